Background: an optimization exercise with open tools, aiming at small area. Do not read the settings as production practice.
At most, simulation tests tie the RTL to the original design; equivalence was not proved.
The runs stand in the order in which they began. Some may have run side by side, so a run need not build on the results above it, and the first need not be the original design.
Some runs may be left out. An edit can pass the tests and still lose a function that they never use.
No functional check of the RTL was part of runs 7 and 8.
No activity file was given, so power comes from the tool's default toggle rates.

===== design/flow/config.mk =====
export PLATFORM = sky130hd
export DESIGN_NAME = slave_controller
export DESIGN_NICKNAME = slave_controller
export VERILOG_FILES = /design/flow/design.v
export SDC_FILE = /design/flow/constraint.sdc
export NUM_CORES = 4
export LEC_CHECK = 0
export CAP_MARGIN = 20
export CORE_MARGIN = 2
export CORE_UTILIZATION = 40
export SLEW_MARGIN = 20

===== design/flow/constraint.sdc =====
create_clock -name core_clock -period 4.0 [get_ports {clk}]
set_input_delay 0.8000 -clock core_clock [delete_from_list [all_inputs] [get_ports {clk}]]
set_output_delay 0.8000 -clock core_clock [all_outputs]
set_load 0.01 [all_outputs]

===== design/flow/design.v =====
module motor_controller (input clk, input reset, input dir, input on, input [15:0] period, input [15:0] duty_cycle, output [3:0] out);
  reg [16-1:0] duty_counter;
  reg dir_reg;
  always @(posedge clk)
  begin
    if (reset)
    begin
      duty_counter <= 0;
      dir_reg <= 1'b0;
    end
    else
    begin
      if (duty_counter == period)
        duty_counter <= 0;
      else
        duty_counter <= duty_counter + 1;
      dir_reg <= (on && duty_counter < duty_cycle) ? ~dir : dir;
    end
  end
  motor_internal mi(clk, reset, dir_reg, on, out);
endmodule
module motor_internal (input clk, input reset, input dir, input on, output reg [3:0] out);
  reg [3:0] out_reg;
  reg [9:0] dead_time_counter;
  reg [1:0] prev_in;
  always @(posedge clk)
  begin
    if (reset)
    begin
      dead_time_counter <= 75;
      out_reg <= 4'b0000;
      prev_in <= 2'b00;
      out <= 4'b0000;
    end
    else
    begin
      if ({dir, on} != prev_in)
        dead_time_counter <= 10'd0;
      if (dead_time_counter != 75)
        dead_time_counter <= dead_time_counter + 10'd1;
      casex ({dir, on})
        2'b00: out_reg <= 4'b0000;
        2'b10: out_reg <= 4'b1010;
        2'b11: out_reg <= 4'b1001;
        2'b01: out_reg <= 4'b0110;
      endcase
      prev_in <= {dir, on};
      out <= (dead_time_counter != 75) ? 4'd0 : out_reg;
    end
  end
endmodule
module slave_controller(input clk, input reset, input chipselect, input write, input [3:0]addr, input [31:0] writedata, output [23:0] GPIO_out);
  reg [11:0] in;
  reg [6*16-1:0] duty_cycle;
  reg [15:0] period;
  always @(posedge clk)
    if (reset)
    begin
      in <= 12'd0;
      duty_cycle <= 0;
      period <= 16'd0;
    end
    else if (chipselect & write)
    casex (addr)
      4'b0000:
        in[1:0] <= writedata[1:0];
      4'b0001:
        in[3:2] <= writedata[1:0];
      4'b0010:
        in[5:4] <= writedata[1:0];
      4'b0011:
        in[7:6] <= writedata[1:0];
      4'b0100:
        in[9:8] <= writedata[1:0];
      4'b0101:
        in[11:10] <= writedata[1:0];
      4'b1000:
        duty_cycle[16-1:0] <= writedata[16-1:0];
      4'b1001:
        duty_cycle[2*16-1:16] <= writedata[16-1:0];
      4'b1010:
        duty_cycle[3*16-1:2*16] <= writedata[16-1:0];
      4'b1011:
        duty_cycle[4*16-1:3*16] <= writedata[16-1:0];
      4'b1100:
        duty_cycle[5*16-1:4*16] <= writedata[16-1:0];
      4'b1101:
        duty_cycle[6*16-1:5*16] <= writedata[16-1:0];
      4'b1110:
        period <= writedata[15:0];
      default:
        ;  
    endcase
  generate
  genvar i;
    for (i=0; i<6; i=i+1)
      begin : motor_control_loop
        motor_controller mc(clk, reset, in[i*2 + 1], in[i*2], period, duty_cycle[(i+1)*16-1:i*16], GPIO_out[i*4+3:i*4]);
      end
  endgenerate
endmodule

===== design/flow/run.sh =====
#!/bin/bash
# synth_recipe.tcl (not shown) runs the flow's synth.tcl, then flattens the netlist and writes it again
# the make line also repeats each setting of config.mk as NAME=value (left out here)
make -C /OpenROAD-flow-scripts/flow DESIGN_CONFIG=/design/flow/config.mk WORK_HOME=/design/flow/orfs CLKGATE_MAP_FILE= SYNTH_SCRIPT=/design/flow/synth_recipe.tcl finish

==> summary.txt, run 1 <==
WS Path Type: flop to flop
maximum vdd drop: 334.6 µV
# fillers: 3,997
largest net degree at the start of global routing: 80
Tcrit/Tclk final: 0.6156
DR iter-0 viols: 702
ys flop type: dfxtp_1
sequential area share after synthesis: 0.4160
Critical Path Sink Type: flop
WP data arrival: 2.89 ns
first-pass GRT wire length: 61.90 mm
gr ovfl total: 0
EDFF count, synth: 0
CP startpoint kind: flop
setup_tns: 0 ns
Syn Nets: 2,030
Hold Crit Class: flop to flop
Worst Path Required: 4.43 ns
Area Overhead vs Synth: 13.50%
FP Rows: 74
number of distinct library cells after synthesis: 44
port buffer count: 47
Setup violations, final: 0
hpwl dp: 26.59 mm
all-layer global routing usage: 0.1766
diode count: 0
Max clock buf depth: 3
layout cells sized above 1: 0.04727
via count: 12.47k
area of the core: 0.04092 mm²
routed vias/inst: 5.074
final worst slack: 1.538 ns
Final Max Tran Viols: 0
final routed DRC violation total: 0
Worst Max-Slew Pin Slew: 0.9814 ns
#FFs+latches synth: 346
crit-path max FO: 5
routed wire length per instance: 15.69 µm
Post-DRT Antenna Nets: 0
Syn Inst Count: 1,859
H-tree lvl count: 2
PostCTS Resize Cnt: 0
Clk Latency, worst-skew pair: 0.54 ns
Clk pin slew, worst setup/hold paths: 0.06 ns
largest registers: duty_cycle: 96 flops, motor_control_loop.mc.duty_counter: 96 flops, motor_control_loop.mc.mi.dead_time_counter: 60 flops
Ys Warns: 3
hold_buf cts: 0
CTS root buf: clkbuf_16
asr flop ratio synth: 0
Clock Sinks: 346
initial antenna violation count: 0
DP Worst Slack: 1.212 ns
DRT Wirelength: 38.56 mm
I/O pins: 64
synthesized area per cell: 8.958 µm²
number of global-route vias before repair: 11.96k
Die Y: 208.0 µm
Final GP Congestion: 0.8399
maxcap violations: 0
Max Freq: 406.1 MHz
status: no timing/DRC/antenna violations
DR pass1 iterations: 5
Initial Util: 0.4069
Slew headroom: 0.3421
TritonCTS clock tree: built
pwr dens: 436.9 mW/mm²
Setup Skew: 0.01750 ns
die area: 0.04328 mm²
Cell Area, Synth: 0.01665 mm²
Layout Nets: 2,066
Inserted Clock Buffers: 39
Fin. Hold Viols: 0
minimum clock period: 2.462 ns
number of setup buffers added after CTS: 0
Lkg Pwr: 7.914 nW
width of the chip: 208.0 µm
RSZ-0062 raised after global routing: no
Yosys cell counts, drive strengths merged, types with 28 or more instances:
master    n  area share
nor4     44       0.017
mux2i    90       0.054
nor3     28      0.0087
nand3    77       0.023
nand4    43       0.017
nor2    300       0.069
clkbuf   29      0.0066
xor2    187       0.098
nand2   115       0.026
xnor2    51       0.027
dfxtp   346        0.42
inv     133       0.030
buf      34       0.011
a21oi    61       0.018
ha      131       0.098
worst max-delay path, cell delays in order (launching register included):
cell     delay [ns]
dfxtp_1        0.46
ha_1           0.30
a21oi_1        0.14
o21ai_0        0.08
or3_1          0.32
nor4_1         0.65
mux2_2         0.41
layer usage:
| metal | routed length [µm] | up-vias | global-route usage |
|---|---|---|---|
| met5 | 0 | - | 0 |
| met4 | 953 | 0 | 0.05405 |
| met3 | 1957 | 69 | 0.02642 |
| met2 | 17230 | 264 | 0.2866 |
| met1 | 18420 | 5851 | 0.2420 |
| li1 | - | 6282 | - |
logic make-up (layout without fill, tap and decap cells):
group	count (synthesis)	in the layout	synth area share
buffers and inverters	196	262	0.04749
AO/OA/AOI/OAI	135	135	0.05192
XOR/XNOR	238	238	0.1252
adder cells (fa/ha/maj)	131	131	0.09843
flip-flops	346	346	0.4160
multiplexers	96	96	0.05816
AND/OR/NAND/NOR	717	717	0.2029
layout by cell type (no fill, tap or decap), types with 44 or more instances in the layout:
| cell | n |
|---|---|
| ha_1 | 131 |
| nor4_1 | 44 |
| xnor2_1 | 51 |
| xor2_1 | 187 |
| inv_1 | 133 |
| dfxtp_1 | 346 |
| nand2_1 | 115 |
| clkdlybuf4s50_1 | 46 |
| nand3_1 | 77 |
| mux2i_1 | 90 |
| nor2_1 | 296 |
| a21oi_1 | 61 |
report_power, final:
group / total, mW / switching (mW) / internal (mW) / leakage [nW]
logic: 0.901 / 0.535 / 0.367 / 4.47
clock network: 3.61 / 1.45 / 2.16 / 0.647
registers: 3.75 / 0.158 / 3.59 / 2.79
total: 8.26 / 2.14 / 6.12 / 7.91
area by class of cell:
type / count / area, µm² / share of cell area
flip-flops and latches: 346 / 6927 / 0.3665
repair buffers: 58 / 566.8 / 0.02999
well taps: 532 / 665.6 / 0.03522
multi-input cells: 1317 / 8935 / 0.4727
clock buffers: 51 / 1071 / 0.05667
inverters: 133 / 499.2 / 0.02641
clock inverters: 20 / 236.5 / 0.01251
path summary, 6_finish.rpt:
check                                                             from                                            end  slack [ns]  cells past startpoint
setup reg to reg  motor_control_loop[2].mc.duty_counter[13]$_SDFF_PP0_    motor_control_loop[2].mc.dir_reg$_SDFF_PP0_        1.54                      6
hold reg to reg      motor_control_loop[3].mc.mi.out_reg[0]$_SDFF_PP0_  motor_control_loop[3].mc.mi.out[0]$_SDFF_PP0_        0.42                      1
setup / recovery  motor_control_loop[2].mc.duty_counter[13]$_SDFF_PP0_    motor_control_loop[2].mc.dir_reg$_SDFF_PP0_        1.54                      6
hold / removal       motor_control_loop[3].mc.mi.out_reg[0]$_SDFF_PP0_  motor_control_loop[3].mc.mi.out[0]$_SDFF_PP0_        0.42                      1
per-stage QoR:
step	hold slack (ns)	cell area [µm²]	utilization	instances	total power, mW
finish	0.4223	18900	0.4618	2457	8.258
global route	0.4325	18900	0.4618	2457	8.635
CTS	0.4230	18900	0.4618	2457	8.357
detailed placement	0.4097	17590	0.4299	2386	4.725
global placement	0.4112	17590	0.4299	2386	4.706
floorplan	0.4057	16650	-	1859	4.485
==> inputs of run 2 (changes only) <==
==> design/flow/design.v (replaced) <==
module motor_controller (input clk, input reset, input dir, input on, input [16-1:0] duty_counter, input [15:0] duty_cycle, output [3:0] out);
  reg dir_reg;
  always @(posedge clk)
    if (reset)
      dir_reg <= 1'b0;
    else
      dir_reg <= dir ^ (on && duty_counter < duty_cycle);
  motor_internal mi(clk, reset, dir_reg, on, out);
endmodule
module motor_internal (input clk, input reset, input dir, input on, output [3:0] out);
  localparam [6:0] START = 7'b1110010;
  localparam [6:0] REST  = 7'b1111111;
  reg [6:0] c;
  reg [1:0] prev_in;
  wire at_end = &c[5:0];
  wire change = {dir, on} != prev_in;
  always @(posedge clk)
  begin
    if (reset)
    begin
      c <= REST;
      prev_in <= 2'b00;
    end
    else if (at_end)
    begin
      c <= change ? START : REST;
    end
    else
    begin
      c <= {c[5:0], ~(c[6] ^ c[4])};
      prev_in <= {dir, on};
    end
  end
  wire show = (c == START) | (c == REST);
  wire d = prev_in[1];
  wire o = prev_in[0];
  assign out = show ? {d, ~d & o, d ^ o, d & o} : 4'b0000;
endmodule
module slave_controller(input clk, input reset, input chipselect, input write, input [3:0]addr, input [31:0] writedata, output [23:0] GPIO_out);
  reg [11:0] in;
  reg [6*16-1:0] duty_cycle;
  reg [15:0] period;
  reg [16-1:0] duty_counter;
  wire wen = chipselect & write;
  wire [15:0] wd = writedata[15:0] & {16{~reset}};
  integer k;
  always @(posedge clk)
  begin
    for (k = 0; k < 6; k = k + 1)
    begin
      if (reset | (wen & (addr == k)))
        in[2*k +: 2] <= wd[1:0];
      if (reset | (wen & (addr == k + 8)))
        duty_cycle[16*k +: 16] <= wd;
    end
    if (reset | (wen & (addr == 4'd14)))
      period <= wd;
  end
  always @(posedge clk)
    if (reset || duty_counter == period)
      duty_counter <= 0;
    else
      duty_counter <= duty_counter + 1'b1;
  generate
  genvar i;
    for (i=0; i<6; i=i+1)
      begin : motor_control_loop
        motor_controller mc(clk, reset, in[i*2 + 1], in[i*2], duty_counter, duty_cycle[(i+1)*16-1:i*16], GPIO_out[i*4+3:i*4]);
      end
  endgenerate
endmodule
==> run 2 against run 1 <==
  * Still clean on timing, DRC and antenna
  * Area after synthesis fell by 42%
  * Via count fell by 51%
  * Sequential share of layout area rose by 10 points
  * Design area fell by 41%
  * Setup slack got worse by 0.42 ns
  * Sequential power fell by about 30%
  * Clock power fell by 52%
  * Synthesized cell count fell by 55%
  * Non-clock buffer count fell by 1
  * Wire length fell by 47%
  * Largest power group unchanged
==> summary.txt, run 2 <==
status: no timing/DRC/antenna violations
routed wire length per instance: 16.60 µm
most frequent cells in the layout: 124 x edfxtp_1, 103 x ha_1, 102 x inv_1, 76 x dfxtp_1, 58 x nor2_1
non-filler instance count after layout: 1,229
# placed instances: 1,197
RSZ-0062 raised after global routing: no
Crit path largest cell delay: 0.54 ns
setup_tns: 0 ns
Lkg Pwr: 4.809 nW
sequential area share after synthesis: 0.5436
maximum vdd drop: 228.3 µV
Tcrit/Tclk final: 0.7204
number of global-route vias before repair: 5,739
first-pass GRT wire length: 31.69 mm
largest net degree at the start of global routing: 30
Final Max Tran Viols: 0
number of setup buffers added after CTS: 0
H-tree lvl count: 4
CP startpoint kind: flop
WP data arrival: 2.08 ns
diode count: 0
max reg flops: 96
synth cell count leaders: 124 x edfxtp_1, 103 x ha_1, 102 x inv_1
gr ovfl total: 0
width of the chip: 159.3 µm
worst hold stages: 1
Worst path top cell family by delay: buffers and inverters
Clock Sinks: 200
Fin. Hold Viols: 0
WS Path Type: flop to output pin
Worst Max-Slew Pin Slew: 1.039 ns
Area contributors post-synth: edfxtp_1 39%, dfxtp_1 16%, ha_1 13%
DRT Wirelength: 20.41 mm
minimum clock period: 2.882 ns
via count: 6,115
area leader, netlist: edfxtp_1
Setup violations, final: 0
Clk Latency, worst-skew pair: 0.44 ns
DR pass1 iterations: 5
most numerous cell in the Yosys netlist: edfxtp_1
Cell Area, Synth: 0.009649 mm²
Yosys top cell area share: 0.3859
Max clock buf depth: 2
worst path bufs/invs: 1
R2R depth: 6
I/O pins: 64
PostCTS Resize Cnt: 0
pwr dens: 477.4 mW/mm²
EDFF count, synth: 124
final routed DRC violation total: 0
Max Freq: 347.0 MHz
Worst Path Required: 3.20 ns
routed vias/inst: 4.976
most flop-heavy register: duty_cycle
Inserted Clock Buffers: 17
hpwl dp: 14.56 mm
Initial Util: 0.4099
FP Rows: 56
number of distinct library cells after synthesis: 42
Layout Nets: 1,040
Syn Nets: 981
Design Power: 5.314 mW
maxcap violations: 0
critical path, cell by cell: or3_1 -> a21oi_1 -> nor2b_1 -> clkdlybuf4s50_1
area of the core: 0.02354 mm²
hold_buf cts: 0
TritonCTS clock tree: built
initial antenna violation count: 0
all-layer global routing usage: 0.1652
largest registers: duty_cycle: 96 flops, motor_control_loop.mc.mi.c: 42 flops
asr flop ratio synth: 0
Post-DRT Antenna Nets: 0
Die Y: 159.3 µm
Max stage delay cell, worst path: clkdlybuf4s50_1
port buffer count: 47
#FFs+latches synth: 200
Hold Crit Class: flop to flop
Final GP Congestion: 0.8083
synthesized area per cell: 11.51 µm²
die area: 0.02538 mm²
WP depth: 4
DR iter-0 viols: 375
most common cell after layout, fill and taps aside: edfxtp_1
Critical Path Sink Type: output pin
CTS root buf: clkbuf_16
Clk pin slew, worst setup/hold paths: 0.07 ns
Syn Inst Count: 838
ys flop type: edfxtp_1
layout cells sized above 1: 0.09121
Slew headroom: 0.3048
crit-path max FO: 4
Area Overhead vs Synth: 15.35%
Setup Skew: 0.01169 ns
Ys Warns: 3
[run 2: cell types whose count changed after synthesis, sizes merged, moves of 33 or more]
cell    change
nor2      -242
edfxtp    +124
xor2      -166
nor4       -44
nand3      -53
a21oi      -33
nand2      -90
dfxtp     -270
mux2i      -84
[run 2: final cells by class]
cell class / instances / area (µm²)
timing repair buffer: 57 / 540.5
clock buffer: 18 / 429.2
clock inverter: 14 / 161.4
inverter: 102 / 382.9
multi-input combinational: 519 / 3973
tap: 319 / 399.1
sequential: 200 / 5245
fill: 2188 / 12410
[run 2: cell families after synthesis]
kind of cell    count (synthesis)  share of synthesized area
compound gates                120                    0.08701
simple gates                  236                     0.1312
mux                            12                    0.01323
flops                         200                     0.5436
fa+ha+maj                     103                     0.1336
buf+inv                       119                    0.04785
xor+xnor                       48                    0.04357
[run 2: layer usage]
layer  vias to the layer above  global-route usage  wire length, µm
met5                         -                   0                0
met4                         0             0.06570              417
met3                        27             0.03256              799
met2                       123              0.2628             9405
met1                      2894              0.2225             9783
li1                       3071                   -                -
[run 2: where the power goes]
part / switching [mW] / leakage, nW / internal, mW / total, mW
Combinational: 0.498 / 2.70 / 0.472 / 0.971
Sequential: 0.166 / 1.82 / 2.46 / 2.62
Clock: 0.830 / 0.282 / 0.891 / 1.72
Total: 1.49 / 4.81 / 3.82 / 5.31
[run 2: through the flow]
| step | setup slack (ns) | hold WS [ns] | util | area (µm²) |
|---|---|---|---|---|
| floorplan | 0.8717 | 0.4332 | - | 9649 |
| global placement | 1.236 | 0.4439 | 0.4477 | 10540 |
| detailed placement | 1.226 | 0.4480 | 0.4477 | 10540 |
| CTS | 1.094 | 0.4618 | 0.4728 | 11130 |
| global route | 1.001 | 0.4797 | 0.4728 | 11130 |
| finish | 1.118 | 0.4584 | 0.4728 | 11130 |
[run 2: final timing paths]
path                                                             startpoint                                           to  slack, ns
worst max-delay path            motor_control_loop[5].mc.mi.c[0]$_SDFF_PP1_                                 GPIO_out[21]       1.12
worst max register to register                   duty_counter[2]$_SDFF_PP0_  motor_control_loop[2].mc.dir_reg$_SDFF_PP0_       1.15
worst min register to register  motor_control_loop[0].mc.mi.c[0]$_SDFF_PP1_  motor_control_loop[0].mc.mi.c[1]$_SDFF_PP1_       0.46
worst min-delay path            motor_control_loop[0].mc.mi.c[0]$_SDFF_PP1_  motor_control_loop[0].mc.mi.c[1]$_SDFF_PP1_       0.46
[run 2: worst register-to-register path, stage by stage (launching register included)]
cell and delay, ns:
dfxtp_1 0.69, ha_1 0.36, a211oi_1 0.23, o21ai_0 0.15, a211oi_1 0.64, o41a_1 0.32, mux2_2 0.35
==> inputs of run 3 (changes only) <==
--- a/design/flow/design.v
+++ b/design/flow/design.v
@@ -1,10 +1,19 @@
 module motor_controller (input clk, input reset, input dir, input on, input [16-1:0] duty_counter, input [15:0] duty_cycle, output [3:0] out);
   reg dir_reg;
+  function less;
+    input [15:0] a, b;
+    integer k;
+    begin
+      less = 1'b0;
+      for (k = 0; k < 16; k = k + 1)
+        less = (b[k] & ~a[k]) | ((b[k] | ~a[k]) & less);
+    end
+  endfunction
   always @(posedge clk)
     if (reset)
       dir_reg <= 1'b0;
     else
-      dir_reg <= dir ^ (on && duty_counter < duty_cycle);
+      dir_reg <= dir ^ (on & less(duty_counter, duty_cycle));
   motor_internal mi(clk, reset, dir_reg, on, out);
 endmodule
 module motor_internal (input clk, input reset, input dir, input on, output [3:0] out);
==> run 3 against run 2 <==
  * Final cell count down 9.0%
  * Still clean
  * Sequential share of layout area up 3.6 points
  * Critical endpoint is now motor_control_loop[1].mc.dir_reg$_SDFF_PP0_
  * Fmax down 5.0%
  * Synthesized cell count down 7.3%
  * Highest routed layer unchanged
  * Largest cell class unchanged
  * Clock skew about the same
==> summary.txt, run 3 <==
port buffer count: 47
Clock Sinks: 200
setup_tns: 0 ns
gr ovfl total: 0
Lkg Pwr: 3.727 nW
ys flop type: edfxtp_1
r2r setup slk: 0.97 ns
routed vias/inst: 5.195
Inserted Clock Buffers: 17
Initial Util: 0.4096
minimum clock period: 3.033 ns
TritonCTS clock tree: built
Setup Skew: 0.01189 ns
DRT Wirelength: 19.08 mm
H-tree lvl count: 4
area leader, netlist: edfxtp_1
# fillers: 2,014
layout cells sized above 1: 0.1193
width of the chip: 153.7 µm
hpwl dp: 12.98 mm
diode count: 0
Final Max Tran Viols: 0
all-layer global routing usage: 0.1666
WS Path Type: flop to flop
Worst Path Required: 4.33 ns
number of distinct library cells after synthesis: 66
Hold Crit Class: flop to flop
routed wire length per instance: 17.06 µm
Yosys top cell area share: 0.4153
most common cell after layout, fill and taps aside: edfxtp_1
number of global-route vias before repair: 5,584
most flop-heavy register: duty_cycle
Max Freq: 329.7 MHz
Area contributors post-synth: edfxtp_1 42%, dfxtp_1 17%, nor2b_1 3.3%
Syn Inst Count: 777
Post-DRT Antenna Nets: 0
number of setup buffers added after CTS: 0
synth cell count leaders: 124 x edfxtp_1, 76 x dfxtp_1, 60 x nor2_1
WP data arrival: 3.36 ns
hold_buf cts: 0
die area: 0.02363 mm²
DR pass1 iterations: 5
Ys Warns: 3
maximum vdd drop: 234.5 µV
area of the core: 0.02189 mm²
PostCTS Resize Cnt: 0
initial antenna violation count: 0
reg2reg end: motor_control_loop[1].mc.dir_reg$_SDFF_PP0_
CP startpoint kind: flop
via count: 5,808
crit-path max FO: 11
maxcap violations: 0
RSZ-0062 raised after global routing: no
synthesized area per cell: 11.54 µm²
first-pass GRT wire length: 30.44 mm
Slew headroom: 0.3480
most frequent cells in the layout: 124 x edfxtp_1, 76 x dfxtp_1, 60 x nor2_1, 48 x nor2b_1, 46 x clkdlybuf4s50_1
Clk Latency, worst-skew pair: 0.44 ns
EDFF count, synth: 124
FP Rows: 54
Setup violations, final: 0
Tcrit/Tclk final: 0.7582
Crit Reg-Reg Startpoint: duty_counter[0]$_SDFF_PP0_
I/O pins: 64
most numerous cell in the Yosys netlist: edfxtp_1
Cell Area, Synth: 0.008966 mm²
#FFs+latches synth: 200
CTS root buf: clkbuf_16
Final GP Congestion: 0.7817
status: no timing/DRC/antenna violations
Fin. Hold Viols: 0
Design Power: 5.379 mW
sequential area share after synthesis: 0.5850
max reg flops: 96
R2R depth: 10
crit path capture: motor_control_loop[1].mc.dir_reg$_SDFF_PP0_
DR iter-0 viols: 361
Die Y: 153.7 µm
largest net degree at the start of global routing: 65
Syn Nets: 830
final routed DRC violation total: 0
final worst slack: 0.9673 ns
Area Overhead vs Synth: 15.27%
DP Worst Slack: 1.023 ns
Layout Nets: 878
Worst Max-Slew Pin Slew: 0.9760 ns
pwr dens: 520.5 mW/mm²
Critical Path Sink Type: flop
worst hold start: motor_control_loop[2].mc.mi.c[0]$_SDFF_PP1_
crit path launch: duty_counter[0]$_SDFF_PP0_
largest registers: duty_cycle: 96 flops, motor_control_loop.mc.mi.c: 42 flops
Clk pin slew, worst setup/hold paths: 0.07 ns
Max clock buf depth: 2
asr flop ratio synth: 0
run 3: where the power goes:
part | switching (mW) | leakage, nW | internal (mW)
clock | 0.810 | 0.316 | 0.996
combinational | 0.468 | 1.59 | 0.463
sequential | 0.180 | 1.82 | 2.46
run 3: cell families after synthesis:
logic type      share of synthesized area
compound gates                     0.1035
mux                              0.007954
fa+ha+maj                         0.05261
buf+inv                           0.03935
flops                              0.5850
xor+xnor                          0.04884
simple gates                       0.1627
run 3: critical path: stages, from the launching register on:
cell	delay [ns]
dfxtp_1	0.59
nor2b_1	0.11
maj3_2	0.33
maj3_2	0.31
maj3_1	0.42
a21oi_1	0.24
a221o_1	0.20
a21oi_1	0.14
a2111oi_2	0.29
o311ai_1	0.17
o41ai_1	0.12
run 3: metal layers:
metal  up-vias  share of wire  track usage  wire length [µm]
met1      2782           0.49       0.2362              9375
li1       2888              -            -                 -
met2       121           0.45       0.2538              8568
met3        17          0.045      0.03382               864
met4         0          0.014      0.06029               269
met5         -              0            0                 0
run 3: final cells by class:
cell class	instances	area, µm²	share of cell area
clock buffer	21	525.5	0.05085
tap	280	350.3	0.03390
multi-input combinational	507	3398	0.3288
sequential	200	5245	0.5075
clock inverter	11	110.1	0.01065
timing repair buffer	59	555.5	0.05375
inverter	40	150.1	0.01453
run 3: how the worst min path moves through the flow:
stage                                                  end  depth (start not counted)  slack [ns]
2_1_floorplan  motor_control_loop[0].mc.mi.c[1]$_SDFF_PP1_                          1        0.43
3_3_place_gp   motor_control_loop[0].mc.mi.c[1]$_SDFF_PP1_                          1        0.44
3_5_place_dp   motor_control_loop[0].mc.mi.c[1]$_SDFF_PP1_                          1        0.45
4_1_cts        motor_control_loop[2].mc.mi.c[1]$_SDFF_PP1_                          1        0.47
5_1_grt        motor_control_loop[5].mc.mi.c[1]$_SDFF_PP1_                          1        0.50
6_report       motor_control_loop[2].mc.mi.c[1]$_SDFF_PP1_                          1        0.46
run 3: stage by stage:
step / hold slack (ns) / instance area (µm²) / std cells / util
2_1_floorplan: 0.4332 / 8966 / 777 / -
3_3_place_gp: 0.4429 / 9699 / 1086 / 0.4431
3_5_place_dp: 0.4491 / 9699 / 1086 / 0.4431
4_1_cts: 0.4675 / 10330 / 1118 / 0.4721
5_1_grt: 0.4960 / 10330 / 1118 / 0.4721
6_report: 0.4641 / 10330 / 1118 / 0.4721
==> inputs of run 4 (changes only) <==
--- a/design/flow/config.mk
+++ b/design/flow/config.mk
@@ -8,4 +8,5 @@
 export CAP_MARGIN = 20
 export CORE_MARGIN = 2
 export CORE_UTILIZATION = 40
+export CTS_BUF_LIST = sky130_fd_sc_hd__clkbuf_8
 export SLEW_MARGIN = 20
==> run 4 against run 3 <==
  * Die area unchanged
  * Sequential share of layout area increased by 0.86 points
  * Clock power fell by 18%
  * Via count about the same
  * Non-clock buffer count unchanged
  * Area after synthesis did not move
  * Clock skew rose by 0.0063 ns
  * Register-to-register slack gained 0.04 ns
  * Fmax is 1.3% higher
  * Worst hold slack improved by 0.0031 ns
  * Critical path type unchanged
  * Largest power group unchanged
==> summary.txt, run 4 <==
synth cell count leaders: 124 x edfxtp_1, 76 x dfxtp_1, 60 x nor2_1
die area: 0.02363 mm²
Critical Path Sink Type: flop
Tcrit/Tclk final: 0.7488
gr ovfl total: 0
Crit path largest cell delay: 0.60 ns
maximum vdd drop: 254.3 µV
Initial Util: 0.4096
layout cells sized above 1: 0.1193
Final Max Tran Viols: 0
Layout Nets: 878
Hold Crit Class: flop to flop
DR pass1 iterations: 5
via count: 5,810
CP startpoint kind: flop
r2r setup slk: 1.00 ns
Clock Sinks: 200
FP Rows: 54
asr flop ratio synth: 0
sequential area share after synthesis: 0.5850
ys flop type: edfxtp_1
CTS root buf: clkbuf_8
Inserted Clock Buffers: 17
largest registers: duty_cycle: 96 flops, motor_control_loop.mc.mi.c: 42 flops
Yosys top cell area share: 0.4153
diode count: 0
#FFs+latches synth: 200
Post-DRT Antenna Nets: 0
initial antenna violation count: 0
worst hold stages: 1
DP Worst Slack: 1.023 ns
first-pass GRT wire length: 30.16 mm
final worst slack: 1.005 ns
WP data arrival: 3.37 ns
most frequent cells in the layout: 124 x edfxtp_1, 76 x dfxtp_1, 60 x nor2_1, 48 x nor2b_1, 46 x clkdlybuf4s50_1
most flop-heavy register: duty_cycle
hpwl dp: 12.98 mm
Clk Latency, worst-skew pair: 0.48 ns
worst hold start: motor_control_loop[2].mc.mi.c[0]$_SDFF_PP1_
Slew headroom: 0.3832
I/O pins: 64
Lkg Pwr: 3.647 nW
crit-path max FO: 11
Sw Share: 0.2781
RSZ-0062 raised after global routing: no
port buffer count: 47
reg2reg end: motor_control_loop[1].mc.dir_reg$_SDFF_PP0_
number of distinct library cells after synthesis: 66
PostCTS Resize Cnt: 0
Setup Skew: 0.01816 ns
Final GP Congestion: 0.7817
EDFF count, synth: 124
pwr dens: 497.9 mW/mm²
synthesized area per cell: 11.54 µm²
sequential fraction of design power: 0.522
DR iter-0 viols: 342
Worst Max-Slew Pin Slew: 0.9232 ns
Hold EP: motor_control_loop[2].mc.mi.c[1]$_SDFF_PP1_
largest net degree at the start of global routing: 65
Max clock buf depth: 2
number of global-route vias before repair: 5,506
most numerous cell in the Yosys netlist: edfxtp_1
WS Path Type: flop to flop
TritonCTS clock tree: built
Area Overhead vs Synth: 13.35%
Fin. Hold Viols: 0
Syn Nets: 830
routed wire length per instance: 16.99 µm
Worst Path Required: 4.37 ns
minimum clock period: 2.995 ns
combinational share of power: 0.184
Area contributors post-synth: edfxtp_1 42%, dfxtp_1 17%, nor2b_1 3.3%
Clk pin slew, worst setup/hold paths: 0.10 ns
setup_tns: 0 ns
Syn Inst Count: 777
width of the chip: 153.7 µm
max reg flops: 96
Max Freq: 333.9 MHz
Switching Power: 1.407 mW
final routed DRC violation total: 0
R2R depth: 10
Crit Reg-Reg Startpoint: duty_counter[0]$_SDFF_PP0_
DRT Wirelength: 19.00 mm
hold_buf cts: 0
design area: 0.01016 mm²
H-tree lvl count: 4
most common cell after layout, fill and taps aside: edfxtp_1
routed vias/inst: 5.197
clock share of power: 0.294
Pint: 3.653 mW
placed instance area: 0.009699 mm²
Ys Warns: 3
area of the core: 0.02189 mm²
area leader, netlist: edfxtp_1
Cell Area, Synth: 0.008966 mm²
Die Y: 153.7 µm
status: no timing/DRC/antenna violations
all-layer global routing usage: 0.1644
Max stage delay cell, worst path: dfxtp_1
maxcap violations: 0
Final Util: 0.4643
Setup violations, final: 0
critical path, cell by cell: nor2b_1 -> maj3_2 -> maj3_2 -> maj3_1 -> a21oi_1 -> a221o_1 -> a21oi_1 -> a2111oi_2 -> o311ai_1 -> o41ai_1
number of setup buffers added after CTS: 0
==> run 4: layout make-up <==
cell class | instances | area [µm²]
fill | 2053 | 11730
sequential | 200 | 5245
multi-input combinational | 507 | 3398
timing repair buffer | 59 | 555.5
tap | 280 | 350.3
clock buffer | 17 | 234.0
clock inverter | 15 | 230.2
inverter | 40 | 150.1
==> run 4: critical path, delay by kind of cell (launching register included) <==
kind,cells,cell delay (ns)
AO/OA/AOI/OAI,6,1.14
AND/OR/NAND/NOR,1,0.11
flip-flops,1,0.60
adder cells (fa/ha/maj),3,1.05
==> run 4: how the worst max path moves through the flow <==
stage / start / endpoint / slack, ns / depth (start not counted)
after floorplan: addr[2] / duty_cycle[0]$_DFFE_PP_ / 0.87 / 2
after global placement: duty_counter[0]$_SDFF_PP0_ / motor_control_loop[2].mc.dir_reg$_SDFF_PP0_ / 1.03 / 10
after detailed placement: duty_counter[3]$_SDFF_PP0_ / motor_control_loop[2].mc.dir_reg$_SDFF_PP0_ / 1.02 / 10
after CTS: duty_counter[3]$_SDFF_PP0_ / motor_control_loop[2].mc.dir_reg$_SDFF_PP0_ / 0.99 / 10
after global routing: duty_counter[3]$_SDFF_PP0_ / motor_control_loop[2].mc.dir_reg$_SDFF_PP0_ / 0.76 / 10
final: duty_counter[0]$_SDFF_PP0_ / motor_control_loop[1].mc.dir_reg$_SDFF_PP0_ / 1.00 / 10
==> run 4: cells by family after synthesis <==
logic type / after synthesis / share of synthesized area
adder cells (fa/ha/maj): 43 / 0.05261
multiplexers: 7 / 0.007954
flip-flops: 200 / 0.5850
AO/OA/AOI/OAI: 133 / 0.1035
AND/OR/NAND/NOR: 274 / 0.1627
buffers and inverters: 70 / 0.03935
XOR/XNOR: 50 / 0.04884
==> run 4: metrics by stage <==
stage / cells / hold slack, ns / power (mW)
after floorplan: 777 / 0.4332 / 3.331
after global placement: 1086 / 0.4429 / 3.611
after detailed placement: 1086 / 0.4491 / 3.623
after CTS: 1118 / 0.4715 / 5.100
after global routing: 1118 / 0.5027 / 5.339
final: 1118 / 0.4672 / 5.061
==> run 4: routing by layer <==
| metal | part of all wire | up-vias | track usage |
|---|---|---|---|
| met5 | 0 | - | 0 |
| met4 | 0.015 | 0 | 0.04806 |
| met3 | 0.040 | 19 | 0.03495 |
| met2 | 0.44 | 125 | 0.2499 |
| met1 | 0.50 | 2783 | 0.2374 |
| li1 | - | 2883 | - |
==> run 4: power groups by stage <==
stage | clock network [mW] | registers, mW | logic (mW)
final | 1.49 | 2.64 | 0.930
after global routing | 1.60 | 2.68 | 1.05
after CTS | 1.52 | 2.64 | 0.942
after detailed placement | 0 | 2.69 | 0.933
after global placement | 0 | 2.68 | 0.928
after floorplan | 0 | 2.64 | 0.694
==> inputs of run 5 (changes only) <==
==> design/flow/flow/run.sh (new file) <==
#!/bin/bash
# Layout flow: the standard synthesis, then the combinational logic is
# mapped again for area (flip-flops untouched), then the standard layout steps.
set -euo pipefail
W=$(pwd)
F=$W/flow
R=$W/orfs/results/$FLOW_PLATFORM/slave_controller/base
L=$W/orfs/logs/$FLOW_PLATFORM/slave_controller/base

bash standard.sh synth > $W/synth.log 2>&1

cp $R/1_2_yosys.v $W/std_netlist.v
export REMAP_LIB=$(ls $FLOW_HOME/platforms/$FLOW_PLATFORM/lib/sky130_fd_sc_hd__tt_025C_1v80.lib)
export REMAP_DONTUSE="$(grep -o '\-dont_use [^ ]*' $L/1_2_yosys.log | sort -u | tr '\n' ' ')"
export REMAP_IN=$W/std_netlist.v
export REMAP_OUT=$W/remap_netlist.v
export REMAP_SCRIPT=$F/area.abc
export REMAP_D=3000
yosys -c $F/remap.tcl > $W/remap.log 2>&1
cp $W/remap_netlist.v $R/1_2_yosys.v
rm -f $R/1_synth.odb $R/1_synth.sdc

bash standard.sh finish "BUFFER_PORTS_ARGS=-buffer_cell sky130_fd_sc_hd__buf_1" > $W/layout.log 2>&1
==> design/flow/flow/area.abc (new file) <==
strash; dc2; dch -f; map -a {D}; topo; stime
==> design/flow/flow/remap.tcl (new file) <==
# Re-map the combinational logic of a mapped netlist for area, keeping every
# flip-flop instance (name, cell type, connections) as it is.
# env: REMAP_IN, REMAP_OUT, REMAP_LIB, REMAP_SCRIPT (abc script), REMAP_D (abc -D)
yosys read_liberty -ignore_miss_func $::env(REMAP_LIB)
# keep sequential cells as black boxes
foreach m {dfxtp dfxbp edfxtp edfxbp dfrtp dfrbp dfstp dfbbp dfsbp sdfxtp sdfxbp sedfxtp dlxtp dlxbp dlxtn dlrtp dlclkp sdlclkp dfrtn sdfrtp sdfstp sdfbbp sdfrbp sdfsbp sedfxbp dlrbp dlrbn dlrtn dlxbn} {
  catch { yosys blackbox sky130_fd_sc_hd__${m}_* }
}
yosys read_verilog -overwrite $::env(REMAP_IN)
yosys hierarchy -top slave_controller
yosys flatten
yosys opt -purge
yosys stat
yosys abc -liberty $::env(REMAP_LIB) -script $::env(REMAP_SCRIPT) -D $::env(REMAP_D) {*}$::env(REMAP_DONTUSE)
yosys opt_clean -purge
yosys setundef -zero
yosys hilomap -singleton -hicell sky130_fd_sc_hd__conb_1 HI -locell sky130_fd_sc_hd__conb_1 LO
yosys insbuf -buf sky130_fd_sc_hd__buf_4 A X
yosys splitnets
yosys opt_clean -purge
yosys tee -o $::env(REMAP_OUT).stat stat -liberty $::env(REMAP_LIB)
yosys write_verilog -noattr -nohex -nodec $::env(REMAP_OUT)
==> design/flow/standard.sh (new file) <==
#!/bin/bash
# synth_recipe.tcl (not shown) runs the flow's synth.tcl, then flattens the netlist and writes it again
# the make line also repeats each setting of config.mk as NAME=value (left out here)
make -C /OpenROAD-flow-scripts/flow DESIGN_CONFIG=/design/flow/config.mk WORK_HOME=/design/flow/orfs CLKGATE_MAP_FILE= SYNTH_SCRIPT=/design/flow/synth_recipe.tcl "${@:-finish}"
--- a/design/flow/config.mk
+++ b/design/flow/config.mk
@@ -8,5 +8,4 @@
 export CAP_MARGIN = 20
 export CORE_MARGIN = 2
 export CORE_UTILIZATION = 40
-export CTS_BUF_LIST = sky130_fd_sc_hd__clkbuf_8
 export SLEW_MARGIN = 20
removed: design/flow/run.sh
==> run 5 against run 4 <==
  * Synthesized cell count increased by 1.9%
  * Core utilization increased by 0.24 points
  * Clock skew decreased by 0.0083 ns
  * Critical path depth increased by 8
  * Worst hold slack got worse by 0.027 ns
  * Total power increased by 6.6%
  * First-iteration DRC count increased by 42%
  * Sequential share of layout area increased by 4.1 points
  * Setup slack got worse by 0.18 ns
  * Flip-flop and latch count unchanged
  * Non-clock buffer count unchanged
  * Count of clock-buffer cells in the layout increased by 2
  * Largest cell class unchanged
==> summary.txt, run 5 <==
Initial Util: 0.4074
non-filler instance count after layout: 1,153
width of the chip: 147.3 µm
via count: 5,989
maximum vdd drop: 307.6 µV
Lkg Pwr: 3.239 nW
port buffer count: 47
hold_buf cts: 0
# fillers: 1,922
DR pass1 iterations: 7
Critical Path Sink Type: flop
crit-path max FO: 13
Setup violations, final: 0
Max stage delay cell, worst path: dfxtp_1
Clock Sinks: 200
FP Rows: 52
routed vias/inst: 5.194
crit path launch: duty_counter[1]$_SDFF_PP0_
minimum clock period: 3.173 ns
# placed instances: 1,121
most flop-heavy register: duty_cycle
Die Y: 147.3 µm
WP depth: 18
WP data arrival: 3.54 ns
Crit path largest cell delay: 0.37 ns
Worst Max-Slew Pin Slew: 1.041 ns
routed wire length per instance: 15.59 µm
most frequent cells in the layout: 126 x clkinv_1, 124 x edfxtp_1, 117 x nor2_1, 76 x dfxtp_1, 70 x nand2_1
Ys Warns: 3
Syn Inst Count: 792
Clk pin slew, worst setup/hold paths: 0.07 ns
Storage cell area: 0.005245 mm²
RSZ-0062 raised after global routing: no
worst path bufs/invs: 2
H-tree lvl count: 4
Layout Nets: 910
Syn Nets: 832
area of the core: 0.02017 mm²
maxcap violations: 0
all-layer global routing usage: 0.1754
hpwl dp: 12.88 mm
number of setup buffers added after CTS: 0
Worst Path Required: 4.37 ns
gr ovfl total: 0
Fin. Hold Viols: 0
R2R depth: 18
Setup Skew: 0.009892 ns
Final GP Congestion: 0.8094
final routed DRC violation total: 0
PostCTS Resize Cnt: 0
layout cells sized above 1: 0.06795
I/O pins: 64
pwr dens: 573.4 mW/mm²
Worst path top cell family by delay: simple AND/OR/NAND/NOR gates
Final Max Tran Viols: 0
DRT Wirelength: 17.97 mm
Area Overhead vs Synth: 14.54%
synthesized area per cell: 10.38 µm²
largest net degree at the start of global routing: 21
Max clock buf depth: 2
Slew headroom: 0.3036
CP startpoint kind: flop
Crit Reg-Reg Startpoint: duty_counter[1]$_SDFF_PP0_
critical path, cell by cell: clkinv_1 -> nor2_1 -> nand2_1 -> nor2_1 -> nand2_1 -> nor2_1 -> nand2_1 -> nor2_1 -> nand2_1 -> nor2_1 -> nand2_1 -> nor2_1 -> nand2_1 -> nor2_1 -> nand2_1 -> clkinv_1 -> nor2_1 -> nor3_1
TritonCTS clock tree: built
largest registers: duty_cycle: 96 flops, motor_control_loop.mc.mi.c: 42 flops
max reg flops: 96
Post-DRT Antenna Nets: 0
number of global-route vias before repair: 5,786
first-pass GRT wire length: 29.24 mm
worst hold start: in[3]$_DFFE_PP_
diode count: 0
die area: 0.02171 mm²
multi-input logic area: 0.002509 mm²
Cell Area, Synth: 0.008218 mm²
Clk Latency, worst-skew pair: 0.44 ns
initial antenna violation count: 0
DR iter-0 viols: 487
Hold Crit Class: flop to flop
Worst path most repeated cell: nor2_1
worst hold stages: 1
Tcrit/Tclk final: 0.7932
status: no timing/DRC/antenna violations
most common cell after layout, fill and taps aside: clkinv_1
CTS root buf: clkbuf_16
Max Freq: 315.2 MHz
WS Path Type: flop to flop
Inserted Clock Buffers: 17
setup_tns: 0 ns
[run 5: layout make-up]
type                    instances  area share
clock buffers                  19     0.04825
flip-flops and latches        200      0.5572
inverters                     126     0.05025
clock inverters                13     0.01343
well taps                     270     0.03589
multi-input cells             466      0.2665
repair buffers                 59     0.02845
[run 5: worst register-to-register path: stages (launching register included)]
cell	delay, ns
dfxtp_1	0.37
clkinv_1	0.30
nor2_1	0.31
nand2_1	0.11
nor2_1	0.22
nand2_1	0.12
nor2_1	0.18
nand2_1	0.10
nor2_1	0.21
nand2_1	0.11
nor2_1	0.18
nand2_1	0.10
nor2_1	0.18
nand2_1	0.10
nor2_1	0.18
nand2_1	0.10
clkinv_1	0.07
nor2_1	0.04
nor3_1	0.12
[run 5: per-layer routing]
metal / track usage / wire (µm) / up-vias
li1: - / - / 2993
met1: 0.2337 / 8341 / 2869
met2: 0.2923 / 8704 / 113
met3: 0.03758 / 710 / 14
met4: 0.04663 / 217 / 0
met5: 0 / 0 / -
[run 5: metrics by stage]
step | util | area [µm²] | power, mW | hold WS [ns] | setup slack (ns)
5_1_grt | 0.4667 | 9413 | 5.727 | 0.4500 | 0.2042
4_1_cts | 0.4667 | 9413 | 5.439 | 0.4440 | 0.8154
2_1_floorplan | - | 8218 | 3.470 | 0.4150 | 1.392
3_3_place_gp | 0.4379 | 8832 | 3.746 | 0.4276 | 0.9049
6_report | 0.4667 | 9413 | 5.397 | 0.4403 | 0.8273
3_5_place_dp | 0.4379 | 8832 | 3.769 | 0.4302 | 0.8642
[run 5: report_power, final]
part	switching (mW)	total [mW]	internal [mW]
Combinational	0.659	1.02	0.364
Sequential	0.191	2.70	2.50
Clock	0.814	1.68	0.864
Total	1.66	5.40	3.73
[run 5: worst paths after layout]
kind | slack, ns | to
worst min register to register | 0.44 | motor_control_loop[1].mc.dir_reg$_SDFF_PP0_
worst max register to register | 0.83 | duty_counter[15]$_SDFF_PP0_
worst min-delay path | 0.44 | motor_control_loop[1].mc.dir_reg$_SDFF_PP0_
worst max-delay path | 0.83 | duty_counter[15]$_SDFF_PP0_
==> inputs of run 6 (changes only) <==
--- a/design/flow/flow/run.sh
+++ b/design/flow/flow/run.sh
@@ -20,4 +20,5 @@
 cp $W/remap_netlist.v $R/1_2_yosys.v
 rm -f $R/1_synth.odb $R/1_synth.sdc
 
-bash standard.sh finish "BUFFER_PORTS_ARGS=-buffer_cell sky130_fd_sc_hd__buf_1" > $W/layout.log 2>&1
+bash standard.sh finish "BUFFER_PORTS_ARGS=-buffer_cell sky130_fd_sc_hd__buf_1" \
+  "CTS_ARGS=-sink_clustering_enable -repair_clock_nets -buf_list sky130_fd_sc_hd__clkbuf_8 -dont_use_dummy_load" > $W/layout.log 2>&1
==> run 6 against run 5 <==
  * Still clean
  * Critical path depth stayed put
  * Core utilization is 1.7 points lower
  * First-iteration DRC count is 19% lower
  * Fmax hardly changed
  * Sequential power hardly changed
==> summary.txt, run 6 <==
Worst Path Required: 4.38 ns
pwr dens: 517.6 mW/mm²
Cell Area, Synth: 0.008218 mm²
Fin. Hold Viols: 0
most frequent cells in the layout: 126 x clkinv_1, 124 x edfxtp_1, 117 x nor2_1, 76 x dfxtp_1, 70 x nand2_1
Ys Warns: 3
RSZ-0062 raised after global routing: no
Tcrit/Tclk final: 0.7929
Syn Nets: 832
Final Max Tran Viols: 0
Area Overhead vs Synth: 10.32%
Setup violations, final: 0
Layout Nets: 910
DR iter-0 viols: 396
H-tree lvl count: 4
DRT Wirelength: 17.80 mm
setup_tns: 0 ns
sequential fraction of design power: 0.574
# fillers: 1,976
minimum clock period: 3.172 ns
crit path launch: duty_counter[1]$_SDFF_PP0_
synthesized area per cell: 10.38 µm²
clock share of power: 0.208
most flop-heavy register: duty_cycle
gr ovfl total: 0
Clock Sinks: 200
number of global-route vias before repair: 5,721
Sw Share: 0.3085
Hold Crit Class: flop to flop
CTS root buf: clkbuf_8
Switching Power: 1.448 mW
FP Rows: 52
I/O pins: 64
routed vias/inst: 5.173
Max Freq: 315.3 MHz
Setup Skew: 0.04170 ns
hold_buf cts: 0
Max clock buf depth: 2
critical path, cell by cell: clkinv_1 -> nor2_1 -> nand2_1 -> nor2_1 -> nand2_1 -> nor2_1 -> nand2_1 -> nor2_1 -> nand2_1 -> nor2_1 -> nand2_1 -> nor2_1 -> nand2_1 -> nor2_1 -> nand2_1 -> clkinv_1 -> nor2_1 -> nor3_1
number of setup buffers added after CTS: 0
max reg flops: 96
initial antenna violation count: 0
Pint: 3.245 mW
Worst Max-Slew Pin Slew: 0.9712 ns
status: no timing/DRC/antenna violations
Inserted Clock Buffers: 17
Clk pin slew, worst setup/hold paths: 0.12 ns
most common cell after layout, fill and taps aside: clkinv_1
routed wire length per instance: 15.64 µm
Crit Reg-Reg Startpoint: duty_counter[1]$_SDFF_PP0_
Initial Util: 0.4074
Syn Inst Count: 792
diode count: 0
WS Path Type: flop to flop
Critical Path Sink Type: flop
area of the core: 0.02017 mm²
Clk Latency, worst-skew pair: 0.47 ns
crit-path max FO: 13
maxcap violations: 0
layout cells sized above 1: 0.05300
Lkg Pwr: 3.076 nW
maximum vdd drop: 274.7 µV
via count: 5,887
Crit path largest cell delay: 0.38 ns
Die Y: 147.3 µm
PostCTS Resize Cnt: 0
largest registers: duty_cycle: 96 flops, motor_control_loop.mc.mi.c: 42 flops
first-pass GRT wire length: 28.95 mm
final routed DRC violation total: 0
Slew headroom: 0.3501
Post-DRT Antenna Nets: 0
all-layer global routing usage: 0.1729
DR pass1 iterations: 4
die area: 0.02171 mm²
combinational share of power: 0.218
CP startpoint kind: flop
hpwl dp: 12.88 mm
TritonCTS clock tree: built
width of the chip: 147.3 µm
Worst path most repeated cell: nor2_1
worst hold start: motor_control_loop[4].mc.mi.c[5]$_SDFF_PP1_
hold slack: 0.4220 ns
largest net degree at the start of global routing: 21
Max stage delay cell, worst path: dfxtp_1
Final GP Congestion: 0.8094
WP data arrival: 3.55 ns
port buffer count: 47
run 6: power by group through the flow:
stage	Sequential, mW	Clock, mW	Combinational, mW
floorplan	2.69	0	0.779
global placement	2.73	0	1.01
detailed placement	2.74	0	1.03
CTS	2.69	1.00	1.03
global route	2.73	1.08	1.20
finish	2.69	0.977	1.02
run 6: layer usage:
metal | vias to the layer above | routed length (µm) | GRT usage
met3 | 12 | 553 | 0.03571
met4 | 0 | 160 | 0.03942
met1 | 2824 | 8530 | 0.2336
li1 | 2965 | - | -
met5 | - | 0 | 0
met2 | 86 | 8555 | 0.2888
run 6: final timing paths:
kind / to / slack (ns) / cells after the start
max: duty_counter[15]$_SDFF_PP0_ / 0.83 / 18
min: motor_control_loop[4].mc.mi.c[6]$_SDFF_PP1_ / 0.42 / 1
max reg2reg: duty_counter[15]$_SDFF_PP0_ / 0.83 / 18
min reg2reg: motor_control_loop[4].mc.mi.c[6]$_SDFF_PP1_ / 0.42 / 1
run 6: layout make-up:
type | count | area (µm²) | share of cell area
multi-input cells | 466 | 2509 | 0.2767
repair buffers | 59 | 267.8 | 0.02953
flip-flops and latches | 200 | 5245 | 0.5785
clock buffers | 17 | 234.0 | 0.02581
well taps | 270 | 337.8 | 0.03726
inverters | 126 | 473.0 | 0.05217
run 6: metrics by stage:
stage | setup slack [ns] | std cells | util | cell area [µm²] | power, mW
floorplan | 1.392 | 792 | - | 8218 | 3.470
global placement | 0.9049 | 1121 | 0.4379 | 8832 | 3.746
detailed placement | 0.8642 | 1121 | 0.4379 | 8832 | 3.769
CTS | 0.8366 | 1138 | 0.4495 | 9066 | 4.731
global route | 0.1893 | 1138 | 0.4495 | 9066 | 5.008
finish | 0.8284 | 1138 | 0.4495 | 9066 | 4.693
run 6: critical path, delay by kind of cell, from the launching register on:
kind	cells	cell delay, ns
simple gates	16	2.34
buf+inv	2	0.38
flops	1	0.38
==> inputs of run 7 (changes only) <==
--- a/design/flow/design.v
+++ b/design/flow/design.v
@@ -17,11 +17,11 @@
   motor_internal mi(clk, reset, dir_reg, on, out);
 endmodule
 module motor_internal (input clk, input reset, input dir, input on, output [3:0] out);
-  localparam [6:0] START = 7'b1110010;
-  localparam [6:0] REST  = 7'b1111111;
+  localparam [6:0] START = 7'b0001101;
+  localparam [6:0] REST  = 7'b0000000;
   reg [6:0] c;
   reg [1:0] prev_in;
-  wire at_end = &c[5:0];
+  wire at_end = ~|c[5:0];
   wire change = {dir, on} != prev_in;
   always @(posedge clk)
   begin
@@ -36,7 +36,7 @@
     end
     else
     begin
-      c <= {c[5:0], ~(c[6] ^ c[4])};
+      c <= {c[5:0], c[6] ^ c[4]};
       prev_in <= {dir, on};
     end
   end
--- a/design/flow/config.mk
+++ b/design/flow/config.mk
@@ -5,7 +5,7 @@
 export SDC_FILE = /design/flow/constraint.sdc
 export NUM_CORES = 4
 export LEC_CHECK = 0
-export CAP_MARGIN = 20
+export CAP_MARGIN = 0
 export CORE_MARGIN = 2
 export CORE_UTILIZATION = 40
-export SLEW_MARGIN = 20
+export SLEW_MARGIN = 0
==> run 7 against run 6 <==
  * Still clean on timing, DRC and antenna
  * Worst hold slack worse by 0.026 ns
  * Fmax is essentially flat
  * Non-clock buffer count down 3
  * Final cell count up 0.79%
  * Core utilization fell by 0.16 points
  * Register-to-register slack about the same
  * Critical path depth decreased by 1
  * Via count grew 0.36%
  * Count of clock-buffer cells in the layout unchanged
  * Setup slack got worse by 0.0026 ns
  * Critical endpoint unchanged
  * Largest cell class unchanged
==> summary.txt, run 7 <==
status: no timing/DRC/antenna violations
max reg flops: 96
port buffer count: 47
largest registers: duty_cycle: 96 flops, motor_control_loop.mc.mi.c: 42 flops
worst hold start: motor_control_loop[5].mc.mi.c[5]$_SDFF_PP0_
Final Max Tran Viols: 0
Final GP Congestion: 0.7956
hold_buf cts: 0
Hold Crit Class: flop to flop
pwr dens: 511.1 mW/mm²
# placed instances: 1,130
Area Overhead vs Synth: 10.11%
gr ovfl total: 0
Max Used Layer: met4
synthesized area per cell: 10.20 µm²
RSZ-0062 raised after global routing: no
Worst path most repeated cell: nor2_1
maximum vdd drop: 244.9 µV
Layout Nets: 919
Syn Inst Count: 804
PostCTS Resize Cnt: 0
Max Freq: 315.0 MHz
most flop-heavy register: duty_cycle
Cell Area, Synth: 0.008204 mm²
M1 WL: 9.243 mm
Crit Reg-Reg Startpoint: duty_counter[1]$_SDFF_PP0_
Setup violations, final: 0
Max clock buf depth: 2
Clock Sinks: 200
Lkg Pwr: 3.081 nW
maxcap violations: 0
most common cell after layout, fill and taps aside: clkinv_1
Design Power: 4.617 mW
initial antenna violation count: 0
Post-DRT Antenna Nets: 0
routed vias/inst: 5.151
design area: 0.009034 mm²
placed instance area: 0.008800 mm²
CTS root buf: clkbuf_8
largest net degree at the start of global routing: 36
hpwl dp: 12.70 mm
most frequent cells in the layout: 130 x clkinv_1, 124 x edfxtp_1, 116 x nor2_1, 76 x dfxtp_1, 69 x nand2_1
Setup Skew: 0.02214 ns
diode count: 0
number of global-route vias before repair: 5,443
routed wl met2: 7.947 mm
Die Y: 147.2 µm
crit-path max FO: 13
WS Path Type: flop to flop
Max stage delay cell, worst path: dfxtp_1
via count: 5,908
area of the core: 0.02017 mm²
WL met3: 725 µm
Syn Nets: 844
FP Rows: 52
Clk pin slew, worst setup/hold paths: 0.10 ns
Critical Path Sink Type: flop
all-layer global routing usage: 0.1721
routed wire length per instance: 15.75 µm
Crit path largest cell delay: 0.38 ns
Fin. Hold Viols: 0
first-pass GRT wire length: 28.92 mm
Worst Path Required: 4.29 ns
WP data arrival: 3.47 ns
DRT Wirelength: 18.07 mm
Clk Latency, worst-skew pair: 0.46 ns
final routed DRC violation total: 0
DR iter-0 viols: 490
H-tree lvl count: 4
Ys Warns: 3
minimum clock period: 3.174 ns
non-filler instance count after layout: 1,147
crit path launch: duty_counter[1]$_SDFF_PP0_
width of the chip: 147.2 µm
layout cells sized above 1: 0.03877
DR pass1 iterations: 5
die area: 0.02167 mm²
Slew headroom: 0.1958
critical path, cell by cell: clkinv_1 -> nor2_1 -> nand2_1 -> nor2_1 -> nand2_1 -> nor2_1 -> nand2_1 -> nor2_1 -> nand2_1 -> nor2_1 -> nand2_1 -> nor2_1 -> nand2_1 -> nor2_1 -> nand2_1 -> nor2_1 -> nor3_1
Worst Max-Slew Pin Slew: 1.198 ns
I/O pins: 64
CP startpoint kind: flop
Inserted Clock Buffers: 17
TritonCTS clock tree: built
Tcrit/Tclk final: 0.7936
number of setup buffers added after CTS: 0
setup_tns: 0 ns
Initial Util: 0.4068
## run 7: worst max-delay path, delay by kind of cell (launching register included)
family | cells | cell delay [ns]
buf+inv | 1 | 0.31
flops | 1 | 0.38
simple gates | 16 | 2.33
## run 7: layout make-up
| type | instances | area (µm²) |
|---|---|---|
| Multi-Input combinational cell | 474 | 2484 |
| Sequential cell | 200 | 5245 |
| Fill cell | 1969 | 11140 |
| Timing Repair Buffer | 56 | 245.2 |
| Clock buffer | 17 | 234.0 |
| Inverter | 130 | 488.0 |
| Tap cell | 270 | 337.8 |
## run 7: metal layers
layer,GRT usage,vias to the layer above
met1,0.2541,2778
met5,0,-
met3,0.03696,11
met4,0.03894,0
li1,-,3018
met2,0.2614,101
## run 7: final timing paths
path	endpoint	slack, ns	depth (start not counted)
max	duty_counter[15]$_SDFF_PP0_	0.83	17
min	motor_control_loop[5].mc.mi.c[6]$_SDFF_PP0_	0.40	2
max reg2reg	duty_counter[15]$_SDFF_PP0_	0.83	17
min reg2reg	motor_control_loop[5].mc.mi.c[6]$_SDFF_PP0_	0.40	2
## run 7: power breakdown
part / switching, mW / leakage [nW] / internal, mW
clock network: 0.595 / 0.122 / 0.377
logic: 0.642 / 1.14 / 0.332
registers: 0.181 / 1.82 / 2.49
total: 1.42 / 3.08 / 3.20
## run 7: metrics by stage
| step | hold WS (ns) | utilization | worst slack [ns] |
|---|---|---|---|
| 6_report | 0.3963 | 0.4479 | 0.8258 |
| 5_1_grt | 0.4173 | 0.4479 | 0.3353 |
| 4_1_cts | 0.4073 | 0.4479 | 0.8322 |
| 3_5_place_dp | 0.4091 | 0.4363 | 0.8680 |
| 3_3_place_gp | 0.4051 | 0.4363 | 0.9503 |
| 2_1_floorplan | 0.3970 | - | 1.246 |
==> inputs of run 8 (changes only) <==
--- a/design/flow/design.v
+++ b/design/flow/design.v
@@ -17,30 +17,25 @@
   motor_internal mi(clk, reset, dir_reg, on, out);
 endmodule
 module motor_internal (input clk, input reset, input dir, input on, output [3:0] out);
-  localparam [6:0] START = 7'b0001101;
-  localparam [6:0] REST  = 7'b0000000;
+  localparam [6:0] START  = 7'b0010000;
+  localparam [6:0] BEFORE = 7'b1100000;    
   reg [6:0] c;
   reg [1:0] prev_in;
-  wire at_end = ~|c[5:0];
+  wire low_clear = ~|{c[5], c[3:0]};
+  wire at_end = low_clear & ~c[4];
+  wire show = low_clear & ~c[6];
   wire change = {dir, on} != prev_in;
   always @(posedge clk)
   begin
     if (reset)
-    begin
-      c <= REST;
-      prev_in <= 2'b00;
-    end
+      c <= BEFORE;
     else if (at_end)
-    begin
-      c <= change ? START : REST;
-    end
+      c <= change ? START : 7'b0000000;
     else
-    begin
-      c <= {c[5:0], c[6] ^ c[4]};
+      c <= {c[5:0], c[6] ^ c[5] ^ c[2] ^ c[1]};
+    if (!at_end)
       prev_in <= {dir, on};
-    end
   end
-  wire show = (c == START) | (c == REST);
   wire d = prev_in[1];
   wire o = prev_in[0];
   assign out = show ? {d, ~d & o, d ^ o, d & o} : 4'b0000;
--- a/design/flow/flow/run.sh
+++ b/design/flow/flow/run.sh
@@ -21,4 +21,5 @@
 rm -f $R/1_synth.odb $R/1_synth.sdc
 
 bash standard.sh finish "BUFFER_PORTS_ARGS=-buffer_cell sky130_fd_sc_hd__buf_1" \
-  "CTS_ARGS=-sink_clustering_enable -repair_clock_nets -buf_list sky130_fd_sc_hd__clkbuf_8 -dont_use_dummy_load" > $W/layout.log 2>&1
+  "CTS_ARGS=-sink_clustering_enable -repair_clock_nets -buf_list sky130_fd_sc_hd__clkbuf_8 -dont_use_dummy_load -sink_clustering_size 30 -sink_clustering_max_diameter 150" \
+  > $W/layout.log 2>&1
==> run 8 against run 7 <==
  * Setup slack better by 0.038 ns
  * Synthesized cell count down 3.7%
  * Still clean
  * Non-clock buffer count decreased by 3
==> summary.txt, run 8 <==
most common cell after layout, fill and taps aside: nor2_1
H-tree lvl count: 4
M1 WL: 8.371 mm
Final Max Tran Viols: 0
Syn Nets: 814
Fin. Hold Viols: 0
first-pass GRT wire length: 27.74 mm
Worst Max-Slew Pin Slew: 1.082 ns
layout cells sized above 1: 0.05687
hpwl dp: 12.01 mm
diode count: 0
DR pass1 iterations: 5
Tcrit/Tclk final: 0.7841
routed vias/inst: 5.164
max reg flops: 96
Cell Area, Synth: 0.008184 mm²
Die Y: 147.0 µm
most flop-heavy register: duty_cycle
Clk pin slew, worst setup/hold paths: 0.09 ns
Layout Nets: 886
Max clock buf depth: 2
gr ovfl total: 0
I/O pins: 64
WP data arrival: 3.50 ns
width of the chip: 147.0 µm
status: no timing/DRC/antenna violations
TritonCTS clock tree: built
number of global-route vias before repair: 5,468
crit-path max FO: 15
Post-DRT Antenna Nets: 0
Final GP Congestion: 0.8022
Max Freq: 318.9 MHz
Ys Warns: 3
Setup Skew: 0.02428 ns
Critical Path Sink Type: flop
design area: 0.009007 mm²
largest registers: duty_cycle: 96 flops, motor_control_loop.mc.mi.c: 42 flops
final routed DRC violation total: 0
number of setup buffers added after CTS: 0
area of the core: 0.02017 mm²
# placed instances: 1,097
maxcap violations: 0
largest net degree at the start of global routing: 53
# fillers: 1,957
Setup violations, final: 0
Final Util: 0.4466
RSZ-0062 raised after global routing: no
Slew headroom: 0.2784
Max Used Layer: met4
CTS root buf: clkbuf_8
setup_tns: 0 ns
FP Rows: 52
routed wl met2: 8.006 mm
Worst Path Required: 4.36 ns
Initial Util: 0.4058
DRT Wirelength: 17.38 mm
PostCTS Resize Cnt: 0
maximum vdd drop: 181.9 µV
worst hold stages: 2
CP startpoint kind: flop
minimum clock period: 3.136 ns
via count: 5,753
Inserted Clock Buffers: 17
Clk Latency, worst-skew pair: 0.47 ns
DR iter-0 viols: 400
Hold Crit Class: flop to flop
hold_buf cts: 0
Clock Sinks: 200
pwr dens: 432.1 mW/mm²
Lkg Pwr: 3.055 nW
initial antenna violation count: 0
WL met3: 710 µm
die area: 0.02162 mm²
synthesized area per cell: 10.57 µm²
most frequent cells in the layout: 137 x nor2_1, 136 x edfxtp_1, 118 x clkinv_1, 65 x nand2_1, 64 x dfxtp_1
all-layer global routing usage: 0.1660
routed wire length per instance: 15.60 µm
Syn Inst Count: 774
non-filler instance count after layout: 1,114
WS Path Type: flop to flop
Area Overhead vs Synth: 10.06%
hold slack: 0.4009 ns
placed instance area: 0.008773 mm²
port buffer count: 47
R2R depth: 18
[run 8: worst paths after layout]
path | from | end | slack [ns]
max | duty_counter[1]$_SDFF_PP0_ | duty_counter[15]$_SDFF_PP0_ | 0.86
min reg2reg | motor_control_loop[1].mc.mi.c[0]$_SDFF_PP0_ | motor_control_loop[1].mc.mi.c[1]$_SDFF_PP0_ | 0.40
max reg2reg | duty_counter[1]$_SDFF_PP0_ | duty_counter[15]$_SDFF_PP0_ | 0.86
min | motor_control_loop[1].mc.mi.c[0]$_SDFF_PP0_ | motor_control_loop[1].mc.mi.c[1]$_SDFF_PP0_ | 0.40
[run 8: power by group]
part           switching (mW)  internal [mW]
registers              0.0994           2.41
logic                   0.259          0.138
clock network           0.605          0.377
[run 8: layout make-up]
cell class	instances	area, µm²	share of cell area
clock buffer	17	234.0	0.02598
inverter	118	442.9	0.04917
multi-input combinational	456	2405	0.2670
sequential	200	5365	0.5956
tap	270	337.8	0.03751
timing repair buffer	53	222.7	0.02473
[run 8: per-stage QoR]
step / setup WS, ns / power [mW]
after floorplan: 1.392 / 2.819
after global placement: 0.9529 / 2.950
after detailed placement: 0.9016 / 2.959
after CTS: 0.8571 / 3.918
after global routing: 0.3966 / 4.073
final: 0.8637 / 3.892
[run 8: metal layers]
layer | GRT usage | up-vias
li1 | - | 2868
met1 | 0.2256 | 2743
met2 | 0.2668 | 118
met3 | 0.03602 | 24
met4 | 0.05385 | 0
met5 | 0 | -
[run 8: critical path, stage by stage, from the launching register on]
cell and delay [ns]:
dfxtp_1 0.33, clkinv_1 0.34, nor2_1 0.30, nand2_1 0.11, nor2_1 0.19, nand2_1 0.10
nor2_1 0.18, nand2_1 0.10, nor2_1 0.18, nand2_1 0.10, nor2_1 0.18, nand2_1 0.10
nor2_1 0.18, nand2_1 0.10, nor2_1 0.17, nand2_1 0.10, clkinv_1 0.07, nand2_1 0.04
a21oi_1 0.14
==> inputs of run 9 (changes only) <==
--- a/design/flow/design.v
+++ b/design/flow/design.v
@@ -60,11 +60,14 @@
     if (reset | (wen & (addr == 4'd14)))
       period <= wd;
   end
+  reg [16-1:0] duty_counter_n;
   always @(posedge clk)
     if (reset || duty_counter == period)
-      duty_counter <= 0;
+      duty_counter_n <= {16{1'b1}};
     else
-      duty_counter <= duty_counter + 1'b1;
+      duty_counter_n <= duty_counter_n - 1'b1;
+  always @*
+    duty_counter = ~duty_counter_n;
   generate
   genvar i;
     for (i=0; i<6; i=i+1)
--- a/design/flow/flow/run.sh
+++ b/design/flow/flow/run.sh
@@ -21,5 +21,5 @@
 rm -f $R/1_synth.odb $R/1_synth.sdc
 
 bash standard.sh finish "BUFFER_PORTS_ARGS=-buffer_cell sky130_fd_sc_hd__buf_1" \
-  "CTS_ARGS=-sink_clustering_enable -repair_clock_nets -buf_list sky130_fd_sc_hd__clkbuf_8 -dont_use_dummy_load -sink_clustering_size 30 -sink_clustering_max_diameter 150" \
+  "CTS_ARGS=-sink_clustering_enable -repair_clock_nets -buf_list sky130_fd_sc_hd__clkbuf_8 -dont_use_dummy_load" \
   > $W/layout.log 2>&1
==> design/flow/flow/area.abc (replaced) <==
strash; dc2; dch -f; &get -n; &nf -a -R 1000 {D}; &put; topo; stime
==> run 9 against run 8 <==
  * Still clean
  * Register-to-register slack worse by 0.48 ns
  * Wire length is 3.1% lower
  * Final cell count is 14% lower
  * Count of clock-buffer cells in the layout stayed put
  * Area after synthesis is 3.2% lower
  * Die area is 3.2% lower
  * Non-clock buffer count is 8 higher
  * Design area is 2.5% lower
  * Largest power group unchanged
  * Highest routed layer unchanged
==> summary.txt, run 9 <==
worst hold stages: 1
Clk Latency, worst-skew pair: 0.46 ns
crit-path max FO: 15
Design Power: 3.871 mW
number of setup buffers added after CTS: 0
Crit path largest cell delay: 0.48 ns
reg2reg end: duty_counter_n[15]$_SDFF_PP1_
diode count: 0
first-pass GRT wire length: 26.76 mm
Post-DRT Antenna Nets: 0
WP data arrival: 3.97 ns
status: no timing/DRC/antenna violations
# placed instances: 943
Initial Util: 0.4069
R2R depth: 10
all-layer global routing usage: 0.1686
final routed DRC violation total: 0
Worst Max-Slew Pin Slew: 0.9406 ns
Max clock buf depth: 2
non-filler instance count after layout: 960
area of the core: 0.01946 mm²
DR pass1 iterations: 7
clock share of power: 0.250
pwr dens: 440.8 mW/mm²
WS Path Type: flop to flop
maximum vdd drop: 217.6 µV
hold_buf cts: 0
setup_tns: 0 ns
Clk pin slew, worst setup/hold paths: 0.10 ns
max reg flops: 96
worst hold start: in[7]$_DFFE_PP_
Hold Crit Class: flop to flop
Worst Path Required: 4.36 ns
Max Freq: 276.6 MHz
Setup Skew: 0.02431 ns
layout cells sized above 1: 0.04892
initial antenna violation count: 0
maxcap violations: 0
Final Max Tran Viols: 0
number of global-route vias before repair: 5,255
largest net degree at the start of global routing: 29
final worst slack: 0.3847 ns
routed vias/inst: 5.519
r2r setup slk: 0.38 ns
port buffer count: 47
hpwl dp: 11.38 mm
Critical Path Sink Type: flop
DR iter-0 viols: 384
RSZ-0062 raised after global routing: no
hold slack: 0.4369 ns
Lkg Pwr: 2.930 nW
Sw Share: 0.2394
Crit Reg-Reg Startpoint: duty_counter_n[2]$_SDFF_PP1_
Setup violations, final: 0
Worst path most repeated cell: or3_1
minimum clock period: 3.615 ns
Pint: 2.944 mW
gr ovfl total: 0
# fillers: 1,764
Slew headroom: 0.3716
Cell Area, Synth: 0.007919 mm²
critical path, cell by cell: or3_1 -> or3_1 -> or3_1 -> or3_1 -> or3_1 -> or3_1 -> or2_0 -> nor2_1 -> xnor2_1 -> nand2_1
DP Worst Slack: 0.3921 ns
synthesized area per cell: 12.83 µm²
die area: 0.02094 mm²
H-tree lvl count: 4
Final GP Congestion: 0.8037
CP startpoint kind: flop
sequential fraction of design power: 0.656
DRT Wirelength: 16.84 mm
most common cell after layout, fill and taps aside: edfxtp_1
PostCTS Resize Cnt: 0
routed wire length per instance: 17.54 µm
Switching Power: 0.9268 mW
TritonCTS clock tree: built
width of the chip: 144.7 µm
Max stage delay cell, worst path: or3_1
I/O pins: 64
most flop-heavy register: duty_cycle
Fin. Hold Viols: 0
Hold EP: motor_control_loop[3].mc.dir_reg$_SDFF_PP0_
combinational share of power: 0.094
Worst path top cell family by delay: simple AND/OR/NAND/NOR gates
Die Y: 144.7 µm
Area Overhead vs Synth: 10.90%
Syn Nets: 657
via count: 5,298
worst path bufs/invs: 0
Layout Nets: 737
Clock Sinks: 200
largest registers: duty_cycle: 96 flops, motor_control_loop.mc.mi.c: 42 flops
FP Rows: 51
Tcrit/Tclk final: 0.9038
CTS root buf: clkbuf_8
most frequent cells in the layout: 136 x edfxtp_1, 64 x dfxtp_1, 46 x buf_1, 42 x nand2_1, 37 x nor2b_1
Syn Inst Count: 617
Inserted Clock Buffers: 17
Ys Warns: 3
==> run 9: cell count changes in the layout (fill, tap and decap cells not counted), sizes merged, moves of 10 or more <==
cell and delta:
clkinv -105, nor2 -105, nor2b +37, xnor2 +31, nor3 -25, nand2 -23, a211oi +11, nor4 +10
==> run 9: per-layer routing <==
metal  vias up  GRT usage  share of wire
met1      2633     0.2062           0.45
met2       105     0.3011           0.51
met3        22    0.03685          0.032
met5         -          0              0
met4         0    0.04701          0.013
li1       2538          -              -
==> run 9: power groups by stage <==
| stage | clock network (mW) | registers, mW | logic, mW |
|---|---|---|---|
| floorplan | 0 | 2.55 | 0.253 |
| global placement | 0 | 2.58 | 0.351 |
| detailed placement | 0 | 2.59 | 0.363 |
| CTS | 0.994 | 2.54 | 0.365 |
| global route | 1.07 | 2.56 | 0.410 |
| finish | 0.969 | 2.54 | 0.363 |
==> run 9: worst register-to-register path: stages, from the launching register on <==
cell	delay [ns]
dfxtp_1	0.47
or3_1	0.48
or3_1	0.40
or3_1	0.41
or3_1	0.39
or3_1	0.39
or3_1	0.37
or2_0	0.25
nor2_1	0.16
xnor2_1	0.13
nand2_1	0.06
==> run 9: area by class of cell <==
type | instances | area, µm² | share of cell area
sequential | 200 | 5365 | 0.6109
clock buffer | 17 | 234.0 | 0.02664
tap | 265 | 331.6 | 0.03775
inverter | 13 | 48.80 | 0.005556
timing repair buffer | 61 | 282.8 | 0.03220
multi-input combinational | 404 | 2520 | 0.2869
==> run 9: per-stage QoR <==
step	cell area, µm²	utilization
floorplan	7919	-
global placement	8548	0.4392
detailed placement	8548	0.4392
CTS	8782	0.4512
global route	8782	0.4512
finish	8782	0.4512
==> run 9: worst max path at each step <==
stage / start / endpoint / slack [ns] / cells after the start
global route: duty_counter_n[2]$_SDFF_PP1_ / duty_counter_n[15]$_SDFF_PP1_ / 0.12 / 10
CTS: duty_counter_n[2]$_SDFF_PP1_ / duty_counter_n[15]$_SDFF_PP1_ / 0.39 / 10
floorplan: duty_counter_n[1]$_SDFF_PP1_ / duty_counter_n[15]$_SDFF_PP1_ / 0.62 / 10
detailed placement: duty_counter_n[2]$_SDFF_PP1_ / duty_counter_n[15]$_SDFF_PP1_ / 0.39 / 10
finish: duty_counter_n[2]$_SDFF_PP1_ / duty_counter_n[15]$_SDFF_PP1_ / 0.38 / 10
global placement: duty_counter_n[2]$_SDFF_PP1_ / duty_counter_n[15]$_SDFF_PP1_ / 0.50 / 10
==> inputs of run 10 (changes only) <==
--- a/design/flow/flow/run.sh
+++ b/design/flow/flow/run.sh
@@ -21,5 +21,5 @@
 rm -f $R/1_synth.odb $R/1_synth.sdc
 
 bash standard.sh finish "BUFFER_PORTS_ARGS=-buffer_cell sky130_fd_sc_hd__buf_1" \
-  "CTS_ARGS=-sink_clustering_enable -repair_clock_nets -buf_list sky130_fd_sc_hd__clkbuf_8 -dont_use_dummy_load" \
+  "CTS_ARGS=-sink_clustering_enable -repair_clock_nets -buf_list {sky130_fd_sc_hd__clkbuf_4 sky130_fd_sc_hd__clkbuf_8} -dont_use_dummy_load" \
   > $W/layout.log 2>&1
==> run 10 against run 9 <==
  * Global-route usage is the same
  * Synthesized cell count unchanged
  * First-iteration DRC count is the same
  * Register-to-register slack hardly changed
  * Count of clock-buffer cells in the layout stayed put
  * Total power unchanged
  * Sequential power about the same
  * Combinational power about the same
  * Core utilization unchanged
  * Setup slack did not move
  * Critical path type unchanged
  * Still clean
==> summary.txt, run 10 <==
maximum vdd drop: 217.6 µV
met3 usage: 0.03685
largest registers: duty_cycle: 96 flops, motor_control_loop.mc.mi.c: 42 flops
Worst path most repeated cell: or3_1
Final Util: 0.4512
combinational share of power: 0.094
Layout Nets: 737
# fillers: 1,764
DP Worst Slack: 0.3921 ns
DR pass1 iterations: 7
Syn Nets: 657
layout cells sized above 1: 0.04892
Hold Crit Class: flop to flop
most frequent cells in the layout: 136 x edfxtp_1, 64 x dfxtp_1, 46 x buf_1, 42 x nand2_1, 37 x nor2b_1
reg2reg end: duty_counter_n[15]$_SDFF_PP1_
Inserted Clock Buffers: 17
Worst Path Required: 4.36 ns
via count: 5,298
width of the chip: 144.7 µm
Crit Reg-Reg Startpoint: duty_counter_n[2]$_SDFF_PP1_
WP data arrival: 3.97 ns
Hold EP: motor_control_loop[3].mc.dir_reg$_SDFF_PP0_
pwr dens: 440.8 mW/mm²
gr ovfl total: 0
first-pass GRT wire length: 26.76 mm
Setup Skew: 0.02431 ns
Clock Sinks: 200
Clk pin slew, worst setup/hold paths: 0.10 ns
most flop-heavy register: duty_cycle
GRT Max-Usage Layer: met2
I/O pins: 64
Lkg Pwr: 2.930 nW
most common cell after layout, fill and taps aside: edfxtp_1
Sw Share: 0.2394
Pint: 2.944 mW
routed vias/inst: 5.519
all-layer global routing usage: 0.1686
CTS root buf: clkbuf_8
final worst slack: 0.3847 ns
Ys Warns: 3
worst hold start: in[7]$_DFFE_PP_
Die Y: 144.7 µm
largest net degree at the start of global routing: 29
minimum clock period: 3.615 ns
routed wire length per instance: 17.54 µm
DRT Wirelength: 16.84 mm
Slew headroom: 0.3716
synthesized area per cell: 12.83 µm²
diode count: 0
Max stage delay cell, worst path: or3_1
critical path, cell by cell: or3_1 -> or3_1 -> or3_1 -> or3_1 -> or3_1 -> or3_1 -> or2_0 -> nor2_1 -> xnor2_1 -> nand2_1
max reg flops: 96
met1 usage: 0.2062
PostCTS Resize Cnt: 0
Tcrit/Tclk final: 0.9038
DR iter-0 viols: 384
number of global-route vias before repair: 5,255
port buffer count: 47
area of the core: 0.01946 mm²
Area Overhead vs Synth: 10.90%
maxcap violations: 0
Max clock buf depth: 2
Final Max Tran Viols: 0
Initial Util: 0.4069
die area: 0.02094 mm²
Switching Power: 0.9268 mW
Fin. Hold Viols: 0
Crit path largest cell delay: 0.48 ns
H-tree lvl count: 4
R2R depth: 10
Cell Area, Synth: 0.007919 mm²
initial antenna violation count: 0
RSZ-0062 raised after global routing: no
Worst Max-Slew Pin Slew: 0.9406 ns
met2 usage: 0.3011
FP Rows: 51
r2r setup slk: 0.38 ns
number of setup buffers added after CTS: 0
worst hold stages: 1
Setup violations, final: 0
Max Freq: 276.6 MHz
Final GP Congestion: 0.8037
TritonCTS clock tree: built
Syn Inst Count: 617
clock share of power: 0.250
hold_buf cts: 0
CP startpoint kind: flop
setup_tns: 0 ns
Post-DRT Antenna Nets: 0
Critical Path Sink Type: flop
hpwl dp: 11.38 mm
crit-path max FO: 15
Design Power: 3.871 mW
sequential fraction of design power: 0.656
final routed DRC violation total: 0
status: no timing/DRC/antenna violations
Clk Latency, worst-skew pair: 0.46 ns
WS Path Type: flop to flop
[run 10: layout make-up]
cell class	instances	area (µm²)	share of cell area
timing repair buffer	61	282.8	0.03220
sequential	200	5365	0.6109
clock buffer	17	234.0	0.02664
inverter	13	48.80	0.005556
multi-input combinational	404	2520	0.2869
tap	265	331.6	0.03775
[run 10: routing by layer]
layer,part of all wire,routed length [µm]
met1,0.45,7573
met2,0.51,8509
met3,0.032,532
met4,0.013,224
met5,0,0
[run 10: worst max path at each step]
stage / cells past startpoint / startpoint / endpoint
3_3_place_gp: 10 / duty_counter_n[2]$_SDFF_PP1_ / duty_counter_n[15]$_SDFF_PP1_
6_report: 10 / duty_counter_n[2]$_SDFF_PP1_ / duty_counter_n[15]$_SDFF_PP1_
5_1_grt: 10 / duty_counter_n[2]$_SDFF_PP1_ / duty_counter_n[15]$_SDFF_PP1_
2_1_floorplan: 10 / duty_counter_n[1]$_SDFF_PP1_ / duty_counter_n[15]$_SDFF_PP1_
3_5_place_dp: 10 / duty_counter_n[2]$_SDFF_PP1_ / duty_counter_n[15]$_SDFF_PP1_
4_1_cts: 10 / duty_counter_n[2]$_SDFF_PP1_ / duty_counter_n[15]$_SDFF_PP1_
[run 10: metrics by stage]
stage	cells	instance area (µm²)	hold WS (ns)
3_5_place_dp	943	8548	0.4272
2_1_floorplan	617	7919	0.4161
5_1_grt	960	8782	0.4657
6_report	960	8782	0.4369
3_3_place_gp	943	8548	0.4260
4_1_cts	960	8782	0.4405
[run 10: power by group through the flow]
stage	clock, mW	combinational, mW	sequential [mW]
2_1_floorplan	0	0.253	2.55
3_3_place_gp	0	0.351	2.58
3_5_place_dp	0	0.363	2.59
4_1_cts	0.994	0.365	2.54
5_1_grt	1.07	0.410	2.56
6_report	0.969	0.363	2.54
[run 10: critical path, delay by kind of cell (launching register included)]
kind / cells / cell delay, ns
xor gates and xnor gates: 1 / 0.13
DFF: 1 / 0.47
and+or+nand+nor: 9 / 2.91
==> inputs of run 11 (changes only) <==
--- a/design/flow/design.v
+++ b/design/flow/design.v
@@ -17,25 +17,25 @@
   motor_internal mi(clk, reset, dir_reg, on, out);
 endmodule
 module motor_internal (input clk, input reset, input dir, input on, output [3:0] out);
-  localparam [6:0] START  = 7'b0010000;
-  localparam [6:0] BEFORE = 7'b1100000;    
+  localparam [6:0] FIRST = 7'b1110111;
+  localparam [6:0] LAST  = 7'b1001100;    
   reg [6:0] c;
-  reg [1:0] prev_in;
-  wire low_clear = ~|{c[5], c[3:0]};
-  wire at_end = low_clear & ~c[4];
-  wire show = low_clear & ~c[6];
+  wire show = ~c[6] & ~c[5] & ~c[3] & ~c[2];      
+  wire at_end = ~c[6] & ~c[5] & c[4] & ~c[2];     
+  wire start = show & ~c[4];
+  wire [1:0] prev_in = c[1:0];
   wire change = {dir, on} != prev_in;
   always @(posedge clk)
-  begin
     if (reset)
-      c <= BEFORE;
+      c <= LAST;
     else if (at_end)
-      c <= change ? START : 7'b0000000;
+      c <= {2'b00, ~change, 2'b00, prev_in};      
+    else if (start)
+      c <= FIRST;
+    else if (c == LAST)
+      c <= {5'b00110, dir, on};                    
     else
-      c <= {c[5:0], c[6] ^ c[5] ^ c[2] ^ c[1]};
-    if (!at_end)
-      prev_in <= {dir, on};
-  end
+      c <= {c[5:0], c[6] ^ c[2]};
   wire d = prev_in[1];
   wire o = prev_in[0];
   assign out = show ? {d, ~d & o, d ^ o, d & o} : 4'b0000;
--- a/design/flow/flow/run.sh
+++ b/design/flow/flow/run.sh
@@ -21,5 +21,5 @@
 rm -f $R/1_synth.odb $R/1_synth.sdc
 
 bash standard.sh finish "BUFFER_PORTS_ARGS=-buffer_cell sky130_fd_sc_hd__buf_1" \
-  "CTS_ARGS=-sink_clustering_enable -repair_clock_nets -buf_list {sky130_fd_sc_hd__clkbuf_4 sky130_fd_sc_hd__clkbuf_8} -dont_use_dummy_load" \
+  "CTS_ARGS=-sink_clustering_enable -repair_clock_nets -buf_list sky130_fd_sc_hd__clkbuf_8 -dont_use_dummy_load" \
   > $W/layout.log 2>&1
==> run 11 against run 10 <==
  * Area after synthesis decreased by 1.5%
  * Still clean
  * Clock skew increased by 0.0030 ns
  * Total power decreased by 6.2%
  * Fmax grew 5.0%
  * First-iteration DRC count up 1.8%
  * Worst hold slack gained 0.0084 ns
  * Design area fell by 1.5%
  * Count of clock-buffer cells in the layout unchanged
  * Clock power shrank 2.9%
  * Flip-flop and latch count fell by 12
  * Register-to-register slack improved by 0.17 ns
  * Sequential power down 7%
==> summary.txt, run 11 <==
layout cells sized above 1: 0.04496
via count: 5,736
Ys Warns: 3
Max Freq: 290.4 MHz
# fillers: 1,830
most common cell after layout, fill and taps aside: edfxtp_1
maxcap violations: 0
Slew headroom: 0.3014
non-filler instance count after layout: 999
CP startpoint kind: flop
RSZ-0062 raised after global routing: no
Clk Latency, worst-skew pair: 0.46 ns
Worst Max-Slew Pin Slew: 1.038 ns
die area: 0.02063 mm²
initial antenna violation count: 0
worst hold stages: 1
Critical Path Sink Type: flop
Final GP Congestion: 0.8469
WP data arrival: 3.79 ns
critical path, cell by cell: or3_1 -> or3_1 -> or3_1 -> or3_1 -> or3_1 -> or2_0 -> or3_1 -> nor2_1 -> xnor2_1 -> nand2_1
Syn Inst Count: 657
I/O pins: 64
Fin. Hold Viols: 0
pwr dens: 419.6 mW/mm²
Setup Skew: 0.02727 ns
# placed instances: 982
Storage cell area: 0.005005 mm²
setup_tns: 0 ns
TritonCTS clock tree: built
Inserted Clock Buffers: 17
multi-input logic area: 0.002744 mm²
first-pass GRT wire length: 28.87 mm
Worst Path Required: 4.35 ns
diode count: 0
Pint: 2.751 mW
clock share of power: 0.259
PostCTS Resize Cnt: 0
Crit Reg-Reg Startpoint: duty_counter_n[2]$_SDFF_PP1_
Clk pin slew, worst setup/hold paths: 0.09 ns
maximum vdd drop: 217.5 µV
Die Y: 143.6 µm
DR iter-0 viols: 391
most frequent cells in the layout: 124 x edfxtp_1, 64 x dfxtp_1, 49 x nand2_1, 46 x buf_1, 42 x o21ai_0
Hold EP: motor_control_loop[1].mc.dir_reg$_SDFF_PP0_
Final Max Tran Viols: 0
R2R depth: 10
Post-DRT Antenna Nets: 0
Setup violations, final: 0
status: no timing/DRC/antenna violations
area of the core: 0.01927 mm²
FP Rows: 51
Sw Share: 0.2423
Initial Util: 0.4046
Clock Sinks: 188
crit-path max FO: 5
all-layer global routing usage: 0.1845
Cell Area, Synth: 0.007797 mm²
max reg flops: 96
final routed DRC violation total: 0
Max stage delay cell, worst path: or3_1
H-tree lvl count: 4
Crit path largest cell delay: 0.43 ns
Lkg Pwr: 2.896 nW
routed vias/inst: 5.742
gr ovfl total: 0
WS Path Type: flop to flop
Worst path most repeated cell: or3_1
minimum clock period: 3.443 ns
synthesized area per cell: 11.87 µm²
DR pass1 iterations: 5
port buffer count: 47
Syn Nets: 697
number of setup buffers added after CTS: 0
Max clock buf depth: 2
Switching Power: 0.8798 mW
Hold Crit Class: flop to flop
width of the chip: 143.6 µm
Area Overhead vs Synth: 10.98%
combinational share of power: 0.089
CTS root buf: clkbuf_8
Tcrit/Tclk final: 0.8608
Layout Nets: 776
r2r setup slk: 0.56 ns
largest net degree at the start of global routing: 29
DRT Wirelength: 18.44 mm
hpwl dp: 12.56 mm
largest registers: duty_cycle: 96 flops, motor_control_loop.mc.mi.c: 42 flops
most flop-heavy register: duty_cycle
sequential fraction of design power: 0.652
hold_buf cts: 0
worst hold start: in[3]$_DFFE_PP_
routed wire length per instance: 18.46 µm
Worst path top cell family by delay: simple AND/OR/NAND/NOR gates
reg2reg end: duty_counter_n[15]$_SDFF_PP1_
number of global-route vias before repair: 5,502
worst path bufs/invs: 0
[run 11: cell type report]
class	count	share of cell area
Multi-Input combinational cell	452	0.3171
Inverter	17	0.007374
Timing Repair Buffer	60	0.03181
Sequential cell	188	0.5784
Clock buffer	17	0.02704
Tap cell	265	0.03832
[run 11: power by group through the flow]
stage                     logic (mW)  clock network, mW  registers, mW
after global placement         0.308                  0           2.40
after detailed placement       0.322                  0           2.41
after CTS                      0.323              0.968           2.37
after floorplan                0.215                  0           2.38
final                          0.322              0.941           2.37
after global routing           0.363               1.04           2.39
[run 11: through the flow]
step / utilization / setup WS [ns] / power, mW / cell area (µm²) / hold slack [ns]
after floorplan: - / 0.6381 / 2.593 / 7797 / 0.4206
after global placement: 0.4369 / 0.6450 / 2.710 / 8419 / 0.4283
after global routing: 0.4490 / 0.3417 / 3.796 / 8653 / 0.4680
after CTS: 0.4490 / 0.5587 / 3.657 / 8653 / 0.4482
final: 0.4490 / 0.5569 / 3.631 / 8653 / 0.4453
after detailed placement: 0.4369 / 0.5970 / 2.732 / 8419 / 0.4339
[run 11: worst max path at each step]
| stage | from | cells after the start | to | slack, ns |
|---|---|---|---|---|
| detailed placement | duty_counter_n[2]$_SDFF_PP1_ | 10 | duty_counter_n[15]$_SDFF_PP1_ | 0.60 |
| finish | duty_counter_n[2]$_SDFF_PP1_ | 10 | duty_counter_n[15]$_SDFF_PP1_ | 0.56 |
| floorplan | duty_counter_n[1]$_SDFF_PP1_ | 10 | duty_counter_n[15]$_SDFF_PP1_ | 0.64 |
| CTS | duty_counter_n[2]$_SDFF_PP1_ | 10 | duty_counter_n[15]$_SDFF_PP1_ | 0.56 |
| global route | duty_counter_n[2]$_SDFF_PP1_ | 10 | duty_counter_n[15]$_SDFF_PP1_ | 0.34 |
| global placement | duty_counter_n[2]$_SDFF_PP1_ | 10 | duty_counter_n[15]$_SDFF_PP1_ | 0.64 |
[run 11: metal layers]
layer  vias to the layer above  part of all wire  wire length, µm  global-route usage
li1                       2750                 -                -                   -
met1                      2786              0.45             8244              0.2410
met2                       173              0.48             8839              0.3030
met4                         0             0.022              414             0.07018
met3                        27             0.051              940             0.03865
met5                         -                 0                0                   0
==> inputs of run 12 (changes only) <==
--- a/design/flow/flow/run.sh
+++ b/design/flow/flow/run.sh
@@ -21,5 +21,5 @@
 rm -f $R/1_synth.odb $R/1_synth.sdc
 
 bash standard.sh finish "BUFFER_PORTS_ARGS=-buffer_cell sky130_fd_sc_hd__buf_1" \
-  "CTS_ARGS=-sink_clustering_enable -repair_clock_nets -buf_list sky130_fd_sc_hd__clkbuf_8 -dont_use_dummy_load" \
+  "CTS_ARGS=-sink_clustering_enable -repair_clock_nets -buf_list sky130_fd_sc_hd__clkbuf_8 -dont_use_dummy_load -sink_clustering_size 40 -sink_clustering_max_diameter 300 -sink_clustering_levels 1" \
   > $W/layout.log 2>&1
==> run 12 against run 11 <==
  * Still clean
  * Worst hold slack did not move
  * First-iteration DRC count did not move
  * Core utilization stayed put
  * Area after synthesis stayed put
  * Register-to-register slack about the same
  * Count of clock-buffer cells in the layout is the same
  * Flip-flop and latch count is the same
  * Die area stayed put
  * Setup slack stayed put
  * Clock power is essentially flat
  * Highest routed layer unchanged
==> summary.txt, run 12 <==
all-layer global routing usage: 0.1845
number of setup buffers added after CTS: 0
H-tree lvl count: 4
Area Overhead vs Synth: 10.98%
width of the chip: 143.6 µm
DR pass1 iterations: 5
crit-path max FO: 5
Post-DRT Antenna Nets: 0
die area: 0.02063 mm²
routed vias/inst: 5.742
maxcap violations: 0
max reg flops: 96
FP Rows: 51
Syn Nets: 697
number of global-route vias before repair: 5,502
most common cell after layout, fill and taps aside: edfxtp_1
Max Freq: 290.4 MHz
CP startpoint kind: flop
Clk Latency, worst-skew pair: 0.46 ns
Final Max Tran Viols: 0
Worst path most repeated cell: or3_1
critical path, cell by cell: or3_1 -> or3_1 -> or3_1 -> or3_1 -> or3_1 -> or2_0 -> or3_1 -> nor2_1 -> xnor2_1 -> nand2_1
PostCTS Resize Cnt: 0
Critical Path Sink Type: flop
diode count: 0
hpwl dp: 12.56 mm
port buffer count: 47
DR iter-0 viols: 391
hold slack: 0.4453 ns
status: no timing/DRC/antenna violations
TritonCTS clock tree: built
Setup violations, final: 0
Slew headroom: 0.3014
final routed DRC violation total: 0
synthesized area per cell: 11.87 µm²
Ys Warns: 3
most flop-heavy register: duty_cycle
Hold Crit Class: flop to flop
WP data arrival: 3.79 ns
first-pass GRT wire length: 28.87 mm
I/O pins: 64
worst path bufs/invs: 0
minimum clock period: 3.443 ns
Cell Area, Synth: 0.007797 mm²
# placed instances: 982
CTS root buf: clkbuf_8
maximum vdd drop: 217.5 µV
Layout Nets: 776
Max clock buf depth: 2
non-filler instance count after layout: 999
gr ovfl total: 0
largest registers: duty_cycle: 96 flops, motor_control_loop.mc.mi.c: 42 flops
hold_buf cts: 0
largest net degree at the start of global routing: 29
Fin. Hold Viols: 0
Syn Inst Count: 657
DRT Wirelength: 18.44 mm
WS Path Type: flop to flop
layout cells sized above 1: 0.04496
area of the core: 0.01927 mm²
Clock Sinks: 188
most frequent cells in the layout: 124 x edfxtp_1, 64 x dfxtp_1, 49 x nand2_1, 46 x buf_1, 42 x o21ai_0
Setup Skew: 0.02727 ns
pwr dens: 419.6 mW/mm²
Crit path largest cell delay: 0.43 ns
RSZ-0062 raised after global routing: no
Die Y: 143.6 µm
Worst Path Required: 4.35 ns
placed instance area: 0.008419 mm²
Inserted Clock Buffers: 17
setup_tns: 0 ns
initial antenna violation count: 0
Worst Max-Slew Pin Slew: 1.038 ns
Initial Util: 0.4046
design area: 0.008653 mm²
routed wire length per instance: 18.46 µm
via count: 5,736
Lkg Pwr: 2.896 nW
Worst path top cell family by delay: simple AND/OR/NAND/NOR gates
Final GP Congestion: 0.8469
Max stage delay cell, worst path: or3_1
Clk pin slew, worst setup/hold paths: 0.09 ns
Tcrit/Tclk final: 0.8608
-- run 12: area by class of cell --
cell class	count	area (µm²)
multi-input cells	452	2744
flip-flops and latches	188	5005
well taps	265	331.6
repair buffers	60	275.3
fillers	1830	10620
clock buffers	17	234.0
inverters	17	63.81
-- run 12: path summary, 6_finish.rpt --
path / from / endpoint / slack [ns] / cells after the start
worst max-delay path: duty_counter_n[2]$_SDFF_PP1_ / duty_counter_n[15]$_SDFF_PP1_ / 0.56 / 10
worst min-delay path: in[3]$_DFFE_PP_ / motor_control_loop[1].mc.dir_reg$_SDFF_PP0_ / 0.45 / 1
worst max register to register: duty_counter_n[2]$_SDFF_PP1_ / duty_counter_n[15]$_SDFF_PP1_ / 0.56 / 10
worst min register to register: in[3]$_DFFE_PP_ / motor_control_loop[1].mc.dir_reg$_SDFF_PP0_ / 0.45 / 1
-- run 12: through the flow --
step	total power, mW	worst slack, ns	utilization
after CTS	3.657	0.5587	0.4490
final	3.631	0.5569	0.4490
after detailed placement	2.732	0.5970	0.4369
after global placement	2.710	0.6450	0.4369
after global routing	3.796	0.3417	0.4490
after floorplan	2.593	0.6381	-
-- run 12: where the power goes --
part | switching [mW] | leakage (nW) | internal, mW
combinational | 0.191 | 1.04 | 0.131
sequential | 0.124 | 1.73 | 2.24
clock | 0.565 | 0.122 | 0.376
-- run 12: layer usage --
layer	part of all wire	track usage	wire length (µm)
met2	0.48	0.3030	8839
met1	0.45	0.2410	8244
met4	0.022	0.07018	414
met5	0	0	0
met3	0.051	0.03865	940
==> inputs of run 13 (changes only) <==
--- a/design/flow/flow/run.sh
+++ b/design/flow/flow/run.sh
@@ -21,5 +21,5 @@
 rm -f $R/1_synth.odb $R/1_synth.sdc
 
 bash standard.sh finish "BUFFER_PORTS_ARGS=-buffer_cell sky130_fd_sc_hd__buf_1" \
-  "CTS_ARGS=-sink_clustering_enable -repair_clock_nets -buf_list sky130_fd_sc_hd__clkbuf_8 -dont_use_dummy_load -sink_clustering_size 40 -sink_clustering_max_diameter 300 -sink_clustering_levels 1" \
+  "CTS_ARGS=-repair_clock_nets -buf_list sky130_fd_sc_hd__clkbuf_8 -dont_use_dummy_load" \
   > $W/layout.log 2>&1
==> run 13 against run 12 <==
  * Highest routed layer unchanged
  * Flip-flop and latch count stayed put
  * Largest cell class unchanged
  * Still clean on timing, DRC and antenna
  * Core utilization is the same
  * Sequential power barely moved
  * Clock power is essentially flat
  * Count of clock-buffer cells in the layout stayed put
  * Register-to-register slack about the same
  * Area after synthesis unchanged
==> summary.txt, run 13 <==
I/O pins: 64
initial antenna violation count: 0
Final GP Congestion: 0.8469
status: no timing/DRC/antenna violations
Tcrit/Tclk final: 0.8608
area of the core: 0.01927 mm²
maxcap violations: 0
H-tree lvl count: 4
die area: 0.02063 mm²
routed vias/inst: 5.742
largest net degree at the start of global routing: 29
DP Worst Slack: 0.5970 ns
most common cell after layout, fill and taps aside: edfxtp_1
DR pass1 iterations: 5
final routed DRC violation total: 0
maximum vdd drop: 217.5 µV
minimum clock period: 3.443 ns
hpwl dp: 12.56 mm
Ys Warns: 3
Setup Skew: 0.02727 ns
pwr dens: 419.6 mW/mm²
RSZ-0062 raised after global routing: no
Lkg Pwr: 2.896 nW
non-filler instance count after layout: 999
largest registers: duty_cycle: 96 flops, motor_control_loop.mc.mi.c: 42 flops
Syn Inst Count: 657
max reg flops: 96
port buffer count: 47
Slew headroom: 0.3014
WP data arrival: 3.79 ns
number of global-route vias before repair: 5,502
number of setup buffers added after CTS: 0
Layout Nets: 776
Critical Path Sink Type: flop
hold slack: 0.4453 ns
Final Max Tran Viols: 0
most frequent cells in the layout: 124 x edfxtp_1, 64 x dfxtp_1, 49 x nand2_1, 46 x buf_1, 42 x o21ai_0
Die Y: 143.6 µm
diode count: 0
Initial Util: 0.4046
Design Power: 3.631 mW
gr ovfl total: 0
CP startpoint kind: flop
Setup violations, final: 0
Clk Latency, worst-skew pair: 0.46 ns
routed wire length per instance: 18.46 µm
DR iter-0 viols: 391
Max clock buf depth: 2
final worst slack: 0.5569 ns
CTS root buf: clkbuf_8
synthesized area per cell: 11.87 µm²
Post-DRT Antenna Nets: 0
Syn Nets: 697
Inserted Clock Buffers: 17
Fin. Hold Viols: 0
hold_buf cts: 0
all-layer global routing usage: 0.1845
width of the chip: 143.6 µm
FP Rows: 51
setup_tns: 0 ns
# placed instances: 982
TritonCTS clock tree: built
DRT Wirelength: 18.44 mm
Worst Max-Slew Pin Slew: 1.038 ns
Hold Crit Class: flop to flop
via count: 5,736
crit-path max FO: 5
Area Overhead vs Synth: 10.98%
WS Path Type: flop to flop
Worst Path Required: 4.35 ns
first-pass GRT wire length: 28.87 mm
PostCTS Resize Cnt: 0
most flop-heavy register: duty_cycle
Clk pin slew, worst setup/hold paths: 0.09 ns
Max Freq: 290.4 MHz
Clock Sinks: 188
layout cells sized above 1: 0.04496
Cell Area, Synth: 0.007797 mm²
-- run 13: stage by stage --
| step | utilization | area [µm²] |
|---|---|---|
| after global routing | 0.4490 | 8653 |
| after CTS | 0.4490 | 8653 |
| after floorplan | - | 7797 |
| after detailed placement | 0.4369 | 8419 |
| final | 0.4490 | 8653 |
| after global placement | 0.4369 | 8419 |
-- run 13: critical path, stage by stage, from the launching register on --
cell	delay, ns
dfxtp_1	0.32
or3_1	0.43
or3_1	0.39
or3_1	0.40
or3_1	0.39
or3_1	0.36
or2_0	0.29
or3_1	0.38
nor2_1	0.16
xnor2_1	0.14
nand2_1	0.07
-- run 13: final cells by class --
type / count / area [µm²]
repair buffers: 60 / 275.3
well taps: 265 / 331.6
clock buffers: 17 / 234.0
inverters: 17 / 63.81
fillers: 1830 / 10620
multi-input cells: 452 / 2744
flip-flops and latches: 188 / 5005
-- run 13: final timing paths --
| kind | end | slack (ns) | from | cells after the start |
|---|---|---|---|---|
| setup / recovery | duty_counter_n[15]$_SDFF_PP1_ | 0.56 | duty_counter_n[2]$_SDFF_PP1_ | 10 |
| hold / removal | motor_control_loop[1].mc.dir_reg$_SDFF_PP0_ | 0.45 | in[3]$_DFFE_PP_ | 1 |
| setup reg to reg | duty_counter_n[15]$_SDFF_PP1_ | 0.56 | duty_counter_n[2]$_SDFF_PP1_ | 10 |
| hold reg to reg | motor_control_loop[1].mc.dir_reg$_SDFF_PP0_ | 0.45 | in[3]$_DFFE_PP_ | 1 |
-- run 13: power by group --
part	switching [mW]	internal (mW)	total, mW
clock network	0.565	0.376	0.941
logic	0.191	0.131	0.322
registers	0.124	2.24	2.37
total	0.880	2.75	3.63
-- run 13: layer usage --
metal,global-route usage,vias up,routed length [µm],share of wire
met1,0.2410,2786,8244,0.45
met5,0,-,0,0
met2,0.3030,173,8839,0.48
met4,0.07018,0,414,0.022
met3,0.03865,27,940,0.051
li1,-,2750,-,-
==> inputs of run 14 (changes only) <==
--- a/design/flow/flow/run.sh
+++ b/design/flow/flow/run.sh
@@ -21,5 +21,5 @@
 rm -f $R/1_synth.odb $R/1_synth.sdc
 
 bash standard.sh finish "BUFFER_PORTS_ARGS=-buffer_cell sky130_fd_sc_hd__buf_1" \
-  "CTS_ARGS=-repair_clock_nets -buf_list sky130_fd_sc_hd__clkbuf_8 -dont_use_dummy_load" \
+  "CTS_ARGS=-sink_clustering_enable -repair_clock_nets -buf_list sky130_fd_sc_hd__clkbuf_8 -dont_use_dummy_load" \
   > $W/layout.log 2>&1
--- a/design/flow/config.mk
+++ b/design/flow/config.mk
@@ -7,5 +7,5 @@
 export LEC_CHECK = 0
 export CAP_MARGIN = 0
 export CORE_MARGIN = 2
-export CORE_UTILIZATION = 40
+export CORE_UTILIZATION = 60
 export SLEW_MARGIN = 0
==> run 14 against run 13 <==
  * Via count up 2.1%
  * Register-to-register slack got worse by 0.05 ns
  * Area after synthesis unchanged
  * Setup slack lost 0.048 ns
  * Critical endpoint unchanged
  * Largest power group unchanged
==> summary.txt, run 14 <==
Max Used Layer: met4
sequential fraction of design power: 0.652
M1 WL: 7.669 mm
critical path, cell by cell: or3_1 -> or3_1 -> or3_1 -> or3_1 -> or3_1 -> or2_0 -> or3_1 -> nor2_1 -> xnor2_1 -> nand2_1
number of global-route vias before repair: 5,619
Worst path most repeated cell: or3_1
Hold Crit Class: flop to flop
TritonCTS clock tree: built
Clock Sinks: 188
hold_buf cts: 0
WP data arrival: 3.81 ns
status: no timing/DRC/antenna violations
area of the core: 0.01267 mm²
design area: 0.008552 mm²
Max Freq: 286.5 MHz
via count: 5,857
I/O pins: 64
maximum vdd drop: 295.4 µV
port buffer count: 47
# placed instances: 891
CTS root buf: clkbuf_8
Sw Share: 0.2425
most frequent cells in the layout: 124 x edfxtp_1, 64 x dfxtp_1, 49 x nand2_1, 46 x buf_1, 42 x o21ai_0
final routed DRC violation total: 0
Inserted Clock Buffers: 17
placed instance area: 0.008318 mm²
PostCTS Resize Cnt: 0
Slew headroom: 0.3086
Cell Area, Synth: 0.007797 mm²
Fin. Hold Viols: 0
hpwl dp: 11.85 mm
max reg flops: 96
Final Util: 0.6749
minimum clock period: 3.491 ns
Syn Inst Count: 657
width of the chip: 118 µm
first-pass GRT wire length: 27.94 mm
Post-DRT Antenna Nets: 0
largest net degree at the start of global routing: 29
Final Max Tran Viols: 0
Setup violations, final: 0
most common cell after layout, fill and taps aside: edfxtp_1
crit-path max FO: 5
RSZ-0062 raised after global routing: no
routed wl met2: 8.492 mm
WL met3: 1.067 mm
gr ovfl total: 0
Crit path largest cell delay: 0.44 ns
H-tree lvl count: 4
Ys Warns: 3
FP Rows: 41
pwr dens: 424.7 mW/mm²
Initial Util: 0.6154
Worst Path Required: 4.32 ns
diode count: 0
Area Overhead vs Synth: 9.676%
most flop-heavy register: duty_cycle
number of setup buffers added after CTS: 0
Syn Nets: 697
WS Path Type: flop to flop
# fillers: 981
CP startpoint kind: flop
Design Power: 3.632 mW
combinational share of power: 0.088
Final GP Congestion: 0.8159
non-filler instance count after layout: 908
Clk pin slew, worst setup/hold paths: 0.09 ns
Max stage delay cell, worst path: or3_1
layout cells sized above 1: 0.04755
worst path bufs/invs: 0
Pint: 2.751 mW
clock share of power: 0.260
Clk Latency, worst-skew pair: 0.46 ns
all-layer global routing usage: 0.2579
Tcrit/Tclk final: 0.8727
Worst Max-Slew Pin Slew: 1.028 ns
Setup Skew: 0.02623 ns
maxcap violations: 0
die area: 0.01392 mm²
routed vias/inst: 6.450
setup_tns: 0 ns
synthesized area per cell: 11.87 µm²
Lkg Pwr: 2.905 nW
Layout Nets: 778
DR iter-0 viols: 515
DR pass1 iterations: 5
Max clock buf depth: 2
Critical Path Sink Type: flop
Switching Power: 0.8808 mW
Die Y: 118 µm
largest registers: duty_cycle: 96 flops, motor_control_loop.mc.mi.c: 42 flops
DRT Wirelength: 17.42 mm
initial antenna violation count: 0
routed wire length per instance: 19.18 µm
Worst path top cell family by delay: simple AND/OR/NAND/NOR gates
[run 14: power groups by stage]
| stage | Clock (mW) | Sequential (mW) | Combinational, mW |
|---|---|---|---|
| 2_1_floorplan | 0 | 2.38 | 0.215 |
| 3_3_place_gp | 0 | 2.40 | 0.304 |
| 3_5_place_dp | 0 | 2.41 | 0.319 |
| 4_1_cts | 0.956 | 2.37 | 0.321 |
| 5_1_grt | 1.03 | 2.39 | 0.360 |
| 6_report | 0.943 | 2.37 | 0.321 |
[run 14: metrics by stage]
step	setup slack, ns	hold slack, ns
6_report	0.5091	0.4378
3_5_place_dp	0.5696	0.4368
5_1_grt	0.3242	0.4620
3_3_place_gp	0.6519	0.4309
4_1_cts	0.5377	0.4343
2_1_floorplan	0.6381	0.4206
[run 14: metal layers]
| layer | vias to the layer above | GRT usage |
|---|---|---|
| met4 | 0 | 0.07229 |
| met1 | 2887 | 0.3467 |
| li1 | 2759 | - |
| met3 | 23 | 0.05814 |
| met2 | 188 | 0.4248 |
| met5 | - | 0 |
[run 14: worst paths after layout]
kind         cells after the start                         start                                          end  slack, ns
min                              1               in[3]$_DFFE_PP_  motor_control_loop[1].mc.dir_reg$_SDFF_PP0_       0.44
max reg2reg                     10  duty_counter_n[2]$_SDFF_PP1_                duty_counter_n[15]$_SDFF_PP1_       0.51
min reg2reg                      1               in[3]$_DFFE_PP_  motor_control_loop[1].mc.dir_reg$_SDFF_PP0_       0.44
max                             10  duty_counter_n[2]$_SDFF_PP1_                duty_counter_n[15]$_SDFF_PP1_       0.51
[run 14: area by class of cell]
class | instances | area, µm² | share of cell area
flip-flops and latches | 188 | 5005 | 0.5852
clock buffers | 17 | 234.0 | 0.02736
multi-input cells | 452 | 2744 | 0.3208
inverters | 17 | 63.81 | 0.007462
repair buffers | 62 | 290.3 | 0.03394
well taps | 172 | 215.2 | 0.02516
==> inputs of run 15 (changes only) <==
--- a/design/flow/config.mk
+++ b/design/flow/config.mk
@@ -7,5 +7,6 @@
 export LEC_CHECK = 0
 export CAP_MARGIN = 0
 export CORE_MARGIN = 2
-export CORE_UTILIZATION = 60
+export CORE_UTILIZATION = 70
+export PLACE_DENSITY = 0.85
 export SLEW_MARGIN = 0
==> run 15 against run 14 <==
  * Clock skew fell by 0.0015 ns
  * Fmax fell by 3.4%
  * Flip-flop and latch count did not move
  * Still clean
  * Count of clock-buffer cells in the layout did not move
  * Critical path depth did not move
  * Wire length rose by 3.7%
  * First-iteration DRC count rose by 59%
  * Sequential power barely moved
  * Worst hold slack improved by 0.022 ns
  * Highest routed layer unchanged
  * Sequential share of layout area rose by 0.28 points
  * Largest power group unchanged
  * Synthesized cell count did not move
  * Area after synthesis did not move
==> summary.txt, run 15 <==
Worst path most repeated cell: or3_1
Worst Max-Slew Pin Slew: 0.9965 ns
Layout Nets: 778
Max stage delay cell, worst path: dfxtp_1
combinational share of power: 0.089
diode count: 0
Clk Latency, worst-skew pair: 0.48 ns
die area: 0.01200 mm²
Final Max Tran Viols: 0
WP data arrival: 3.96 ns
area of the core: 0.01084 mm²
DR pass1 iterations: 5
setup_tns: 0 ns
largest registers: duty_cycle: 96 flops, motor_control_loop.mc.mi.c: 42 flops
width of the chip: 109.5 µm
Clk pin slew, worst setup/hold paths: 0.09 ns
r2r setup slk: 0.39 ns
Max Used Layer: met4
RSZ-0062 raised after global routing: no
I/O pins: 64
gr ovfl total: 0
Crit Reg-Reg Startpoint: duty_counter_n[0]$_SDFF_PP1_
hold_buf cts: 0
crit-path max FO: 12
clock share of power: 0.260
worst hold stages: 1
R2R depth: 10
hold slack: 0.4593 ns
Lkg Pwr: 2.905 nW
layout cells sized above 1: 0.04755
Max clock buf depth: 2
all-layer global routing usage: 0.3174
TritonCTS clock tree: built
Die Y: 109.5 µm
Switching Power: 0.8921 mW
largest net degree at the start of global routing: 35
Tcrit/Tclk final: 0.9034
Sw Share: 0.2449
H-tree lvl count: 4
status: no timing/DRC/antenna violations
WS Path Type: flop to flop
pwr dens: 427.9 mW/mm²
Syn Inst Count: 657
M1 WL: 7.240 mm
Worst Path Required: 4.35 ns
final routed DRC violation total: 0
minimum clock period: 3.614 ns
Slew headroom: 0.3295
Syn Nets: 697
Setup violations, final: 0
routed wire length per instance: 20.61 µm
DR iter-0 viols: 820
routed vias/inst: 6.912
# fillers: 653
Design Power: 3.643 mW
routed wl met2: 8.902 mm
Inserted Clock Buffers: 17
CTS root buf: clkbuf_8
via count: 6,055
FP Rows: 38
Crit path largest cell delay: 0.43 ns
DRT Wirelength: 18.05 mm
initial antenna violation count: 0
maxcap violations: 0
Worst path top cell family by delay: simple AND/OR/NAND/NOR gates
Fin. Hold Viols: 0
Post-DRT Antenna Nets: 0
Pint: 2.751 mW
reg2reg end: duty_counter_n[15]$_SDFF_PP1_
sequential fraction of design power: 0.651
critical path, cell by cell: or3_1 -> or3_1 -> or3_1 -> or3_1 -> or3_1 -> or2_0 -> or3_1 -> nor2_1 -> xnor2_1 -> nand2_1
Ys Warns: 3
first-pass GRT wire length: 28.43 mm
Clock Sinks: 188
most common cell after layout, fill and taps aside: edfxtp_1
max reg flops: 96
Cell Area, Synth: 0.007797 mm²
Initial Util: 0.7193
Final GP Congestion: 0.8955
synthesized area per cell: 11.87 µm²
worst hold start: in[7]$_DFFE_PP_
port buffer count: 47
Hold EP: motor_control_loop[3].mc.dir_reg$_SDFF_PP0_
hpwl dp: 12.08 mm
WL met3: 1.509 mm
most flop-heavy register: duty_cycle
multi-input logic area: 0.002744 mm²
number of global-route vias before repair: 5,839
Area Overhead vs Synth: 9.162%
most frequent cells in the layout: 124 x edfxtp_1, 64 x dfxtp_1, 49 x nand2_1, 46 x buf_1, 42 x o21ai_0
Storage cell area: 0.005005 mm²
number of setup buffers added after CTS: 0
maximum vdd drop: 306.2 µV
CP startpoint kind: flop
Max Freq: 276.7 MHz
Setup Skew: 0.02471 ns
worst path bufs/invs: 0
PostCTS Resize Cnt: 0
Hold Crit Class: flop to flop
Critical Path Sink Type: flop
run 15: layout make-up:
type                       instances  share of cell area
timing repair buffer              62             0.03410
inverter                          17            0.007497
multi-input combinational        452              0.3224
clock buffer                      17             0.02749
sequential                       188              0.5880
tap                              140             0.02058
run 15: worst max path at each step:
stage,slack [ns],depth (start not counted),end,start
after floorplan,0.64,10,duty_counter_n[15]$_SDFF_PP1_,duty_counter_n[1]$_SDFF_PP1_
after global placement,0.59,10,duty_counter_n[15]$_SDFF_PP1_,duty_counter_n[0]$_SDFF_PP1_
after global routing,0.21,10,duty_counter_n[15]$_SDFF_PP1_,duty_counter_n[0]$_SDFF_PP1_
final,0.39,10,duty_counter_n[15]$_SDFF_PP1_,duty_counter_n[0]$_SDFF_PP1_
after detailed placement,0.47,10,duty_counter_n[15]$_SDFF_PP1_,duty_counter_n[0]$_SDFF_PP1_
after CTS,0.42,10,duty_counter_n[15]$_SDFF_PP1_,duty_counter_n[0]$_SDFF_PP1_
run 15: stage by stage:
step | utilization | cell area [µm²] | setup WS, ns | instances
global route | 0.7852 | 8512 | 0.2135 | 876
global placement | 0.7636 | 8278 | 0.5877 | 859
floorplan | - | 7797 | 0.6381 | 657
detailed placement | 0.7636 | 8278 | 0.4712 | 859
CTS | 0.7852 | 8512 | 0.4237 | 876
finish | 0.7852 | 8512 | 0.3864 | 876
run 15: layer usage:
metal | vias to the layer above | GRT usage
met1 | 2933 | 0.4140
met5 | - | 0
met4 | 0 | 0.1157
met2 | 323 | 0.5225
met3 | 50 | 0.07587
li1 | 2749 | -
run 15: power groups by stage:
stage	combinational, mW	clock (mW)	sequential (mW)
finish	0.324	0.946	2.37
global route	0.359	1.01	2.39
CTS	0.319	0.936	2.37
detailed placement	0.316	0	2.41
global placement	0.298	0	2.40
floorplan	0.215	0	2.38
==> inputs of run 16 (changes only) <==
--- a/design/flow/flow/run.sh
+++ b/design/flow/flow/run.sh
@@ -21,5 +21,5 @@
 rm -f $R/1_synth.odb $R/1_synth.sdc
 
 bash standard.sh finish "BUFFER_PORTS_ARGS=-buffer_cell sky130_fd_sc_hd__buf_1" \
-  "CTS_ARGS=-sink_clustering_enable -repair_clock_nets -buf_list sky130_fd_sc_hd__clkbuf_8 -dont_use_dummy_load" \
+  "CTS_ARGS=-sink_clustering_enable -buf_list sky130_fd_sc_hd__clkbuf_8 -dont_use_dummy_load" \
   > $W/layout.log 2>&1
--- a/design/flow/config.mk
+++ b/design/flow/config.mk
@@ -7,6 +7,6 @@
 export LEC_CHECK = 0
 export CAP_MARGIN = 0
 export CORE_MARGIN = 2
-export CORE_UTILIZATION = 70
-export PLACE_DENSITY = 0.85
+export CORE_UTILIZATION = 40
+export GPL_TIMING_DRIVEN = 0
 export SLEW_MARGIN = 0
==> run 16 against run 15 <==
  * Flip-flop and latch count did not move
  * Sequential power barely moved
  * Clock skew rose by 0.018 ns
  * Critical endpoint unchanged
  * Wire length rose by 0.93%
  * Largest power group unchanged
  * First-iteration DRC count fell by 40%
  * Fmax fell by 3.1%
  * Clock power barely moved
  * Area after synthesis did not move
  * Total power fell by 0.22%
  * Synthesized cell count did not move
==> summary.txt, run 16 <==
Setup Skew: 0.04240 ns
hold slack: 0.4431 ns
final routed DRC violation total: 0
Syn Inst Count: 657
DR pass1 iterations: 5
number of setup buffers added after CTS: 0
R2R depth: 10
die area: 0.02063 mm²
H-tree lvl count: 4
via count: 5,791
CP startpoint kind: flop
CTS root buf: clkbuf_8
WP data arrival: 4.03 ns
first-pass GRT wire length: 27.91 mm
clock share of power: 0.260
Initial Util: 0.4046
synthesized area per cell: 11.87 µm²
hold_buf cts: 0
Clock Sinks: 188
Final Max Tran Viols: 0
Cell Area, Synth: 0.007797 mm²
sequential fraction of design power: 0.654
width of the chip: 143.6 µm
Hold EP: motor_control_loop[0].mc.dir_reg$_SDFF_PP0_
multi-input logic area: 0.002765 mm²
Layout Nets: 771
Fin. Hold Viols: 0
final worst slack: 0.2726 ns
routed wl met2: 8.536 mm
DR iter-0 viols: 495
gr ovfl total: 0
Ys Warns: 3
r2r setup slk: 0.27 ns
most common cell after layout, fill and taps aside: edfxtp_1
pwr dens: 419.6 mW/mm²
maxcap violations: 0
Design Power: 3.635 mW
combinational share of power: 0.086
max reg flops: 96
WS Path Type: flop to flop
Max clock buf depth: 2
number of global-route vias before repair: 5,394
largest registers: duty_cycle: 96 flops, motor_control_loop.mc.mi.c: 42 flops
routed wire length per instance: 18.33 µm
Slew headroom: 0.2678
Max Freq: 268.3 MHz
hpwl dp: 12.18 mm
Pint: 2.751 mW
Critical Path Sink Type: flop
DP Worst Slack: 0.2396 ns
all-layer global routing usage: 0.1782
M1 WL: 8.407 mm
crit-path max FO: 16
Clk pin slew, worst setup/hold paths: 0.09 ns
area of the core: 0.01927 mm²
diode count: 0
Storage cell area: 0.005007 mm²
Syn Nets: 697
Die Y: 143.6 µm
FP Rows: 51
worst hold start: in[1]$_DFFE_PP_
status: no timing/DRC/antenna violations
most frequent cells in the layout: 124 x edfxtp_1, 62 x dfxtp_1, 49 x nand2_1, 46 x buf_1, 42 x o21ai_0
Hold Crit Class: flop to flop
DRT Wirelength: 18.22 mm
Setup violations, final: 0
I/O pins: 64
initial antenna violation count: 0
most flop-heavy register: duty_cycle
Final Util: 0.4496
Inserted Clock Buffers: 17
Clk Latency, worst-skew pair: 0.48 ns
Max Used Layer: met4
Lkg Pwr: 2.886 nW
Switching Power: 0.8838 mW
layout cells sized above 1: 0.04801
PostCTS Resize Cnt: 0
WL met3: 905 µm
maximum vdd drop: 221.1 µV
Worst Path Required: 4.30 ns
port buffer count: 47
RSZ-0062 raised after global routing: no
largest net degree at the start of global routing: 37
# fillers: 1,794
minimum clock period: 3.727 ns
Area Overhead vs Synth: 11.10%
Final GP Congestion: 0.8424
reg2reg end: duty_counter_n[15]$_SDFF_PP1_
Sw Share: 0.2432
Worst Max-Slew Pin Slew: 1.091 ns
routed vias/inst: 5.826
worst hold stages: 1
Tcrit/Tclk final: 0.9318
Post-DRT Antenna Nets: 0
TritonCTS clock tree: built
Crit Reg-Reg Startpoint: duty_counter_n[2]$_SDFF_PP1_
-- run 16: stage by stage --
stage / TNS (ns) / instances / area [µm²]
after floorplan: 0 / 657 / 7797
after global placement: -256.58 / 969 / 8305
after detailed placement: 0 / 977 / 8427
after CTS: 0 / 994 / 8661
after global routing: 0 / 994 / 8663
final: 0 / 994 / 8663
-- run 16: area by class of cell --
class | instances | area share
multi-input cells | 452 | 0.3192
flip-flops and latches | 188 | 0.5780
repair buffers | 55 | 0.03018
well taps | 265 | 0.03827
inverters | 17 | 0.007366
clock buffers | 17 | 0.02701
-- run 16: worst max path at each step --
stage,end,from,depth (start not counted)
finish,duty_counter_n[15]$_SDFF_PP1_,duty_counter_n[2]$_SDFF_PP1_,10
floorplan,duty_counter_n[15]$_SDFF_PP1_,duty_counter_n[1]$_SDFF_PP1_,10
detailed placement,duty_counter_n[15]$_SDFF_PP1_,duty_counter_n[2]$_SDFF_PP1_,10
CTS,duty_counter_n[15]$_SDFF_PP1_,duty_counter_n[2]$_SDFF_PP1_,10
global route,duty_counter_n[15]$_SDFF_PP1_,duty_counter_n[2]$_SDFF_PP1_,10
global placement,duty_cycle[39]$_DFFE_PP_,reset,3
-- run 16: metal layers --
layer  track usage  vias up
met4       0.06140        0
met2        0.2825      189
met5             0        -
met1        0.2445     2830
li1              -     2742
met3       0.03699       30
-- run 16: critical path, stage by stage, from the launching register on --
cell and delay (ns):
dfxtp_2 0.42, or3_1 0.48, or3_1 0.40, or3_1 0.44, or3_1 0.42, or3_1 0.37
or2_0 0.29, or3_1 0.37, nor2_1 0.17, xnor2_1 0.14, nand2_1 0.07
-- run 16: power groups by stage --
stage | sequential [mW] | combinational, mW | clock, mW
after floorplan | 2.38 | 0.215 | 0
after global placement | 2.41 | 0.287 | 0
after detailed placement | 2.42 | 0.310 | 0
after CTS | 2.37 | 0.311 | 0.969
after global routing | 2.40 | 0.349 | 1.04
final | 2.38 | 0.312 | 0.946
==> inputs of run 17 (changes only) <==
--- a/design/flow/flow/run.sh
+++ b/design/flow/flow/run.sh
@@ -21,5 +21,5 @@
 rm -f $R/1_synth.odb $R/1_synth.sdc
 
 bash standard.sh finish "BUFFER_PORTS_ARGS=-buffer_cell sky130_fd_sc_hd__buf_1" \
-  "CTS_ARGS=-sink_clustering_enable -buf_list sky130_fd_sc_hd__clkbuf_8 -dont_use_dummy_load" \
+  "CTS_ARGS=-sink_clustering_enable -repair_clock_nets -buf_list sky130_fd_sc_hd__clkbuf_8 -dont_use_dummy_load" \
   > $W/layout.log 2>&1
==> design/flow/flow/area.abc (replaced) <==
strash; dc2; &get -n; &deepsyn -T 180; &put; dch -f; &get -n; &nf -R 1000 {D}; &put; topo; stime
--- a/design/flow/config.mk
+++ b/design/flow/config.mk
@@ -8,5 +8,4 @@
 export CAP_MARGIN = 0
 export CORE_MARGIN = 2
 export CORE_UTILIZATION = 40
-export GPL_TIMING_DRIVEN = 0
 export SLEW_MARGIN = 0
==> run 17 against run 16 <==
  * Count of clock-buffer cells in the layout did not move
  * Area after synthesis fell by 1.2%
  * Design area fell by 1.8%
  * Global-route usage fell by 0.40 points
  * Sequential share of layout area rose by 1.1 points
  * Final cell count fell by 2.2%
  * Die area fell by 1.1%
  * Flip-flop and latch count did not move
  * Fmax rose by 10%
  * Largest power group unchanged
==> summary.txt, run 17 <==
RSZ-0062 raised after global routing: no
non-filler instance count after layout: 972
routed vias/inst: 5.680
CTS root buf: clkbuf_8
Syn Inst Count: 640
Max Freq: 295.5 MHz
Clock Sinks: 188
Lkg Pwr: 2.828 nW
largest registers: duty_cycle: 96 flops, motor_control_loop.mc.mi.c: 42 flops
diode count: 0
H-tree lvl count: 4
Slew headroom: 0.3378
hpwl dp: 11.34 mm
hold_buf cts: 0
die area: 0.02039 mm²
number of setup buffers added after CTS: 0
DR iter-0 viols: 452
WP data arrival: 3.73 ns
Fin. Hold Viols: 0
most frequent cells in the layout: 124 x edfxtp_1, 64 x dfxtp_1, 51 x nor2_1, 47 x o21ai_0, 46 x buf_1
all-layer global routing usage: 0.1742
minimum clock period: 3.384 ns
crit-path max FO: 5
Inserted Clock Buffers: 17
port buffer count: 47
most flop-heavy register: duty_cycle
synthesized area per cell: 12.04 µm²
initial antenna violation count: 0
largest net degree at the start of global routing: 56
PostCTS Resize Cnt: 0
Clk Latency, worst-skew pair: 0.47 ns
maxcap violations: 0
Critical Path Sink Type: flop
TritonCTS clock tree: built
first-pass GRT wire length: 27.23 mm
layout cells sized above 1: 0.03652
final routed DRC violation total: 0
setup_tns: 0 ns
Final GP Congestion: 0.8225
Die Y: 142.8 µm
Initial Util: 0.4093
Worst Max-Slew Pin Slew: 0.9913 ns
Tcrit/Tclk final: 0.8459
DR pass1 iterations: 6
maximum vdd drop: 247.5 µV
FP Rows: 50
r2r setup slk: 0.62 ns
width of the chip: 142.8 µm
routed wire length per instance: 17.62 µm
Worst Path Required: 4.34 ns
Cell Area, Synth: 0.007707 mm²
CP startpoint kind: flop
via count: 5,521
gr ovfl total: 0
Syn Nets: 680
DRT Wirelength: 17.12 mm
most common cell after layout, fill and taps aside: edfxtp_1
Max clock buf depth: 2
number of global-route vias before repair: 5,172
Setup violations, final: 0
Area Overhead vs Synth: 10.34%
# placed instances: 955
Final Max Tran Viols: 0
Layout Nets: 754
WS Path Type: flop to flop
max reg flops: 96
Clk pin slew, worst setup/hold paths: 0.08 ns
status: no timing/DRC/antenna violations
Setup Skew: 0.02619 ns
Ys Warns: 3
# fillers: 1,736
area of the core: 0.01883 mm²
pwr dens: 423.6 mW/mm²
placed instance area: 0.008270 mm²
Hold Crit Class: flop to flop
I/O pins: 64
Post-DRT Antenna Nets: 0
design area: 0.008504 mm²
[run 17: area by class of cell]
type | instances | area, µm² | share of cell area
repair buffers | 55 | 237.7 | 0.02795
flip-flops and latches | 188 | 5005 | 0.5885
clock buffers | 17 | 234.0 | 0.02751
inverters | 9 | 33.78 | 0.003972
well taps | 260 | 325.3 | 0.03825
multi-input cells | 443 | 2669 | 0.3138
[run 17: metrics by stage]
| stage | total power [mW] | setup WS (ns) | util | hold WS (ns) |
|---|---|---|---|---|
| 5_1_grt | 3.757 | 0.4324 | 0.4516 | 0.4497 |
| 6_report | 3.603 | 0.6164 | 0.4516 | 0.4327 |
| 4_1_cts | 3.629 | 0.6175 | 0.4516 | 0.4364 |
| 3_5_place_dp | 2.700 | 0.6441 | 0.4392 | 0.4467 |
| 3_3_place_gp | 2.682 | 0.6644 | 0.4392 | 0.4324 |
| 2_1_floorplan | 2.571 | 0.6401 | - | 0.4234 |
[run 17: final timing paths]
kind | start | end | cells after the start
hold reg to reg | in[1]$_DFFE_PP_ | motor_control_loop[0].mc.dir_reg$_SDFF_PP0_ | 1
setup / recovery | duty_counter_n[2]$_SDFF_PP1_ | duty_counter_n[15]$_SDFF_PP1_ | 10
hold / removal | in[1]$_DFFE_PP_ | motor_control_loop[0].mc.dir_reg$_SDFF_PP0_ | 1
setup reg to reg | duty_counter_n[2]$_SDFF_PP1_ | duty_counter_n[15]$_SDFF_PP1_ | 10
[run 17: critical path, stage by stage (launching register included)]
cell and delay [ns]:
dfxtp_1 0.31, or3_1 0.45, or3_1 0.39, or3_1 0.38
or3_1 0.39, or3_1 0.36, or2_0 0.27, or3_1 0.36
nor2_1 0.15, xnor2_1 0.13, nand2_1 0.06
[run 17: report_power, final]
group	internal [mW]	total, mW	leakage [nW]	switching (mW)
Sequential	2.24	2.36	1.73	0.122
Combinational	0.120	0.295	0.975	0.175
Clock	0.376	0.944	0.122	0.568
Total	2.74	3.60	2.83	0.865
[run 17: per-layer routing]
metal	track usage	vias to the layer above	wire, µm
met3	0.03353	16	769
met4	0.05524	0	201
met2	0.2763	142	8200
met1	0.2426	2690	7950
met5	0	-	0
li1	-	2673	-
==> inputs of run 18 (changes only) <==
--- a/design/flow/design.v
+++ b/design/flow/design.v
@@ -47,17 +47,19 @@
   reg [16-1:0] duty_counter;
   wire wen = chipselect & write;
   wire [15:0] wd = writedata[15:0] & {16{~reset}};
+  wire [3:0] hi = {4{reset}} | ({4{wen}} & (4'b0001 << addr[3:2]));
+  wire [3:0] lo = {4{reset}} | (4'b0001 << addr[1:0]);
   integer k;
   always @(posedge clk)
   begin
     for (k = 0; k < 6; k = k + 1)
     begin
-      if (reset | (wen & (addr == k)))
+      if (hi[k / 4] & lo[k % 4])
         in[2*k +: 2] <= wd[1:0];
-      if (reset | (wen & (addr == k + 8)))
+      if (hi[(k + 8) / 4] & lo[(k + 8) % 4])
         duty_cycle[16*k +: 16] <= wd;
     end
-    if (reset | (wen & (addr == 4'd14)))
+    if (hi[3] & lo[2])
       period <= wd;
   end
   reg [16-1:0] duty_counter_n;
==> run 18 against run 17 <==
  * Sequential power up 2%
  * Via count barely moved
  * Synthesized cell count unchanged
  * Still clean
  * Clock power decreased by 1%
  * Highest routed layer unchanged
==> summary.txt, run 18 <==
max reg flops: 96
port buffer count: 47
Initial Util: 0.4102
FP Rows: 50
Clk pin slew, worst setup/hold paths: 0.08 ns
Fin. Hold Viols: 0
final routed DRC violation total: 0
Slew headroom: 0.3426
Max clock buf depth: 2
Critical Path Sink Type: flop
Clk Latency, worst-skew pair: 0.46 ns
I/O pins: 64
Post-DRT Antenna Nets: 0
TritonCTS clock tree: built
maxcap violations: 0
Clock Sinks: 188
routed vias/inst: 5.664
R2R depth: 10
Storage cell area: 0.005005 mm²
routed wire length per instance: 17.53 µm
Die Y: 143.0 µm
Layout Nets: 757
diode count: 0
Inserted Clock Buffers: 17
most frequent cells in the layout: 124 x edfxtp_1, 67 x nor2_1, 64 x dfxtp_1, 46 x buf_1, 43 x a21oi_1
synthesized area per cell: 12.07 µm²
Max stage delay cell, worst path: dfxtp_1
worst hold stages: 1
layout cells sized above 1: 0.04056
number of setup buffers added after CTS: 0
most flop-heavy register: duty_cycle
Final GP Congestion: 0.8306
first-pass GRT wire length: 27.03 mm
Tcrit/Tclk final: 0.8988
die area: 0.02044 mm²
hpwl dp: 11.33 mm
Crit path largest cell delay: 0.47 ns
Ys Warns: 3
hold_buf cts: 0
pwr dens: 426.8 mW/mm²
largest registers: duty_cycle: 96 flops, motor_control_loop.mc.mi.c: 42 flops
Worst Path Required: 4.34 ns
Cell Area, Synth: 0.007725 mm²
CTS root buf: clkbuf_8
status: no timing/DRC/antenna violations
minimum clock period: 3.595 ns
Crit Reg-Reg Startpoint: duty_counter_n[2]$_SDFF_PP1_
Hold EP: motor_control_loop[3].mc.dir_reg$_SDFF_PP0_
area of the core: 0.01883 mm²
Setup violations, final: 0
number of global-route vias before repair: 5,111
most common cell after layout, fill and taps aside: edfxtp_1
Final Max Tran Viols: 0
Area Overhead vs Synth: 10.77%
WS Path Type: flop to flop
Worst Max-Slew Pin Slew: 0.9771 ns
initial antenna violation count: 0
Worst path most repeated cell: or3_1
crit-path max FO: 15
WP data arrival: 3.94 ns
Syn Nets: 680
Lkg Pwr: 2.742 nW
all-layer global routing usage: 0.1722
hold slack: 0.4734 ns
CP startpoint kind: flop
worst path bufs/invs: 0
gr ovfl total: 0
setup_tns: 0 ns
H-tree lvl count: 4
critical path, cell by cell: or3_1 -> or3_1 -> or3_1 -> or3_1 -> or3_1 -> or2_0 -> or3_1 -> nor2_1 -> xnor2_1 -> nand2_1
Worst path top cell family by delay: simple AND/OR/NAND/NOR gates
RSZ-0062 raised after global routing: no
crit path launch: duty_counter_n[2]$_SDFF_PP1_
Max Freq: 278.2 MHz
Hold Crit Class: flop to flop
DR pass1 iterations: 5
Syn Inst Count: 640
r2r setup slk: 0.40 ns
via count: 5,522
Setup Skew: 0.02811 ns
DR iter-0 viols: 442
worst hold start: in[7]$_DFFE_PP_
maximum vdd drop: 246.8 µV
reg2reg end: duty_counter_n[15]$_SDFF_PP1_
DRT Wirelength: 17.10 mm
multi-input logic area: 0.002683 mm²
# fillers: 1,715
width of the chip: 143.0 µm
PostCTS Resize Cnt: 0
largest net degree at the start of global routing: 59
run 18: changes by cell type in the layout (fill, tap and decap cells not counted), moves of 5 or more:
cell	delta
o21ai_0	-17
nor2_1	+16
nand2_1	-13
o211ai_1	+9
a22oi_1	-7
a31o_1	-6
o21a_1	+6
a21o_1	-5
a21oi_1	+5
nand2b_1	-5
run 18: worst max-delay path by stage:
stage          cells after the start  slack, ns                       endpoint
4_1_cts                           10       0.42  duty_counter_n[15]$_SDFF_PP1_
3_5_place_dp                      10       0.44  duty_counter_n[15]$_SDFF_PP1_
5_1_grt                           10       0.18  duty_counter_n[15]$_SDFF_PP1_
2_1_floorplan                     10       0.62  duty_counter_n[15]$_SDFF_PP1_
6_report                          10       0.40  duty_counter_n[15]$_SDFF_PP1_
3_3_place_gp                      10       0.52  duty_counter_n[15]$_SDFF_PP1_
run 18: metal layers:
layer	vias to the layer above	global-route usage	wire (µm)
met5	-	0	0
met4	0	0.05472	280
met3	21	0.03722	916
met2	167	0.2722	7991
met1	2670	0.2376	7906
li1	2664	-	-
run 18: area by class of cell:
class | instances | share of cell area
inverter | 10 | 0.004387
tap | 260 | 0.03802
sequential | 188 | 0.5849
timing repair buffer | 58 | 0.03188
clock buffer | 17 | 0.02734
multi-input combinational | 442 | 0.3135
run 18: metrics by stage:
stage | instance area (µm²) | setup WS, ns | std cells | utilization | power (mW)
after global routing | 8557 | 0.1758 | 975 | 0.4544 | 3.807
after global placement | 8323 | 0.5155 | 958 | 0.4420 | 2.742
after floorplan | 7725 | 0.6179 | 640 | - | 2.620
after CTS | 8557 | 0.4248 | 975 | 0.4544 | 3.681
after detailed placement | 8323 | 0.4418 | 958 | 0.4420 | 2.763
final | 8557 | 0.4050 | 975 | 0.4544 | 3.652
run 18: power breakdown:
group	internal [mW]	switching (mW)	leakage (nW)
registers	2.26	0.136	1.65
logic	0.134	0.187	0.970
clock network	0.376	0.557	0.122
total	2.77	0.880	2.74
run 18: worst register-to-register path: stages, from the launching register on:
cell and delay, ns:
dfxtp_1 0.47, or3_1 0.45, or3_1 0.40, or3_1 0.39, or3_1 0.39, or3_1 0.36, or2_0 0.28, or3_1 0.37
nor2_1 0.18, xnor2_1 0.15, nand2_1 0.06

==> separate check: timing with driven ports <==
The results above use ideal ports. As a check the final layouts listed here were re-extracted and re-timed, cells and wires unchanged.
Step 1, drivers: a clkbuf_16 drives clk and a buf_2 each remaining input, both assumed.
Step 2 moves the port delays by t, midway between the first and last clock arrival at a register: inputs arrive t later, outputs are due t later. That takes back most of the time a late clock gives input paths.
Slacks: ideal / step 1 / step 2; pairs: ideal / step 1.
| run | t (ns) | setup WS [ns] | worst setup path after step 2 | latest minus earliest clock arrival (ns) | worst data-port slew with drivers (ns) |
|---|---|---|---|---|---|
| run 1 | 0.585 | 1.538 / 1.538 / 1.134 | input to register | 0.019 / 0.019 | 0.07 |
| run 2 | 0.485 | 1.118 / 1.069 / 1.155 | register to register | 0.014 / 0.014 | 0.06 |
| run 3 | 0.480 | 0.967 / 0.967 / 0.967 | register to register | 0.015 / 0.015 | 0.06 |
| run 4 | 0.511 | 1.005 / 1.005 / 1.005 | register to register | 0.020 / 0.020 | 0.06 |
| run 5 | 0.483 | 0.827 / 0.827 / 0.827 | register to register | 0.014 / 0.014 | 0.04 |
| run 6 | 0.492 | 0.828 / 0.828 / 0.828 | register to register | 0.046 / 0.046 | 0.04 |
| run 7 | 0.480 | 0.826 / 0.826 / 0.826 | register to register | 0.023 / 0.023 | 0.03 |
| run 8 | 0.492 | 0.864 / 0.864 / 0.864 | register to register | 0.026 / 0.027 | 0.04 |
| run 9 | 0.485 | 0.385 / 0.385 / 0.385 | register to register | 0.025 / 0.025 | 0.04 |
| run 10 | 0.485 | 0.385 / 0.385 / 0.385 | register to register | 0.025 / 0.025 | 0.04 |
| run 11 | 0.488 | 0.557 / 0.557 / 0.557 | register to register | 0.028 / 0.029 | 0.05 |
| run 12 | 0.488 | 0.557 / 0.557 / 0.557 | register to register | 0.028 / 0.029 | 0.05 |
| run 13 | 0.488 | 0.557 / 0.557 / 0.557 | register to register | 0.028 / 0.029 | 0.05 |
| run 14 | 0.482 | 0.509 / 0.509 / 0.509 | register to register | 0.028 / 0.027 | 0.03 |
| run 15 | 0.502 | 0.386 / 0.386 / 0.386 | register to register | 0.025 / 0.025 | 0.03 |
| run 16 | 0.493 | 0.273 / 0.273 / 0.273 | register to register | 0.045 / 0.045 | 0.04 |
| run 17 | 0.488 | 0.616 / 0.616 / 0.616 | register to register | 0.029 / 0.029 | 0.05 |
| run 18 | 0.487 | 0.405 / 0.405 / 0.405 | register to register | 0.028 / 0.028 | 0.06 |
After both steps setup and hold are still met in every run listed. The setup slack of run 1, which loses most, moves by 0.000 ns with the drivers and by -0.404 ns with both steps.
